This design comes from an exercise in tuning for small area, a short achievable clock period and few clock cycles on the open sky130 flow, not from production work. Only simulation tests tie the RTL to the original design; equivalence was not proved. Order is by start time. A run may have started before the one above it ended, and the first run may already hold edits. Not every run is shown, and edits may drop behaviour that the tests do not exercise. Power figures rest on the tool's default switching activity, not on a simulated workload.

`design/flow/design.v`:
```
`timescale 1ns / 1ps
module clock_divider(clock_in, reset, counter, last_phase
    );
	input clock_in;
	input reset;
	output reg [1:0] counter;
	output last_phase;
	parameter [1:0] DIVISOR = 2'd3;
always @(posedge clock_in or posedge reset)
	begin
 if (reset)
  counter <= 2'd0;
 else if(counter>=DIVISOR)
  counter <= 2'd0;
 else
  counter <= counter + 2'd1;
	end
assign last_phase = (counter == DIVISOR);
endmodule
`timescale 1ns / 1ps
module adder( input [31:0] inp , output wire [31:0] out
    );
        assign out = inp + 1  ;
endmodule
`timescale 1ns / 1ps
module adder32( input [31:0] a , input [31:0] b , output [31:0] c 
    );
	assign c = (a + b ) ;
endmodule
`timescale 1ns / 1ps
module mux2_1( input [31:0] a , input [31:0] b ,  input s ,  output [31:0] out
    );
	 assign out = (s) ? b : a ; 
endmodule
`timescale 1ns / 1ps
module sign_extend(input [15:0] a , input zero_ext , input clock , input en , output reg [31:0] b
    );
	 always @ (posedge clock ) begin
	  if (en)
	  b <=  (a[15] & ~zero_ext) ? {{16{1'b1}} , a } : {{16{1'b0}} , a };
		end
endmodule
`timescale 1ns / 1ps
module Latch_alu_reg( input [31:0] result_alu , input zero , input clock , input en , input reset , output reg[31:0] funal_alu , output reg z );
	always @(posedge clock or posedge reset) begin
		if (reset) begin
		funal_alu <= 32'd0 ;
		z <= 1'b0 ;
		end
		else if (en) begin
		funal_alu <= result_alu ;
		z <= zero ;
		end
	end
endmodule
`timescale 1ns / 1ps
module bank_reg(input [4:0] src1 , input [4:0] src2 ,  input [4:0] dst , input [31:0] Data , input reg_write , input clock ,
                  output [31:0] data1 , output [31:0] data2
    );
	 reg [31:0] Bank [31:1] ;
	 assign data1 = (src1 == 5'd0) ? 32'd0 : Bank[src1] ;
	 assign data2 = (src2 == 5'd0) ? 32'd0 : Bank[src2] ;
	 always @ (posedge clock) begin
	 if (reg_write && dst != 5'd0)
	   Bank[dst] <= Data ;
	 end
endmodule
`timescale 1ns / 1ps
module alu(
      input          [31:0]     a,           
      input          [31:0]     b,           
      input          [3:0]     alu_control,      
      output     reg     [31:0]     result,           
      output zero
   );
		always @ (*)
		begin
			case (alu_control)
	   4'b0000: result = a & b;
      4'b0001: result = a | b;
      4'b0010: result = a + b;
      4'b0110: result = a - b;
		 4'b0111: result = (a > b ) ?  b : a ;
		 4'b1100: result =  ~ (a ^ b ) ;
		 4'b0011: result =  a ;     
      default: result = a + b;
			endcase
		end
		assign zero = (result == 0  ) ? 1'b1 : 1'b0 ;
endmodule
`timescale 1ns / 1ps
module ALU_control(
input [1:0]ALU_op,
input [5:0]inst,
input opc0,
output reg [3:0]op,
output reg JR
 );
always @(*)
begin
JR = 0 ;
op = 4'b0010 ;
	if(ALU_op == 2'b00)
	begin
	op = 4'b0010 ;
	end
	else if(ALU_op == 2'b01)
	begin
	op = 4'b0110 ;
	end
	else if(ALU_op == 2'b11) 
	begin
	op = opc0 ? 4'b0001 : 4'b0000 ;
	end
	else if(ALU_op == 2'b10)
	begin
		if(inst == 6'b100000)
		op = 4'b0010 ;
		if(inst == 6'b011000)
		op = 4'b0010 ;
		if(inst == 6'b100010)
		op = 4'b0110 ;
		if(inst == 6'b100100)
		op = 4'b0000 ;
		if(inst == 6'b100101)
		op = 4'b0001 ;
		if(inst == 6'b101010)
		op = 4'b0111 ;
		if(inst == 6'b001100)
		op = 4'b0000 ;
		if(inst == 6'b001101)
		op = 4'b0001 ;
		if(inst == 6'b001000) 
		begin
		JR = 1 ;
		op = 4'b0011 ;
		end
	end
end
endmodule
`timescale 1ns / 1ps
module control(
    input [5:0] inst_in,
    output reg RegDst,
	 output reg Branch,
    output reg MemRead,
    output reg MemtoReg,
    output reg [1:0] ALUop,
    output reg MemWrite,
    output reg ALUsrc,
    output reg RegWrite,
	 output reg Jump ,
	 output reg JAL
    );
always @(*)
begin
	RegDst = 0;
	ALUsrc = 0;
	MemtoReg = 0;
	RegWrite = 0;
	MemRead = 0;
	MemWrite = 0;
	Branch = 0;
	Jump = 0 ;
	JAL = 0 ;
	ALUop = 2'b00;
   if(inst_in == 6'b000000) 
	begin
	RegDst = 1;
	RegWrite = 1;
	ALUop = 2'b10;
	end
	else if(inst_in == 6'b100011) 
	begin
	ALUsrc = 1;
	MemtoReg = 1;
	RegWrite = 1;
	MemRead = 1;
	ALUop = 2'b00;
	end
	else if(inst_in == 6'b001000) 
	begin
	ALUsrc = 1;
	RegWrite = 1;
	ALUop = 2'b00;
	end
	else if(inst_in == 6'b001100) 
	begin
	ALUsrc = 1;
	RegWrite = 1;
	ALUop = 2'b11;
	end
	else if(inst_in == 6'b001101) 
	begin
	ALUsrc = 1;
	RegWrite = 1;
	ALUop = 2'b11;
	end
	else if(inst_in == 6'b000100) 
	begin
	Branch = 1;
	ALUop = 2'b01;
	end
	else if(inst_in == 6'b000010) 
	begin
	Jump = 1 ;
	ALUop = 2'b01;
	end
	else if(inst_in == 6'b000011) 
	begin
	RegWrite = 1;
	Jump = 1 ;
	JAL = 1 ;
	ALUop = 2'b01;
	end
end
endmodule
`timescale 1ns / 1ps
module Mips_core( input clock , input reset ,
	output wire [31:0] imem_addr , input [31:0] imem_data ,
	output wire [6:0] dmem_addr , input [31:0] dmem_data ,
	output wire wb_valid , output wire [4:0] wb_reg , output wire [31:0] wb_data
    );
	 reg [31:0] current_pc ;
	 wire[31:0] pc1 ;
	 wire[31:0] sign_data ;
	 wire[31:0] pc2;
	 wire[31:0] instruction ;
	 wire [1:0] phase ;
	 wire last_phase ;
	 clock_divider  clk ( clock , reset , phase , last_phase ) ;
	 wire[31:0] pc_JR ;
	 always @ (posedge clock or posedge reset)
	 begin
	 if (reset)
	 current_pc <= 0 ;
	 else if (last_phase)
	 current_pc <= pc_JR ;
	 end
	 assign imem_addr = current_pc ;
	 assign instruction = imem_data ;
    wire RegDst;
	 wire Branch;
    wire MemRead;
    wire MemtoReg;
    wire [1:0] ALUop;
    wire MemWrite;
    wire ALUsrc;
    wire RegWrite;
	 wire Jump ;
	 wire jr ;
	 wire JAL ;
	  wire [4:0]  reg_wr2 ;
	  wire[4:0] miany ;
	  wire[4:0] JAL_specefic ;
	  assign JAL_specefic = 5'd31 ;
	assign miany = (RegDst) ?   instruction[15:11] : instruction[20:16]  ;
	assign reg_wr2 = (JAL)  ?   JAL_specefic :  miany  ;
	wire[31:0] final_write_data ;
	wire[31:0] JAL_write_data ;
	mux2_1    p_JAL   ( final_write_data , pc1 , JAL , JAL_write_data ) ;
	   adder  		     pc_plus_1( current_pc ,  pc1 ) ;
	  sign_extend    sign ( instruction[15:0] , ALUop == 2'b11 , clock , phase == 2'd0 , sign_data) ;
	  adder32  		  pc_32 ( pc1 , sign_data , pc2) ;
	 control      control_unit (instruction[31:26] , RegDst , Branch , MemRead , MemtoReg , ALUop , MemWrite , ALUsrc , RegWrite , Jump , JAL) ;
	 wire [31:0] Read_data1 ;
	 wire [31:0] Read_data2 ;
	 wire do_write = RegWrite & ~jr ;
 bank_reg  Regsisters ( instruction [25:21] , instruction [20:16] , reg_wr2 , JAL_write_data  ,   do_write & last_phase , clock , Read_data1 , Read_data2 ) ;
	wire [31:0] for_src2_alu ;
	wire [31:0] Result_alu ;
	wire [31:0] result_alu ;
	wire Zero ;
	wire zero ;
	mux2_1 SRC2_ALU ( Read_data2 , sign_data , ALUsrc , for_src2_alu) ;
	wire [3:0] cont_alu ;
	alu   Alu (  Read_data1 , for_src2_alu , cont_alu , Result_alu , Zero ) ;
	Latch_alu_reg  lutch (Result_alu , Zero , clock , phase == 2'd1 , reset , result_alu ,  zero ) ;
	ALU_control contrat  ( ALUop , instruction[5:0] , instruction[26] , cont_alu , jr) ;
	 reg [31:0] data_Date_memory ;
	 assign dmem_addr = result_alu[6:0] ;
	 always @ (posedge clock)
	 if (phase == 2'd2 && MemRead)
	   data_Date_memory <= dmem_data ;
	 wire [31:0] jump_adress ;
	 wire [31:0] pc_next ;
	 wire [31:0] pc_next_j ;
	 assign jump_adress =  {6'b000000 , instruction[25:0] } ;
	 mux2_1  ff ( result_alu , data_Date_memory , MemtoReg , final_write_data ) ;
	 mux2_1  p_counter ( pc1 , pc2 , (zero & Branch ) ,  pc_next ) ;
	 mux2_1  p_jump    ( pc_next , jump_adress , Jump , pc_next_j ) ;
	 mux2_1  p_JR     ( pc_next_j , result_alu , jr , pc_JR ) ;
	 assign wb_valid = do_write & last_phase ;
	 assign wb_reg = reg_wr2 ;
	 assign wb_data = JAL_write_data ;
endmodule
```
`design/flow/run.sh`:
```
#!/bin/bash
# synth_recipe.tcl (not shown) runs the flow's synth.tcl, then flattens the netlist and writes it again
# the make line also repeats each setting of config.mk as NAME=value (left out here)
make -C /OpenROAD-flow-scripts/flow DESIGN_CONFIG=/design/flow/config.mk WORK_HOME=/design/flow/orfs CLKGATE_MAP_FILE= SYNTH_SCRIPT=/design/flow/synth_recipe.tcl finish
```
`design/flow/config.mk`:
```
export PLATFORM = sky130hd
export DESIGN_NAME = Mips_core
export DESIGN_NICKNAME = Mips_core
export VERILOG_FILES = /design/flow/design.v
export SDC_FILE = /design/flow/constraint.sdc
export NUM_CORES = 4
export LEC_CHECK = 0
export CAP_MARGIN = 20
export CORE_MARGIN = 2
export CORE_UTILIZATION = 40
export PLACE_DENSITY = 0.6
export SLEW_MARGIN = 20
```
`design/flow/constraint.sdc`:
```
create_clock -name core_clock -period 9.0 [get_ports {clock}]
set_input_delay 1.8000 -clock core_clock [delete_from_list [all_inputs] [get_ports {clock}]]
set_output_delay 1.8000 -clock core_clock [all_outputs]
set_load 0.01 [all_outputs]
```
==> results of run 1 <==
[cells by family after synthesis]
group	count (synthesis)	share of synthesized area
AND/OR/NAND/NOR	821	0.0635
adder cells (fa/ha/maj)	135	0.0286
XOR/XNOR	86	0.0126
multiplexers	712	0.204
AO/OA/AOI/OAI	930	0.105
flip-flops	1108	0.550
buffers and inverters	437	0.0354
[area by class of cell]
class / count / area share
Timing Repair Buffer: 440 / 0.0580
Antenna cell: 4 / 0.000145
Multi-Input combinational cell: 2684 / 0.365
Sequential cell: 1108 / 0.476
Inverter: 131 / 0.00713
Clock buffer: 135 / 0.0436
Tap cell: 1930 / 0.0349
Clock inverter: 84 / 0.0145
[power groups by stage]
| stage | registers [mW] | logic (mW) | clock network [mW] |
|---|---|---|---|
| after floorplan | 6.55 | 2.01 | 0 |
| after global placement | 6.59 | 3.68 | 0 |
| after detailed placement | 6.59 | 3.69 | 0 |
| after CTS | 6.48 | 3.71 | 5.12 |
| after global routing | 6.49 | 4.01 | 5.33 |
| final | 6.49 | 3.76 | 5.07 |
[worst min-delay path by stage]
| stage | slack (ns) | cells after the start | start | end |
|---|---|---|---|---|
| after floorplan | 0.45 | 1 | clk.counter[0] | clk.counter[0] |
| after global routing | 0.52 | 1 | clk.counter[0] | clk.counter[0] |
| after global placement | 0.49 | 1 | clk.counter[0] | clk.counter[0] |
| after CTS | 0.51 | 1 | clk.counter[0] | clk.counter[0] |
| final | 0.51 | 1 | clk.counter[0] | clk.counter[0] |
| after detailed placement | 0.50 | 1 | clk.counter[0] | clk.counter[0] |
[placed cells by master, fill, tap and decap left out, drive strengths merged, types with 59 or more instances in the layout]
| cell | synthesis | layout |
|---|---|---|
| dfrtp | 67 | 67 |
| a22oi | 61 | 61 |
| clkdlybuf4s50 | 0 | 132 |
| o221ai | 59 | 59 |
| ha | 132 | 132 |
| mux4 | 399 | 399 |
| o21ai | 132 | 132 |
| mux2i | 259 | 259 |
| o211ai | 66 | 66 |
| inv | 131 | 135 |
| nand3 | 76 | 76 |
| nor2 | 293 | 293 |
| clkbuf | 132 | 135 |
| a21oi | 264 | 264 |
| buf | 174 | 308 |
| edfxtp | 1041 | 1041 |
| nand2 | 225 | 225 |
[per-layer routing]
layer | share of wire | vias up
met5 | 0.00031 | -
met4 | 0.044 | 8
met3 | 0.12 | 493
met2 | 0.45 | 2692
met1 | 0.38 | 21900
li1 | - | 17500
[stage by stage]
step                      area (sq um)  power [mW]  std cells  setup slack, ns  hold slack (ns)
after floorplan                  59800        8.56       4229             1.57            0.450
after global placement           65100        10.3       6291            0.285            0.489
after detailed placement         65100        10.3       6292            0.226            0.499
after CTS                        69100        15.3       6511            0.972            0.509
after global routing             69100        15.8       6513            0.515            0.518
final                            69200        15.3       6516            0.934            0.511
==> run notes, run 1 <==
* Static Leakage at 23.7 nW
* CTS Buffer Depth at 3
* Top Ports at 143
* Post-Syn Instances at 4,229
* Post_cts resized at 0
* Final min period at 8.07 ns
* Num rows at 141
* Sw frac at 0.314
* # clock sinks at 1,108
* Worst-Margin Slew at 1.29 ns
* Grt peak-use layer: met2
* Initial DRC Count at 6,059
* Die height at 391 um
* Relative slew slack at 0.135
* Global-route wire length before repair at 314 mm
* Met3 Track Usage GR at 0.0732
* Synth unique cells at 102
* GPL Wtd Cong at 0.977
* Reg2reg setup slack at 2.13 ns
* Biggest register: Regsisters.Bank
* Startpoint Class: input port
* PortBufs at 142
* Top-count cell post-synth: edfxtp_1
* Multi-input gate area at 25,300 sq um
* NumNets Final at 4,683
* Largest cells by area after synthesis: edfxtp_1, mux4_2, mux2i_1
* Pwr per Cell Area at 221 nW/um^2
* Critical Path Stages at 21
* Vias in the first global route at 41,000
* Cell Area, Synth at 59,800 sq um
* Fin util at 0.467
* Critical path fanouts, max at 18
* Routed WL per cell at 34.5 um
* Net Switching at 4.80 mW
* CTS Buf Count at 117
* Fillcell total at 12,900
* Final Setup Violations at 0
* Met1 usage at 0.396
* Initial antenna violation count at 15
* Synth cell count leaders: edfxtp_1, mux4_2, nor2_1, a21oi_1, mux2i_1
* CP endpoint: lutch.z
* Combinational Power Share at 0.246
* Final hold violations at 0
* CP startpoint: imem_data[29]
* Post-synth EDFFs at 1,041
* Ys async rst share at 0.0605
* Hpwl dp at 147 mm
* Crit. End Element: flip-flop
* TritonCTS clock tree: yes
* Pre-antenna DRT Iters at 5
* RR Startpoint: Regsisters.Bank[14][0]
* Most used DFF post-synth: edfxtp_1
* Critical path data required time at 9.63 ns
* # DRC at 0
* GR Layer Usage met2 at 0.447
* P_int at 10.5 mW
* CP bufs+invs at 3
* Max-cap viol count at 0
* Die span in x at 391 um
* Drt via density at 6.53
* Max reg flops at 992
* CP top delay family: simple AND/OR/NAND/NOR gates
* P&R area growth vs syn at 15.6%
* Capture point of the worst reg-to-reg path: lutch.z
* Full die area at 153,000 sq um
* Clock power frac at 0.331
* RSZ-0062 raised after global routing: no
* Critical path data arrival time at 8.69 ns
* Setup TNS at 0 ns
* Fin crit share at 0.896
* R2r worst-path depth at 20
* Crit Path Class: in -> reg
* Worst-skew pair later-pin latency at 0.81 ns
* Setup Buffers After CTS at 0
* Placeable Area at 148,000 sq um
* Vias at 42,600
* Run status: no timing/DRC/antenna violations
* Clock skew at 0.0907 ns
* Share of layout cells above drive strength 1 at 0.233
* Clock root cell: clkbuf_16
* Htree depth at 3
* Max Clock Freq at 124 MHz
* Cells along the critical path: clkdlybuf4s50_1 > or3b_1 > nor3_2 > or2_2 > and2_1 > a31oi_1 > inv_1 > ha_1 > or4_4 > nor3_2 > nand3_1 > or2_1 > o211a_4 > o21ai_2 > a211oi_1 > a211oi_1 > buf_4 > or4bb_1 > nor4_2 > nand4_1 > o32ai_2
* Worst path slowest cell: o21ai_2
* Largest net degree at the start of global routing at 69
* Peak supply drop at 0.165 mV
* Post-route antenna net violation count at 0
* Initial core utilization at 0.404
* Max Slew Vio Count at 0
* Routed WL at 225 mm
* Slowest stage delay, CP at 0.62 ns
* Gr ovfl total at 0
* CTS Hold Buffers Added at 0
* Hold WC Path Type: reg -> reg
* Worst-path clk slew at 0.07 ns
* Syn Area/Cell at 14.1 sq um
* Post-synth top area share at 0.522
* Seq/Total Area, Yosys at 0.550
* Syn Nets at 4,430
* Post-synth top area cell: edfxtp_1
* Synth Warn # at 8
* Total global-route track usage at 0.291
* Seq pwr share at 0.423
* Synth Register Bits at 1,108
* Register area at 32,900 sq um
Testbench counts, summed over its fixed seeds: cycles 101,656.
==> run 2: changes to the inputs <==
--- a/design/flow/design.v
+++ b/design/flow/design.v
@@ -219,78 +219,78 @@
 module Mips_core( input clock , input reset ,
 	output wire [31:0] imem_addr , input [31:0] imem_data ,
 	output wire [6:0] dmem_addr , input [31:0] dmem_data ,
-	output wire wb_valid , output wire [4:0] wb_reg , output wire [31:0] wb_data
-    );
-	 reg [31:0] current_pc ;
-	 wire[31:0] pc1 ;
-	 wire[31:0] sign_data ;
-	 wire[31:0] pc2;
-	 wire[31:0] instruction ;
-	 wire [1:0] phase ;
-	 wire last_phase ;
-	 clock_divider  clk ( clock , reset , phase , last_phase ) ;
-	 wire[31:0] pc_JR ;
-	 always @ (posedge clock or posedge reset)
-	 begin
-	 if (reset)
-	 current_pc <= 0 ;
-	 else if (last_phase)
-	 current_pc <= pc_JR ;
-	 end
-	 assign imem_addr = current_pc ;
-	 assign instruction = imem_data ;
-    wire RegDst;
-	 wire Branch;
-    wire MemRead;
-    wire MemtoReg;
-    wire [1:0] ALUop;
-    wire MemWrite;
-    wire ALUsrc;
-    wire RegWrite;
-	 wire Jump ;
-	 wire jr ;
-	 wire JAL ;
-	  wire [4:0]  reg_wr2 ;
-	  wire[4:0] miany ;
-	  wire[4:0] JAL_specefic ;
-	  assign JAL_specefic = 5'd31 ;
-	assign miany = (RegDst) ?   instruction[15:11] : instruction[20:16]  ;
-	assign reg_wr2 = (JAL)  ?   JAL_specefic :  miany  ;
-	wire[31:0] final_write_data ;
-	wire[31:0] JAL_write_data ;
-	mux2_1    p_JAL   ( final_write_data , pc1 , JAL , JAL_write_data ) ;
-	   adder  		     pc_plus_1( current_pc ,  pc1 ) ;
-	  sign_extend    sign ( instruction[15:0] , ALUop == 2'b11 , clock , phase == 2'd0 , sign_data) ;
-	  adder32  		  pc_32 ( pc1 , sign_data , pc2) ;
-	 control      control_unit (instruction[31:26] , RegDst , Branch , MemRead , MemtoReg , ALUop , MemWrite , ALUsrc , RegWrite , Jump , JAL) ;
-	 wire [31:0] Read_data1 ;
-	 wire [31:0] Read_data2 ;
-	 wire do_write = RegWrite & ~jr ;
- bank_reg  Regsisters ( instruction [25:21] , instruction [20:16] , reg_wr2 , JAL_write_data  ,   do_write & last_phase , clock , Read_data1 , Read_data2 ) ;
-	wire [31:0] for_src2_alu ;
-	wire [31:0] Result_alu ;
-	wire [31:0] result_alu ;
-	wire Zero ;
-	wire zero ;
-	mux2_1 SRC2_ALU ( Read_data2 , sign_data , ALUsrc , for_src2_alu) ;
-	wire [3:0] cont_alu ;
-	alu   Alu (  Read_data1 , for_src2_alu , cont_alu , Result_alu , Zero ) ;
-	Latch_alu_reg  lutch (Result_alu , Zero , clock , phase == 2'd1 , reset , result_alu ,  zero ) ;
-	ALU_control contrat  ( ALUop , instruction[5:0] , instruction[26] , cont_alu , jr) ;
-	 reg [31:0] data_Date_memory ;
-	 assign dmem_addr = result_alu[6:0] ;
-	 always @ (posedge clock)
-	 if (phase == 2'd2 && MemRead)
-	   data_Date_memory <= dmem_data ;
-	 wire [31:0] jump_adress ;
-	 wire [31:0] pc_next ;
-	 wire [31:0] pc_next_j ;
-	 assign jump_adress =  {6'b000000 , instruction[25:0] } ;
-	 mux2_1  ff ( result_alu , data_Date_memory , MemtoReg , final_write_data ) ;
-	 mux2_1  p_counter ( pc1 , pc2 , (zero & Branch ) ,  pc_next ) ;
-	 mux2_1  p_jump    ( pc_next , jump_adress , Jump , pc_next_j ) ;
-	 mux2_1  p_JR     ( pc_next_j , result_alu , jr , pc_JR ) ;
-	 assign wb_valid = do_write & last_phase ;
-	 assign wb_reg = reg_wr2 ;
-	 assign wb_data = JAL_write_data ;
-endmodule
+	output reg wb_valid , output reg [4:0] wb_reg , output reg [31:0] wb_data
+    );
+	reg [31:0] pc ;
+	assign imem_addr = pc ;
+	wire [31:0] ins = imem_data ;
+	wire [5:0] op = ins[31:26] ;
+	wire [5:0] fn = ins[5:0] ;
+	wire [4:0] rs = ins[25:21] ;
+	wire [4:0] rt = ins[20:16] ;
+	wire [4:0] rd = ins[15:11] ;
+	wire is_r    = (op == 6'b000000) ;
+	wire is_lw   = (op == 6'b100011) ;
+	wire is_addi = (op == 6'b001000) ;
+	wire is_andi = (op == 6'b001100) ;
+	wire is_ori  = (op == 6'b001101) ;
+	wire is_beq  = (op == 6'b000100) ;
+	wire is_j    = (op == 6'b000010) ;
+	wire is_jal  = (op == 6'b000011) ;
+	wire is_jr   = is_r & (fn == 6'b001000) ;
+	reg [31:0] bank [1:31] ;
+	wire [31:0] a = (rs == 5'd0) ? 32'd0 : bank[rs] ;
+	wire [31:0] b = (rt == 5'd0) ? 32'd0 : bank[rt] ;
+	wire [31:0] simm = {{16{ins[15]}}, ins[15:0]} ;
+	wire [31:0] zimm = {16'd0, ins[15:0]} ;
+	wire r_sub = (fn == 6'b100010) ;
+	wire r_and = (fn == 6'b100100) | (fn == 6'b001100) ;
+	wire r_or  = (fn == 6'b100101) | (fn == 6'b001101) ;
+	wire r_min = (fn == 6'b101010) ;
+	wire [31:0] add_b = is_r ? (r_sub ? ~b : b) : simm ;
+	wire [31:0] sum = a + add_b + {31'd0, is_r & r_sub} ;
+	wire [31:0] min_ab = (a > b) ? b : a ;
+	reg [31:0] res ;
+	always @(*) begin
+		if (is_r) begin
+			if (r_and)      res = a & b ;
+			else if (r_or)  res = a | b ;
+			else if (r_min) res = min_ab ;
+			else            res = sum ;
+		end
+		else if (is_andi) res = a & zimm ;
+		else if (is_ori)  res = a | zimm ;
+		else              res = sum ;
+	end
+	wire [31:0] pc1 = pc + 32'd1 ;
+	assign dmem_addr = a[6:0] + ins[6:0] ;
+	wire we = (is_r & ~is_jr) | is_lw | is_addi | is_andi | is_ori | is_jal ;
+	wire [4:0] wreg = is_jal ? 5'd31 : (is_r ? rd : rt) ;
+	wire [31:0] wdata = is_lw ? dmem_data : (is_jal ? pc1 : res) ;
+	always @(posedge clock) begin
+		if (we && wreg != 5'd0)
+			bank[wreg] <= wdata ;
+	end
+	wire [31:0] pc_br = pc1 + simm ;
+	reg [31:0] pc_n ;
+	always @(*) begin
+		if (is_j | is_jal)           pc_n = {6'd0, ins[25:0]} ;
+		else if (is_jr)              pc_n = a ;
+		else if (is_beq && a == b)   pc_n = pc_br ;
+		else                         pc_n = pc1 ;
+	end
+	always @(posedge clock or posedge reset) begin
+		if (reset) begin
+			pc <= 32'd0 ;
+			wb_valid <= 1'b0 ;
+		end
+		else begin
+			pc <= pc_n ;
+			wb_valid <= we ;
+		end
+	end
+	always @(posedge clock) begin
+		wb_reg <= wreg ;
+		wb_data <= wdata ;
+	end
+endmodule
==> run 2 against run 1 <==
Net effect:
- synthesized area fell by 3.4%
- clock power fell by 4.9%
- worst hold slack improved by 0.26 ns
- die area fell by 3.3%
- clock skew fell by 0.011 ns
- combinational power fell by 17%
- still clean
- register-to-register slack improved by 0.86 ns
- global-route usage fell by 1.8 points
- setup slack improved by 0.099 ns
- highest routed layer unchanged
- final cell count fell by 4.7%
- cell area fell by 3.8%
==> run notes, run 2 <==
* Clock skew at 0.0801 ns (-0.0106 ns)
* Clock root cell: clkbuf_16
* Clock power frac at 0.343 (+0.012)
* Net Switching at 4.12 mW (-14%)
* Full die area at 148,000 sq um (-3.3%)
* Initial core utilization at 0.403 (-0.000731)
* Most common cell after layout, fill and taps aside: edfxtp_1
* Max-cap viol count at 0 (unchanged)
* Reg2reg setup slack at 2.99 ns (+0.86 ns)
* Post-synth top area cell: edfxtp_1
* Post-Syn Instances at 4,009 (-5.2%)
* Max Slew Vio Count at 0 (unchanged)
* Crit. End Element: output port
* Gr ovfl total at 0 (unchanged)
* Final hold violations at 0 (unchanged)
* Synth Register Bits at 1,062 (-4.2%)
* Final Setup Violations at 0 (unchanged)
* CTS Hold Buffers Added at 0 (unchanged)
* Pre-antenna DRT Iters at 6 (+1)
* # DRC at 0 (unchanged)
* NumNets Final at 4,449 (-5.0%)
* CP startpoint: imem_data[21]
* Relative slew slack at 0.227 (+0.0921)
* Largest net degree at the start of global routing at 91 (+32%)
* R2r worst-path depth at 19 (-5.0%)
* Capture point of the worst reg-to-reg path: bank[29][25]
* Post_cts resized at 0 (unchanged)
* Placeable Area at 143,000 sq um (-3.2%)
* P_int at 9.91 mW (-5.7%)
* Commonest cells after routing, fill and taps aside: edfxtp_1, mux4_2, mux2i_1
* Vias in the first global route at 39,000 (-4.9%)
* Die height at 384 um (-1.7%)
* Critical path data arrival time at 6.17 ns (-2.52 ns)
* Num rows at 139 (-1.4%)
* Worst-skew pair later-pin latency at 0.78 ns (-0.03 ns)
* Max Clock Freq at 126 MHz (+1.2%)
* Total global-route track usage at 0.273 (-0.0182)
* Initial antenna violation count at 6 (-9)
* Die span in x at 384 um (-1.7%)
* Largest cells by area after synthesis: edfxtp_1, mux4_2, mux2i_1
* Global-route wire length before repair at 289 mm (-8.2%)
* Fin util at 0.464 (-0.00305)
* Critical path data required time at 7.20 ns (-2.43 ns)
* Htree depth at 3 (unchanged)
* Synth Warn # at 1 (-7)
* Fin crit share at 0.885 (-0.0110)
* Setup TNS at 0 ns (unchanged)
* Top Ports at 143 (unchanged)
* Run status: no timing/DRC/antenna violations
* Hold Crit Depth at 4 (+3)
* Seq/Total Area, Yosys at 0.542 (-0.00824)
* Final min period at 7.97 ns (-0.0994 ns)
* Hold EP: pc[31]
* Post-route antenna net violation count at 0 (unchanged)
* Peak supply drop at 0.187 mV (+14%)
* RR Startpoint: bank[7][1]
* CTS Buffer Depth at 3 (unchanged)
* Sw frac at 0.294 (-0.0201)
* Hold WC Path Type: reg -> reg
* Synth unique cells at 90 (-12%)
* CTS Buf Count at 110 (-6.0%)
* Routed WL per cell at 32.8 um (-4.9%)
* HP Start: pc[31]
* Hpwl dp at 133 mm (-10%)
* Crit Path Class: in -> out
* Syn Area/Cell at 14.4 sq um (+1.9%)
* Routed WL at 203 mm (-9.4%)
* Combinational Power Share at 0.223 (-0.023)
* Synth cell count leaders: edfxtp_1, mux4_2, mux2i_1, a21oi_1, nor2_1
* Static Leakage at 23.0 nW (-3.0%)
* Setup Buffers After CTS at 0 (unchanged)
* Cell Area, Synth at 57,800 sq um (-3.4%)
* Post-synth EDFFs at 992 (-4.7%)
* Critical path fanouts, max at 33 (+15)
* Syn Nets at 4,251 (-4.0%)
* Vias at 40,000 (-6.1%)
* Share of layout cells above drive strength 1 at 0.218 (-0.0146)
* TritonCTS clock tree: yes
* GPL Wtd Cong at 0.977 (about the same)
* Pwr per Cell Area at 211 nW/um^2 (-4.7%)
* P&R area growth vs syn at 15.0%
* # clock sinks at 1,062 (-4.2%)
* Fillcell total at 12,400 (-4.0%)
* PortBufs at 142 (unchanged)
* Worst-path clk slew at 0.06 ns (about the same)
* Post-synth top area share at 0.515 (-0.00731)
* Top-count cell post-synth: edfxtp_1
* Ys async rst share at 0.0311 (-0.0294)
* Initial DRC Count at 4,693 (-23%)
* Worst-Margin Slew at 1.16 ns (-0.130 ns)
* Seq pwr share at 0.434 (+0.011)
* Drt via density at 6.44 (-1.4%)
* Max reg flops at 992 (unchanged)
* Most used DFF post-synth: edfxtp_1
* Startpoint Class: input port
* Worst hold slack at 0.769 ns (+0.259 ns)
* RSZ-0062 raised after global routing: no
[run 2: power by group through the flow]
stage | clock [mW] | combinational (mW) | sequential (mW)
3_5_place_dp | 0 | 3.07 | 6.20
2_1_floorplan | 0 | 1.77 | 6.21
5_1_grt | 5.07 | 3.36 | 6.10
3_3_place_gp | 0 | 3.06 | 6.20
6_report | 4.82 | 3.13 | 6.09
4_1_cts | 4.88 | 3.09 | 6.09
[run 2: worst max-delay path by stage]
stage,end,slack [ns],cells after the start
final,dmem_addr[6],1.03,18
after global routing,dmem_addr[6],0.79,18
after CTS,dmem_addr[6],1.08,18
after detailed placement,bank[11][26],0.77,21
after global placement,bank[12][26],0.73,21
after floorplan,bank[10][30],0.96,24
[run 2: routing by layer]
metal | up-vias | global-route usage | wire (um)
met1 | 20500 | 0.376 | 81000
met5 | - | 0 | 24
met4 | 4 | 0.120 | 9630
li1 | 16700 | - | -
met2 | 2417 | 0.423 | 92400
met3 | 447 | 0.0497 | 20400
[run 2: cells by family (layout without fill, tap and decap cells)]
group / Yosys count / after routing / synth area share
and+or+nand+nor: 632 / 632 / 0.0500
AOI/OAI and AO/OA: 915 / 915 / 0.105
buffers and inverters: 399 / 693 / 0.0333
xor gates and xnor gates: 116 / 116 / 0.0176
other: 0 / 1 / 0
DFF: 1062 / 1062 / 0.542
adders and majority gates: 176 / 176 / 0.0386
muxes: 709 / 709 / 0.214
[run 2: layout make-up]
type / count / area, sq um / area share
antenna: 1 / 2.50 / 0.0000376
clock inverter: 64 / 818 / 0.0123
clock buffer: 144 / 2980 / 0.0448
timing repair buffer: 368 / 3540 / 0.0532
sequential: 1062 / 31400 / 0.471
inverter: 117 / 439 / 0.00660
multi-input combinational: 2548 / 25000 / 0.376
tap: 1903 / 2380 / 0.0358
[run 2: through the flow]
| stage | setup WS (ns) | instances | power [mW] | cell area [sq um] |
|---|---|---|---|---|
| floorplan | 0.958 | 4009 | 7.98 | 57800 |
| global placement | 0.731 | 5994 | 9.26 | 62600 |
| detailed placement | 0.768 | 5997 | 9.27 | 62700 |
| CTS | 1.08 | 6205 | 14.1 | 66500 |
| global route | 0.789 | 6206 | 14.5 | 66500 |
| finish | 1.03 | 6207 | 14.0 | 66500 |
[run 2: critical path, cell delays in order]
cell	delay, ns
buf_8	0.35
buf_4	0.48
mux2i_1	0.25
a21oi_1	0.08
mux4_2	0.48
mux2_2	0.28
nand2_1	0.24
inv_2	0.12
ha_1	0.22
inv_1	0.08
fa_1	0.22
inv_1	0.05
a21oi_1	0.14
o21bai_1	0.11
a21o_1	0.20
a21oi_1	0.19
xnor2_1	0.19
clkdlybuf4s50_1	0.59
Testbench counts for the RTL of run 2, summed over its fixed seeds: cycles 25,478.
==> run 3: changes to the inputs <==
--- a/design/flow/design.v
+++ b/design/flow/design.v
@@ -23,9 +23,31 @@
         assign out = inp + 1  ;
 endmodule
 `timescale 1ns / 1ps
-module adder32( input [31:0] a , input [31:0] b , output [31:0] c 
+module adder32 #( parameter W = 32 , parameter L = 5 ) ( input [W-1:0] a , input [W-1:0] b , input cin , output [W-1:0] c , output cout
     );
-	assign c = (a + b ) ;
+	wire [W-1:0] p0 = a ^ b ;
+	wire [W-1:0] g0 = a & b ;
+	wire [W-1:0] g [0:L] ;
+	wire [W-1:0] p [0:L] ;
+	assign g[0] = {g0[W-1:1], g0[0] | (p0[0] & cin)} ;
+	assign p[0] = p0 ;
+	genvar k , i ;
+	generate
+		for (k = 0 ; k < L ; k = k + 1) begin : lvl
+			for (i = 0 ; i < W ; i = i + 1) begin : bitk
+				if (i >= (1 << k)) begin : comb
+					assign g[k+1][i] = g[k][i] | (p[k][i] & g[k][i - (1 << k)]) ;
+					assign p[k+1][i] = p[k][i] & p[k][i - (1 << k)] ;
+				end
+				else begin : pass
+					assign g[k+1][i] = g[k][i] ;
+					assign p[k+1][i] = p[k][i] ;
+				end
+			end
+		end
+	endgenerate
+	assign c = p0 ^ {g[L][W-2:0], cin} ;
+	assign cout = g[L][W-1] ;
 endmodule
 `timescale 1ns / 1ps
 module mux2_1( input [31:0] a , input [31:0] b ,  input s ,  output [31:0] out
@@ -238,59 +260,103 @@
 	wire is_j    = (op == 6'b000010) ;
 	wire is_jal  = (op == 6'b000011) ;
 	wire is_jr   = is_r & (fn == 6'b001000) ;
-	reg [31:0] bank [1:31] ;
-	wire [31:0] a = (rs == 5'd0) ? 32'd0 : bank[rs] ;
-	wire [31:0] b = (rt == 5'd0) ? 32'd0 : bank[rt] ;
+	wire same_rs_rt = (rs == rt) ;
 	wire [31:0] simm = {{16{ins[15]}}, ins[15:0]} ;
 	wire [31:0] zimm = {16'd0, ins[15:0]} ;
+	reg [31:0] e_A , e_B , e_tgt ;
+	reg [4:0] e_wreg ;
+	reg e_we , e_beq ;
+	reg e_neg , e_and , e_or , e_min , e_lw ;
+	reg [6:0] d_addr ;
+	wire [31:0] res ;
+	wire redirect ;
+	reg [31:0] bank [1:31] ;
+	reg [31:0] rA , rB ;
+	integer ri ;
+	always @(*) begin
+		rA = 32'd0 ;
+		rB = 32'd0 ;
+		for (ri = 1 ; ri < 32 ; ri = ri + 1) begin
+			rA = rA | (bank[ri] & {32{rs == ri[4:0]}}) ;
+			rB = rB | (bank[ri] & {32{rt == ri[4:0]}}) ;
+		end
+	end
+	wire fwdA_sel = e_we & (e_wreg == rs) & (rs != 5'd0) ;
+	wire fwdB_sel = e_we & (e_wreg == rt) & (rt != 5'd0) ;
+	wire [31:0] fA = fwdA_sel ? res : rA ;
+	wire [31:0] fB = fwdB_sel ? res : rB ;
+	wire [31:0] pc1 , br_tgt ;
+	adder32 pc_inc ( pc , 32'd0 , 1'b1 , pc1 , ) ;
+	adder32 br_add ( pc , simm , 1'b1 , br_tgt , ) ;
+	wire [6:0] lw_addr ;
+	adder32 #(7, 3) da_add ( rA[6:0] , ins[6:0] , 1'b0 , lw_addr , ) ;
+	wire stall = is_lw & fwdA_sel ;
 	wire r_sub = (fn == 6'b100010) ;
 	wire r_and = (fn == 6'b100100) | (fn == 6'b001100) ;
 	wire r_or  = (fn == 6'b100101) | (fn == 6'b001101) ;
 	wire r_min = (fn == 6'b101010) ;
-	wire [31:0] add_b = is_r ? (r_sub ? ~b : b) : simm ;
-	wire [31:0] sum = a + add_b + {31'd0, is_r & r_sub} ;
-	wire [31:0] min_ab = (a > b) ? b : a ;
-	reg [31:0] res ;
-	always @(*) begin
-		if (is_r) begin
-			if (r_and)      res = a & b ;
-			else if (r_or)  res = a | b ;
-			else if (r_min) res = min_ab ;
-			else            res = sum ;
+	wire dec_we = (is_r & ~is_jr) | is_lw | is_addi | is_andi | is_ori | is_jal ;
+	always @(posedge clock or posedge reset) begin
+		if (reset) begin
+			e_we <= 1'b0 ;
+			e_beq <= 1'b0 ;
+			d_addr <= 7'd0 ;
+		end
+		else begin
+			e_we <= dec_we & ~redirect & ~stall ;
+			e_beq <= is_beq & ~same_rs_rt & ~redirect ;
+			d_addr <= lw_addr ;
 		end
-		else if (is_andi) res = a & zimm ;
-		else if (is_ori)  res = a | zimm ;
-		else              res = sum ;
-	end
-	wire [31:0] pc1 = pc + 32'd1 ;
-	assign dmem_addr = a[6:0] + ins[6:0] ;
-	wire we = (is_r & ~is_jr) | is_lw | is_addi | is_andi | is_ori | is_jal ;
-	wire [4:0] wreg = is_jal ? 5'd31 : (is_r ? rd : rt) ;
-	wire [31:0] wdata = is_lw ? dmem_data : (is_jal ? pc1 : res) ;
+	end
 	always @(posedge clock) begin
-		if (we && wreg != 5'd0)
-			bank[wreg] <= wdata ;
+		e_A <= is_jal ? 32'd0 : fA ;
+		e_B <= is_jal ? pc1 : (is_lw | is_addi) ? simm : (is_andi | is_ori) ? zimm :
+		       (is_r & (r_sub | r_min)) ? ~fB : fB ;
+		e_tgt <= br_tgt ;
+		e_wreg <= is_jal ? 5'd31 : (is_r ? rd : rt) ;
+		e_neg <= is_r & (r_sub | r_min) ;
+		e_and <= (is_r & r_and) | is_andi ;
+		e_or  <= (is_r & r_or) | is_ori ;
+		e_min <= is_r & r_min ;
+		e_lw  <= is_lw ;
 	end
-	wire [31:0] pc_br = pc1 + simm ;
 	reg [31:0] pc_n ;
 	always @(*) begin
-		if (is_j | is_jal)           pc_n = {6'd0, ins[25:0]} ;
-		else if (is_jr)              pc_n = a ;
-		else if (is_beq && a == b)   pc_n = pc_br ;
-		else                         pc_n = pc1 ;
+		if (redirect)                   pc_n = e_tgt ;
+		else if (is_j | is_jal)         pc_n = {6'd0, ins[25:0]} ;
+		else if (stall)                 pc_n = pc ;
+		else if (is_jr)                 pc_n = fA ;
+		else if (is_beq & same_rs_rt)   pc_n = br_tgt ;
+		else                            pc_n = pc1 ;
 	end
 	always @(posedge clock or posedge reset) begin
-		if (reset) begin
+		if (reset)
 			pc <= 32'd0 ;
-			wb_valid <= 1'b0 ;
-		end
-		else begin
+		else
 			pc <= pc_n ;
-			wb_valid <= we ;
-		end
+	end
+	assign dmem_addr = d_addr ;
+	wire [31:0] sum ;
+	wire cout ;
+	adder32 alu_add ( e_A , e_B , e_neg , sum , cout ) ;
+	wire [31:0] min_ab = cout ? ~e_B : e_A ;
+	assign res = e_lw ? dmem_data :
+	             e_and ? (e_A & e_B) :
+	             e_or ? (e_A | e_B) :
+	             e_min ? min_ab : sum ;
+	assign redirect = e_beq & (e_A == e_B) ;
+	always @(posedge clock) begin
+		if (e_we && e_wreg != 5'd0)
+			bank[e_wreg] <= res ;
+	end
+	always @(posedge clock or posedge reset) begin
+		if (reset)
+			wb_valid <= 1'b0 ;
+		else
+			wb_valid <= e_we ;
 	end
 	always @(posedge clock) begin
-		wb_reg <= wreg ;
-		wb_data <= wdata ;
+		wb_reg <= e_wreg ;
+		wb_data <= res ;
 	end
 endmodule
==> run 3 against run 2 <==
Net effect:
- still clean
- largest power group unchanged
- global-route usage increased by 12 points
- non-clock buffer count decreased by 14
- die area decreased by 4.1%
- maximum frequency increased by 32%
- utilization increased by 0.81 points
- highest routed layer unchanged
- combinational power increased by about 20%
- sequential power increased by 19%
- setup slack improved by 1.9 ns
- cell area decreased by 2.5%
- sequential cell count increased by 115
==> run notes, run 3 <==
* Max reg flops at 992 (unchanged)
* Relative slew slack at 0.111 (-0.116)
* Cell Area, Synth at 55,400 sq um (-4.2%)
* Post-synth top area share at 0.538 (+0.0224)
* Compound-Gate Fraction of Synth Area at 0.209 (+0.104)
* Grt peak-use layer: met2
* Post-Synth XOR/XNOR Area at 0.0171 (-0.000500)
* Clock root cell: clkbuf_16
* RR Startpoint: e_B[0]
* Syn Nets at 4,861 (+14%)
* PortBufs at 142 (unchanged)
* Post-synth top area cell: edfxtp_1
* Top Ports at 143 (unchanged)
* Fin util at 0.472 (+0.00813)
* RSZ-0062 raised after global routing: no
* Final Cell Area at 64,900 sq um (-2.5%)
* Clock skew at 0.0568 ns (-0.0232 ns)
* Routed WL at 287 mm (+41%)
* Setup TNS at 0 ns (unchanged)
* Most common cell after layout, fill and taps aside: edfxtp_1
* Final min period at 6.02 ns (-1.94 ns)
* Worst-path clk slew at 0.06 ns (about the same)
* Share of layout cells above drive strength 1 at 0.121 (-0.0972)
* Full die area at 142,000 sq um (-4.1%)
* Synth Warn # at 3 (+2)
* # clock sinks at 1,177 (+11%)
* Hold WC Path Type: reg -> reg
* Num rows at 136 (-2.2%)
* Total global-route track usage at 0.396 (+0.124)
* Critical path data required time at 9.66 ns (+2.46 ns)
* NumNets Final at 5,030 (+13%)
* Commonest cells after routing, fill and taps aside: edfxtp_1, a22oi_1, nand2_1
* Die height at 376 um (-2.1%)
* Post-Synth Simple-Gate Area at 0.103 (+0.0532)
* Crit Path Class: in -> reg
* Drt via density at 7.37 (+14%)
* Setup Buffers After CTS at 0 (unchanged)
* Gr ovfl total at 0 (unchanged)
* Die span in x at 376 um (-2.1%)
* Worst-Margin Slew at 1.32 ns (+0.166 ns)
* Peak supply drop at 0.165 mV (-12%)
* Post-synthesis mux area share at 0.00865 (-0.205)
* Run status: no timing/DRC/antenna violations
* Final Setup Violations at 0 (unchanged)
* Met3 Track Usage GR at 0.161 (+0.111)
* Cells along the critical path: clkdlybuf4s50_1 > nand2_1 > nor2_4 > buf_4 > a22oi_1 > nand4_1 > nor2_1 > or4b_2 > inv_1 > fa_1 > inv_1 > a21o_1 > a21oi_1 > o21bai_1 > a21oi_1 > xor2_1 > xnor2_1
* Hpwl dp at 176 mm (+33%)
* CTS Hold Buffers Added at 0 (unchanged)
* Largest net degree at the start of global routing at 56 (-38%)
* Pre-antenna DRT Iters at 11 (+5)
* Initial antenna violation count at 26 (+20)
* Met1 usage at 0.488 (+0.112)
* Pwr per Cell Area at 254 nW/um^2 (+21%)
* Max Slew Vio Count at 0 (unchanged)
* Initial DRC Count at 10,600 (+120%)
* # DRC at 0 (unchanged)
* CP top delay family: simple AND/OR/NAND/NOR gates
* CTS Buffer Depth at 3 (unchanged)
* Vias in the first global route at 46,400 (+19%)
* Top-count cell post-synth: edfxtp_1
* Syn Area/Cell at 11.8 sq um (-18%)
* CP startpoint: imem_data[22]
* Max Clock Freq at 166 MHz (+32%)
* Largest cells by area after synthesis: edfxtp_1, a22oi_1, dfxtp_1
* Fin crit share at 0.669 (-0.216)
* Htree depth at 4 (+1)
* Max-cap viol count at 0 (unchanged)
* Synth unique cells at 86 (-4.4%)
* Static Leakage at 22.2 nW (-3.2%)
* GR Layer Usage met2 at 0.565 (+0.142)
* Placeable Area at 137,000 sq um (-4.2%)
* Post-Syn Instances at 4,688 (+17%)
* Vias at 49,900 (+25%)
* CTS Buf Count at 133 (+21%)
* Crit. End Element: flip-flop
* Critical path fanouts, max at 17 (-48%)
* Seq/Total Area, Yosys at 0.608 (+0.0660)
* Most used DFF post-synth: edfxtp_1
* CP bufs+invs at 4 (-2)
* Initial core utilization at 0.403 (about the same)
* Routed WL per cell at 42.5 um (+30%)
* HP Start: e_tgt[28]
* Synth Register Bits at 1,177 (+11%)
* Worst path slowest cell: nor2_4
* Post_cts resized at 0 (unchanged)
* Ys async rst share at 0.0357 (+0.00461)
* P&R area growth vs syn at 17.0%
* Critical path data arrival time at 6.69 ns (+0.52 ns)
* Worst-skew pair later-pin latency at 0.83 ns (+0.05 ns)
* GPL Wtd Cong at 1.01 (+3.8%)
* Post-route antenna net violation count at 0 (unchanged)
* Fillcell total at 12,300 (-0.85%)
* Post-synth EDFFs at 992 (unchanged)
* Area share of fa/ha/maj cells after synthesis at 0.0247 (-0.0139)
* TritonCTS clock tree: yes
* Final hold violations at 0 (unchanged)
* Synth cell count leaders: edfxtp_1, a22oi_1, nand2_1, nor2_1, clkbuf_1
* Largest family of logic cells by synthesized area: compound AO/OA/AOI/OAI gates
* Slowest stage delay, CP at 1.00 ns (+0.41 ns)
* Post-DP Area at 60,400 sq um (-3.6%)
* Startpoint Class: input port
* Global-route wire length before repair at 387 mm (+34%)
[run 3: cell types whose count changed in the layout (fill, tap and decap cells not counted), sizes merged, moves of 50 or more]
cell | previous run | this run
o221ai | 91 | 17
nand2 | 178 | 402
dfxtp | 37 | 143
ha | 172 | 103
mux4 | 419 | 0
nor2 | 225 | 282
nand3 | 45 | 141
mux2i | 279 | 40
nor3 | 55 | 105
a22oi | 16 | 901
a211oi | 119 | 37
a222oi | 3 | 60
a21oi | 227 | 170
nand4 | 14 | 111
[run 3: worst register-to-register path: stages (launching register included)]
cell,delay [ns]
dfxtp_1,0.42
fa_1,0.28
inv_1,0.07
fa_1,0.42
nand2b_1,0.21
a21o_1,0.20
a31o_2,0.27
o211a_1,0.41
nor2_1,0.48
buf_4,0.29
nor2_2,0.13
buf_4,0.21
a2111oi_0,0.78
o31ai_4,0.12
buf_4,0.28
o21ai_0,0.93
or2_1,0.21
a21oi_1,0.06
[run 3: metrics by stage]
| stage | worst slack [ns] | hold WS (ns) | std cells | total power, mW |
|---|---|---|---|---|
| floorplan | 3.98 | 0.329 | 4688 | 9.09 |
| global placement | 2.39 | 0.456 | 6512 | 10.9 |
| detailed placement | 2.49 | 0.459 | 6513 | 10.9 |
| CTS | 3.21 | 0.468 | 6756 | 16.3 |
| global route | 3.03 | 0.494 | 6759 | 16.9 |
| finish | 2.98 | 0.466 | 6765 | 16.5 |
[run 3: final timing paths]
check	to	slack [ns]	depth (start not counted)
worst max-delay path	d_addr[6]	2.98	17
worst min-delay path	pc[28]	0.47	2
worst max register to register	pc[17]	3.12	17
worst min register to register	pc[28]	0.47	2
max in group asynchronous	wb_valid	6.95	2
min in group asynchronous	pc[10]	1.49	2
[run 3: layout make-up]
class	instances	area (sq um)	area share
sequential	1177	33700	0.520
multi-input combinational	3089	21100	0.325
clock buffer	168	3560	0.0549
timing repair buffer	354	3080	0.0475
tap	1794	2240	0.0346
clock inverter	75	816	0.0126
inverter	102	384	0.00592
antenna	6	15.0	0.000231
[run 3: cell families after synthesis]
kind of cell	after synthesis
AOI/OAI and AO/OA	1609
and+or+nand+nor	1218
DFF	1177
buffers and inverters	422
xor gates and xnor gates	108
adders and majority gates	107
muxes	47
[run 3: power by group]
group	internal, mW	switching, mW	total [mW]
registers	6.96	0.257	7.22
logic	1.13	2.64	3.77
clock network	3.13	2.37	5.51
[run 3: layer usage]
metal  part of all wire  vias to the layer above
li1                   -                    19100
met3               0.16                     1631
met2               0.41                     5263
met5            0.00054                        -
met4              0.095                       20
met1               0.34                    23900
Testbench counts for the RTL of run 3, summed over its fixed seeds: cycles 26,702.
==> run 4: changes to the inputs <==
--- a/design/flow/config.mk
+++ b/design/flow/config.mk
@@ -9,4 +9,5 @@
 export CORE_MARGIN = 2
 export CORE_UTILIZATION = 40
 export PLACE_DENSITY = 0.6
+export SETUP_SLACK_MARGIN = 5
 export SLEW_MARGIN = 20
==> run 4 against run 3 <==
Net effect:
- clock skew shrank 0.0025 ns
- cell area grew 5.5%
- worst hold slack improved by 0.0039 ns
- non-clock buffer count grew 176
- register-to-register slack improved by 1.9 ns
- power rose by 4.9%
- combinational power increased by 25%
- sequential power about the same
- critical path depth down 5
- wire length increased by 6.4%
- sequential cell count unchanged
- largest cell class unchanged
==> run notes, run 4 <==
* Run status: no timing/DRC/antenna violations
* Hold WC Path Type: reg -> reg
* Worst-path clk slew at 0.06 ns (about the same)
* Total global-route track usage at 0.416 (+0.0200)
* Worst Slack Setup Final at 4.82 ns (+1.85 ns)
* RSZ-0062 raised after global routing: yes
* Synth Register Bits at 1,177 (unchanged)
* Share of layout cells above drive strength 1 at 0.188 (+0.0669)
* Startpoint Class: input port
* Initial antenna violation count at 27 (+3.8%)
* Worst-skew pair later-pin latency at 0.82 ns (about the same)
* Static Leakage at 23.7 nW (+6.7%)
* Pre-antenna DRT Iters at 17 (+6)
* Synth unique cells at 86 (unchanged)
* Gr ovfl total at 0 (unchanged)
* R2r worst-path depth at 9 (-8)
* Critical path data arrival time at 4.82 ns (-1.87 ns)
* Largest net degree at the start of global routing at 56 (unchanged)
* Final Setup Violations at 0 (unchanged)
* Num rows at 136 (unchanged)
* Post-synth EDFFs at 992 (unchanged)
* Post-Synth XOR/XNOR Area at 0.0171 (unchanged)
* Final Cell Area at 68,400 sq um (+5.5%)
* Post-synth top area cell: edfxtp_1
* Cell Area, Synth at 55,400 sq um (unchanged)
* Compound-Gate Fraction of Synth Area at 0.209 (unchanged)
* Worst hold slack at 0.469 ns (+0.00389 ns)
* Most used DFF post-synth: edfxtp_1
* Post-place setup slack at 2.41 ns (-0.0855 ns)
* Final std cells w/o fill at 6,955 (+2.8%)
* Cells after DPL at 6,469 (-0.68%)
* Syn Nets at 4,861 (unchanged)
* Max Clock Freq at 240 MHz (+44%)
* Met1 Wirelength at 102 mm (+5.6%)
* Global-route wire length before repair at 403 mm (+4.0%)
* Max Slew Vio Count at 0 (unchanged)
* Largest family of logic cells by synthesized area: compound AO/OA/AOI/OAI gates
* Post-Synth Simple-Gate Area at 0.103 (unchanged)
* DR WL met3 at 53.3 mm (+14%)
* P&R area growth vs syn at 23.5%
* Worst-Margin Slew at 1.36 ns (+0.0353 ns)
* GPL Wtd Cong at 1.01 (-0.67%)
* Routed WL at 306 mm (+6.4%)
* Most common cell after layout, fill and taps aside: edfxtp_1
* Post-Syn Instances at 4,688 (unchanged)
* Setup TNS at 0 ns (unchanged)
* # DRC at 0 (unchanged)
* Ys async rst share at 0.0357 (unchanged)
* Htree depth at 4 (unchanged)
* Peak supply drop at 0.183 mV (+11%)
* Max-cap viol count at 0 (unchanged)
* Seq/Total Area, Yosys at 0.608 (unchanged)
* Pwr per Cell Area at 253 nW/um^2 (-0.55%)
* Post-synthesis mux area share at 0.00865 (unchanged)
* Placeable Area at 137,000 sq um (unchanged)
* Critical path data required time at 9.64 ns (-0.02 ns)
* Initial core utilization at 0.403 (unchanged)
* Commonest cells after routing, fill and taps aside: edfxtp_1, a22oi_1, nand2_1
* Post-synth top area share at 0.538 (unchanged)
* DR WL met2 at 119 mm (+2.5%)
* Crit Path Class: in -> reg
* NumNets Final at 5,214 (+3.7%)
* Clock root cell: clkbuf_16
* Critical path fanouts, max at 18 (+1)
* Full die area at 142,000 sq um (unchanged)
* Routed WL per cell at 44.0 um (+3.5%)
* Post-route antenna net violation count at 0 (unchanged)
* Syn Area/Cell at 11.8 sq um (unchanged)
* Max reg flops at 992 (unchanged)
* PortBufs at 142 (unchanged)
* Top layer in use: met5
* Clock skew at 0.0544 ns (-0.00247 ns)
* Area share of fa/ha/maj cells after synthesis at 0.0247 (unchanged)
* Final hold violations at 0 (unchanged)
* Hold Crit Depth at 2 (unchanged)
* Overall power at 17.3 mW (+4.9%)
* Die span in x at 376 um (unchanged)
* Drt via density at 7.51 (+1.8%)
* CTS Buf Count at 130 (-2.3%)
* CTS Hold Buffers Added at 0 (unchanged)
* Post-DP Area at 60,300 sq um (-0.19%)
* Fin crit share at 0.464 (-0.205)
* Synth cell count leaders: edfxtp_1, a22oi_1, nand2_1, nor2_1, clkbuf_1
* Top Ports at 143 (unchanged)
* Crit. End Element: flip-flop
* Vias at 52,200 (+4.7%)
* Largest cells by area after synthesis: edfxtp_1, a22oi_1, dfxtp_1
* Final min period at 4.18 ns (-1.85 ns)
* Top-count cell post-synth: edfxtp_1
* Relative slew slack at 0.0947 (-0.0162)
* Die height at 376 um (unchanged)
* Vias in the first global route at 47,800 (+3.0%)
* Hpwl dp at 174 mm (-0.97%)
* Fin util at 0.498 (+0.0259)
* TritonCTS clock tree: yes
* Synth Warn # at 3 (unchanged)
* CTS Buffer Depth at 3 (unchanged)
* # clock sinks at 1,177 (unchanged)
* Initial DRC Count at 11,600 (+10%)
[run 4: cell counts after synthesis]
No cell type changed its count.
[run 4: cell type report]
type	count	area [sq um]
repair buffers	530	5340
fillers	12000	69100
clock inverters	57	627
diodes	17	42.5
clock buffers	178	3590
multi-input cells	3100	22500
well taps	1794	2240
inverters	102	409
flip-flops and latches	1177	33700
[run 4: critical path, stage by stage]
cell and delay (ns):
clkbuf_4 0.20, or3b_4 0.36, nor2_4 0.06, buf_12 0.14
buf_4 0.29, a222oi_1 0.56, nand3_1 0.14, nor3_1 0.27
nand3_2 0.27, o21ai_0 0.23, mux2i_2 0.37, nor3_1 0.10
[run 4: cells by family after synthesis]
logic type / count (synthesis)
AOI/OAI and AO/OA: 1609
xor gates and xnor gates: 108
adders and majority gates: 107
buffers and inverters: 422
DFF: 1177
muxes: 47
and+or+nand+nor: 1218
[run 4: path summary, 6_finish.rpt]
path                       slack, ns      end     startpoint
setup / recovery                4.82  e_B[31]  imem_data[20]
hold / removal                  0.47   pc[28]      e_tgt[28]
setup reg to reg                5.01   pc[15]        e_B[15]
hold reg to reg                 0.47   pc[28]      e_tgt[28]
max in group asynchronous       6.97   pc[25]          reset
min in group asynchronous       1.50   pc[20]          reset
[run 4: report_power, final]
| part | internal, mW | leakage (nW) | total, mW | switching [mW] |
|---|---|---|---|---|
| registers | 6.95 | 10.6 | 7.22 | 0.272 |
| clock network | 3.07 | 2.04 | 5.39 | 2.31 |
| logic | 1.59 | 11.1 | 4.70 | 3.10 |
[run 4: layer usage]
metal	up-vias	GRT usage
li1	19500	-
met1	25100	0.493
met2	5671	0.568
met3	1945	0.216
met4	34	0.310
met5	-	0.0247
[run 4: what timing repair did]
action                                  in CTS  in global routing
cloned                                      13                  8
resized for setup                          288                200
pin swaps                                   89                 49
buffers inserted                           156                 51
endpoints found under the setup margin     765                287
==> run 5: changes to the inputs <==
==> design/flow/flow/run.sh (new file) <==
#!/bin/bash
# The standard layout (standard.sh: unchanged synthesis, the design's clock
# and constraints), with two settings changed for the later steps:
#  - the port buffers are buf_4 cells instead of the default delay buffers.
# Each step's full output goes to its own log file in this folder.
set -euo pipefail
MARGIN=5.5
sed "s|CLKGATE_MAP_FILE= |CLKGATE_MAP_FILE= SETUP_SLACK_MARGIN=$MARGIN 'BUFFER_PORTS_ARGS=-buffer_cell sky130_fd_sc_hd__buf_4' |" standard.sh > standard_tuned.sh
bash standard.sh synth > synth.log 2>&1
bash standard_tuned.sh floorplan > floorplan.log 2>&1
bash standard_tuned.sh place > place.log 2>&1
bash standard_tuned.sh cts > cts.log 2>&1
bash standard_tuned.sh route > route.log 2>&1
bash standard_tuned.sh finish > finish.log 2>&1
test -f out/final.def
==> design/flow/standard.sh (new file) <==
#!/bin/bash
# synth_recipe.tcl (not shown) runs the flow's synth.tcl, then flattens the netlist and writes it again
# the make line also repeats each setting of config.mk as NAME=value (left out here)
make -C /OpenROAD-flow-scripts/flow DESIGN_CONFIG=/design/flow/config.mk WORK_HOME=/design/flow/orfs CLKGATE_MAP_FILE= SYNTH_SCRIPT=/design/flow/synth_recipe.tcl "${@:-finish}"
--- a/design/flow/config.mk
+++ b/design/flow/config.mk
@@ -9,5 +9,4 @@
 export CORE_MARGIN = 2
 export CORE_UTILIZATION = 40
 export PLACE_DENSITY = 0.6
-export SETUP_SLACK_MARGIN = 5
 export SLEW_MARGIN = 20
removed: design/flow/run.sh
==> run 5 against run 4 <==
Net effect:
- sequential power barely moved
- global-route usage up 2.7 points
- largest cell class unchanged
- still clean on timing, DRC and antenna
- setup slack improved by 0.045 ns
- largest power group is now combinational cells
- worst hold slack got worse by 0.0097 ns
- count of clock-buffer cells in the layout shrank 19
==> run notes, run 5 <==
* Run status: no timing/DRC/antenna violations
* Top-count cell post-synth: edfxtp_1
* Clock root cell: clkbuf_16
* HP Start: e_tgt[28]
* Final Cell Area at 76,300 sq um (+11%)
* Placeable Area at 137,000 sq um (unchanged)
* Static Leakage at 27.2 nW (+14%)
* Max-cap viol count at 0 (unchanged)
* Peak supply drop at 0.183 mV (about the same)
* Pwr per Cell Area at 263 nW/um^2 (+3.8%)
* Gr ovfl total at 0 (unchanged)
* Worst Slack Setup Final at 4.87 ns (+0.0450 ns)
* Drt via density at 7.69 (+2.4%)
* Final hold violations at 0 (unchanged)
* # clock sinks at 1,177 (unchanged)
* Pre-antenna DRT Iters at 15 (-2)
* Most used DFF post-synth: edfxtp_1
* Capture point of the worst reg-to-reg path: pc[27]
* RR Startpoint: e_B[0]
* Most common cell after layout, fill and taps aside: edfxtp_1
* RSZ-0062 raised after global routing: yes
* Vias in the first global route at 50,100 (+4.8%)
* # DRC at 0 (unchanged)
* Commonest cells after routing, fill and taps aside: edfxtp_1, a22oi_1, buf_4
* Initial antenna violation count at 17 (-37%)
* Post-DP Area at 60,400 sq um (+0.16%)
* Post-route antenna net violation count at 0 (unchanged)
* Die span in x at 376 um (unchanged)
* Post-Syn Instances at 4,688 (unchanged)
* Relative slew slack at 0.134 (+0.0390)
* Routed WL per cell at 45.5 um (+3.4%)
* Worst-Margin Slew at 1.29 ns (-0.0671 ns)
* Initial core utilization at 0.403 (unchanged)
* Post-synth top area cell: edfxtp_1
* Critical path data required time at 9.73 ns (+0.09 ns)
* Hold EP: pc[28]
* Synth cell count leaders: edfxtp_1, a22oi_1, nand2_1, nor2_1, clkbuf_1
* Ys async rst share at 0.0357 (unchanged)
* Share of layout cells above drive strength 1 at 0.314 (+0.126)
* Seq/Total Area, Yosys at 0.608 (unchanged)
* Global-route wire length before repair at 428 mm (+6.1%)
* Synth unique cells at 86 (unchanged)
* Final min period at 4.13 ns (-0.0450 ns)
* Synth Register Bits at 1,177 (unchanged)
* Post-synth top area share at 0.538 (unchanged)
* Largest net degree at the start of global routing at 56 (unchanged)
* Syn Nets at 4,861 (unchanged)
* Fillcell total at 11,100 (-6.9%)
* Max reg flops at 992 (unchanged)
* Setup TNS at 0 ns (unchanged)
* Reg2reg setup slack at 5.15 ns (+0.14 ns)
* Critical path data arrival time at 4.86 ns (+0.04 ns)
* Top Ports at 143 (unchanged)
* Hold WC Path Type: reg -> reg
* Clock skew at 0.0455 ns (-0.00885 ns)
* Critical path fanouts, max at 22 (+4)
* CTS Buf Count at 121 (-6.9%)
* Startpoint Class: input port
* Cell Area, Synth at 55,400 sq um (unchanged)
* CTS Buffer Depth at 3 (unchanged)
* Die height at 376 um (unchanged)
* Max Clock Freq at 242 MHz (+1.1%)
* Initial DRC Count at 12,900 (+11%)
* R2r worst-path depth at 18 (+9)
* Htree depth at 3 (-1)
* Post-synth EDFFs at 992 (unchanged)
* Num rows at 136 (unchanged)
* NumNets Final at 5,534 (+6.1%)
* Max Slew Vio Count at 0 (unchanged)
* Hold Crit Depth at 2 (unchanged)
* Hpwl dp at 171 mm (-2.0%)
* Vias at 56,000 (+7.2%)
* PortBufs at 142 (unchanged)
* Full die area at 142,000 sq um (unchanged)
* Syn Area/Cell at 11.8 sq um (unchanged)
* Final Setup Violations at 0 (unchanged)
* Fin crit share at 0.459 (-0.00500)
* TritonCTS clock tree: yes
* Total global-route track usage at 0.443 (+0.0271)
* Largest cells by area after synthesis: edfxtp_1, a22oi_1, dfxtp_1
* Crit. End Element: flip-flop
* Worst-path clk slew at 0.06 ns (about the same)
* Synth Warn # at 3 (unchanged)
* P&R area growth vs syn at 37.6%
* Post-place setup slack at 3.09 ns (+0.679 ns)
* Crit Path Class: in -> reg
* GPL Wtd Cong at 0.997 (-0.97%)
* Routed WL at 331 mm (+8.2%)
* Worst-skew pair later-pin latency at 0.82 ns (about the same)
-- run 5: what timing repair did --
item,in CTS,in global routing
hold buffers,0,0
cloned,69,27
pin swaps,249,233
setup buffers,338,111
resized for setup,851,373
setup endpoints to repair,1132,1069
-- run 5: worst max path at each step --
| stage | startpoint | to | slack (ns) | depth (start not counted) |
|---|---|---|---|---|
| 3_5_place_dp | imem_data[21] | d_addr[6] | 3.09 | 17 |
| 2_1_floorplan | imem_data[22] | d_addr[6] | 4.51 | 20 |
| 6_report | imem_data[24] | d_addr[5] | 4.87 | 17 |
| 4_1_cts | imem_data[25] | d_addr[6] | 4.99 | 17 |
| 3_3_place_gp | imem_data[21] | d_addr[6] | 3.02 | 17 |
| 5_1_grt | imem_data[22] | d_addr[5] | 4.85 | 16 |
-- run 5: per-layer routing --
metal | up-vias | GRT usage | wire length, um
met5 | - | 0.0762 | 2180
met4 | 42 | 0.335 | 35800
met3 | 2301 | 0.262 | 63500
met2 | 6665 | 0.590 | 125000
met1 | 26800 | 0.512 | 104000
li1 | 20100 | - | -
-- run 5: final cells by class --
type | instances | area [sq um] | share of cell area
flip-flops and latches | 1177 | 33700 | 0.442
repair buffers | 853 | 10900 | 0.143
multi-input cells | 3104 | 24800 | 0.325
inverters | 102 | 433 | 0.00568
clock inverters | 71 | 718 | 0.00942
repair inverters | 2 | 27.5 | 0.000361
diodes | 18 | 45.0 | 0.000591
well taps | 1794 | 2240 | 0.0294
clock buffers | 159 | 3380 | 0.0443
-- run 5: per-stage QoR --
| stage | utilization | std cells | total power [mW] | hold WS (ns) |
|---|---|---|---|---|
| after CTS | 0.530 | 7120 | 18.6 | 0.462 |
| after global placement | 0.439 | 6482 | 10.9 | 0.449 |
| after global routing | 0.555 | 7268 | 20.3 | 0.485 |
| after detailed placement | 0.439 | 6483 | 11.0 | 0.449 |
| after floorplan | - | 4688 | 9.24 | 0.329 |
| final | 0.555 | 7280 | 20.0 | 0.460 |
-- run 5: logic make-up (layout without fill, tap and decap cells) --
group                    after synthesis  count (layout)  synth area share
AND/OR/NAND/NOR                     1218            1227             0.103
multiplexers                          47              47           0.00865
buffers and inverters                422            1187            0.0291
AO/OA/AOI/OAI                       1609            1615             0.209
adder cells (fa/ha/maj)              107             107            0.0247
other                                  0              18                 0
flip-flops                          1177            1177             0.608
XOR/XNOR                             108             108            0.0171
-- run 5: critical path, cell delays in order --
cell      delay, ns
buf_12         0.13
nand3b_1       0.14
buf_6          0.17
nor2_4         0.06
buf_6          0.23
a22oi_1        0.21
nand4_1        0.13
nor2_1         0.14
or4b_4         0.57
buf_6          0.16
buf_6          0.11
ha_4           0.20
a21o_1         0.18
a21oi_2        0.16
o21bai_1       0.09
a21oi_1        0.17
xnor2_1        0.14
-- run 5: power breakdown --
group | switching, mW | total [mW] | internal, mW
clock network | 2.35 | 5.27 | 2.92
logic | 4.18 | 7.51 | 3.34
registers | 0.310 | 7.25 | 6.94
total | 6.84 | 20.0 | 13.2
==> run 6: changes to the inputs <==
==> design/flow/flow/run.sh (replaced) <==
#!/bin/bash
# The standard layout (standard.sh: unchanged synthesis, the design's clock
# and constraints), with some settings changed for the later steps:
#  - the port buffers are buf_4 cells instead of the default delay buffers;
#  - the clock tree is built from clkbuf_8 cells.
# Each step's full output goes to its own log file in this folder.
set -euo pipefail
MARGIN=5
sed "s|CLKGATE_MAP_FILE= |CLKGATE_MAP_FILE= SETUP_SLACK_MARGIN=$MARGIN 'BUFFER_PORTS_ARGS=-buffer_cell sky130_fd_sc_hd__buf_4' 'CTS_BUF_LIST=sky130_fd_sc_hd__clkbuf_8' |" standard.sh > standard_tuned.sh
bash standard.sh synth > synth.log 2>&1
bash standard_tuned.sh floorplan > floorplan.log 2>&1
bash standard_tuned.sh place > place.log 2>&1
bash standard_tuned.sh cts > cts.log 2>&1
bash standard_tuned.sh route > route.log 2>&1
bash standard_tuned.sh finish > finish.log 2>&1
test -f out/final.def
==> run 6 against run 5 <==
Net effect:
- wire length down 10%
- critical endpoint is now e_B[10]
- register-to-register slack lost 0.20 ns
- sequential power barely moved
- critical path depth fell by 5
- non-clock buffer count is 360 lower
- still clean
- utilization decreased by 6.9 points
- worst hold slack better by 0.0038 ns
- global-route usage is 4.2 points lower
- final cell count shrank 3.2%
- first-iteration DRC count is 5.6% lower
- power decreased by 18%
==> run notes, run 6 <==
* Worst path slowest cell: buf_4
* Worst-path clk slew at 0.07 ns (about the same)
* Share of layout cells above drive strength 1 at 0.204 (-0.110)
* Num rows at 136 (unchanged)
* Setup TNS at 0 ns (unchanged)
* Pwr per Cell Area at 245 nW/um^2 (-6.8%)
* Critical path data required time at 9.82 ns (+0.09 ns)
* Total global-route track usage at 0.402 (-0.0416)
* Die height at 376 um (unchanged)
* Vias at 52,100 (-6.9%)
* # DRC at 0 (unchanged)
* Hpwl dp at 167 mm (-2.5%)
* Post-synth EDFFs at 992 (unchanged)
* Max Clock Freq at 242 MHz (about the same)
* Hold WC Path Type: reg -> reg
* Initial core utilization at 0.403 (unchanged)
* Static Leakage at 23.6 nW (-13%)
* Syn Nets at 4,861 (unchanged)
* # clock sinks at 1,177 (unchanged)
* Cells along the critical path: buf_4 > nand3_1 > nor2_4 > buf_4 > a22oi_1 > nand2_1 > nor4_2 > nand3_2 > o21ai_0 > xnor2_1 > a211o_1 > o21ai_0
* PortBufs at 142 (unchanged)
* Relative slew slack at 0.119 (-0.0143)
* Final Setup Violations at 0 (unchanged)
* Post-synth top area share at 0.538 (unchanged)
* NumNets Final at 5,240 (-5.3%)
* RSZ-0062 raised after global routing: yes
* Initial DRC Count at 12,100 (-5.6%)
* Commonest cells after routing, fill and taps aside: edfxtp_1, a22oi_1, buf_4
* Cell Area, Synth at 55,400 sq um (unchanged)
* Vias in the first global route at 47,700 (-4.9%)
* Synth cell count leaders: edfxtp_1, a22oi_1, nand2_1, nor2_1, clkbuf_1
* Max reg flops at 992 (unchanged)
* CP top delay family: simple AND/OR/NAND/NOR gates
* Die span in x at 376 um (unchanged)
* Most common cell after layout, fill and taps aside: edfxtp_1
* Post-Syn Instances at 4,688 (unchanged)
* Most used DFF post-synth: edfxtp_1
* Worst-skew pair later-pin latency at 1.00 ns (+0.18 ns)
* Top Ports at 143 (unchanged)
* Routed WL at 298 mm (-10%)
* Largest net degree at the start of global routing at 56 (unchanged)
* Max-cap viol count at 0 (unchanged)
* Max Slew Vio Count at 0 (unchanged)
* Synth unique cells at 86 (unchanged)
* Final min period at 4.13 ns (-0.00171 ns)
* Crit. End Element: flip-flop
* Critical path data arrival time at 4.95 ns (+0.09 ns)
* Post-route antenna net violation count at 0 (unchanged)
* Crit Path Class: in -> reg
* Syn Area/Cell at 11.8 sq um (unchanged)
* Htree depth at 4 (+1)
* Initial antenna violation count at 22 (+5)
* Final hold violations at 0 (unchanged)
* Clock root cell: clkbuf_8
* TritonCTS clock tree: yes
* Gr ovfl total at 0 (unchanged)
* Clock skew at 0.0817 ns (+0.0362 ns)
* Routed WL per cell at 42.3 um (-7.0%)
* Global-route wire length before repair at 391 mm (-8.5%)
* Fin crit share at 0.459 (about the same)
* GPL Wtd Cong at 0.985 (-1.1%)
* P&R area growth vs syn at 20.4%
* Synth Register Bits at 1,177 (unchanged)
* CP bufs+invs at 2 (-3)
* Top-count cell post-synth: edfxtp_1
* Drt via density at 7.40 (-3.8%)
* Peak supply drop at 0.158 mV (-14%)
* Ys async rst share at 0.0357 (unchanged)
* Placeable Area at 137,000 sq um (unchanged)
* CTS Buf Count at 192 (+59%)
* Seq/Total Area, Yosys at 0.608 (unchanged)
* Pre-antenna DRT Iters at 14 (-1)
* Fin util at 0.485 (-0.0694)
* Synth Warn # at 3 (unchanged)
* Worst-Margin Slew at 1.32 ns (+0.0302 ns)
* Largest cells by area after synthesis: edfxtp_1, a22oi_1, dfxtp_1
* Post-synth top area cell: edfxtp_1
* Full die area at 142,000 sq um (unchanged)
* Startpoint Class: input port
* Run status: no timing/DRC/antenna violations
* Critical path fanouts, max at 26 (+18%)
* Slowest stage delay, CP at 0.65 ns (+0.08 ns)
* CTS Buffer Depth at 3 (unchanged)
-- run 6: cell types whose count changed in the layout (fill, tap and decap cells not counted), moves of 53 or more --
| cell | before | now |
|---|---|---|
| o21ai_0 | 68 | 121 |
| inv_1 | 89 | 156 |
| clkbuf_8 | 9 | 203 |
| clkbuf_16 | 152 | 7 |
| buf_6 | 139 | 33 |
| buf_12 | 155 | 37 |
-- run 6: worst register-to-register path, delay by kind of cell (launching register included) --
family                   cells  cell delay [ns]
adder cells (fa/ha/maj)      2             0.63
buffers and inverters        4             0.69
multiplexers                 2             0.78
AND/OR/NAND/NOR              2             0.25
flip-flops                   1             0.32
AO/OA/AOI/OAI                6             1.05
XOR/XNOR                     1             0.20
-- run 6: report_power, final --
part	switching (mW)	internal (mW)	total [mW]
sequential	0.278	6.95	7.23
clock	2.35	2.38	4.73
combinational	2.94	1.43	4.37
-- run 6: per-layer routing --
metal,track usage,share of wire
met5,0,0.00089
met1,0.492,0.33
met4,0.268,0.094
met3,0.193,0.18
met2,0.559,0.39
-- run 6: path summary, 6_finish.rpt --
kind / startpoint / end / slack [ns] / cells past startpoint
worst max-delay path: imem_data[18] / e_B[10] / 4.87 / 12
worst min register to register: e_tgt[28] / pc[28] / 0.46 / 2
min in group asynchronous: reset / pc[4] / 1.00 / 2
worst max register to register: e_neg / e_B[13] / 4.95 / 17
max in group asynchronous: reset / pc[29] / 7.41 / 2
worst min-delay path: e_tgt[28] / pc[28] / 0.46 / 2
-- run 6: area by class of cell --
class                           instances  area [sq um]
Tap cell                             1794          2240
Timing Repair Buffer                  493          4570
Fill cell                           12200         70700
Multi-Input combinational cell       3100         22000
Timing Repair inverter                  1          8.76
Clock inverter                        152          1010
Clock buffer                          201          2770
Inverter                              102           407
Sequential cell                      1177         33700
Antenna cell                           24          60.1
-- run 6: cell families (layout without fill, tap and decap cells) --
| kind of cell | count (synthesis) | after routing | synth area share |
|---|---|---|---|
| adders and majority gates | 107 | 107 | 0.0247 |
| xor gates and xnor gates | 108 | 108 | 0.0171 |
| AOI/OAI and AO/OA | 1609 | 1613 | 0.209 |
| other | 0 | 24 | 0 |
| buffers and inverters | 422 | 949 | 0.0291 |
| DFF | 1177 | 1177 | 0.608 |
| muxes | 47 | 47 | 0.00865 |
| and+or+nand+nor | 1218 | 1225 | 0.103 |
-- run 6: metrics by stage --
stage,instance area [sq um],power [mW],std cells,hold slack [ns],setup WS (ns)
global route,66700,16.7,7025,0.474,4.85
global placement,59900,10.8,6472,0.442,2.96
floorplan,56400,9.16,4688,0.329,4.51
finish,66700,16.3,7044,0.463,4.87
CTS,65300,15.9,6946,0.459,4.97
detailed placement,59900,10.9,6472,0.453,3.02
-- run 6: repair_timing --
| action | CTS | global route |
|---|---|---|
| endpoints found under the hold margin | 0 | 0 |
| buffers inserted | 109 | 63 |
| setup endpoints to repair | 607 | 243 |
| gates resized for setup | 140 | 158 |
| cloned | 12 | 10 |
| pin swaps | 59 | 46 |
| hold buffers | 0 | 0 |
==> run 7: changes to the inputs <==
--- a/design/flow/flow/run.sh
+++ b/design/flow/flow/run.sh
@@ -5,7 +5,7 @@
 #  - the clock tree is built from clkbuf_8 cells.
 # Each step's full output goes to its own log file in this folder.
 set -euo pipefail
-MARGIN=5
+MARGIN=4.75
 sed "s|CLKGATE_MAP_FILE= |CLKGATE_MAP_FILE= SETUP_SLACK_MARGIN=$MARGIN 'BUFFER_PORTS_ARGS=-buffer_cell sky130_fd_sc_hd__buf_4' 'CTS_BUF_LIST=sky130_fd_sc_hd__clkbuf_8' |" standard.sh > standard_tuned.sh
 bash standard.sh synth > synth.log 2>&1
 bash standard_tuned.sh floorplan > floorplan.log 2>&1
==> run 7 against run 6 <==
Net effect:
- sequential share of layout area is 0.92 points higher
- worst hold slack got worse by 0.0051 ns
- utilization shrank 0.88 points
- power down 0.44%
- first-iteration DRC count is 15% lower
- critical endpoint is now e_B[12]
- largest power group unchanged
- highest routed layer unchanged
==> run notes, run 7 <==
* Initial core utilization at 0.403 (unchanged)
* Vias in the first global route at 47,600 (-0.27%)
* Post-place setup slack at 3.22 ns (+0.206 ns)
* Gr ovfl total at 0 (unchanged)
* # clock sinks at 1,177 (unchanged)
* Post-route antenna net violation count at 0 (unchanged)
* Synth unique cells at 86 (unchanged)
* Worst-skew pair later-pin latency at 1.03 ns (+0.03 ns)
* Overall power at 16.3 mW (-0.44%)
* Hpwl dp at 178 mm (+7.1%)
* RSZ-0062 raised after global routing: yes
* Final std cells w/o fill at 6,971 (-1.0%)
* Largest cells by area after synthesis: edfxtp_1, a22oi_1, dfxtp_1
* Capture point of the worst reg-to-reg path: pc[12]
* Vias at 51,100 (-2.0%)
* Run status: no timing/DRC/antenna violations
* Relative slew slack at 0.125 (+0.00573)
* Max Slew Vio Count at 0 (unchanged)
* Max reg flops at 992 (unchanged)
* Final hold violations at 0 (unchanged)
* Post-Syn Instances at 4,688 (unchanged)
* Cells after DPL at 6,474 (+0.031%)
* CP startpoint: imem_data[18]
* Critical path data arrival time at 5.26 ns (+0.31 ns)
* Share of layout cells above drive strength 1 at 0.185 (-0.0190)
* CTS Buf Count at 201 (+4.7%)
* Worst hold slack at 0.458 ns (-0.00513 ns)
* Critical path fanouts, max at 24 (-7.7%)
* CTS Hold Buffers Added at 0 (unchanged)
* TritonCTS clock tree: yes
* Global-route wire length before repair at 397 mm (+1.4%)
* Crit. End Element: flip-flop
* NumNets Final at 5,162 (-1.5%)
* Largest net degree at the start of global routing at 56 (unchanged)
* Seq/Total Area, Yosys at 0.608 (unchanged)
* Cell Area, Synth at 55,400 sq um (unchanged)
* Ys async rst share at 0.0357 (unchanged)
* Clock skew at 0.108 ns (+0.0259 ns)
* Synth Warn # at 3 (unchanged)
* Most common cell after layout, fill and taps aside: edfxtp_1
* Setup TNS at 0 ns (unchanged)
* Drt via density at 7.32 (-0.99%)
* R2r worst-path depth at 10 (-7)
* Grt peak-use layer: met2
* Pwr per Cell Area at 248 nW/um^2 (+1.4%)
* Synth Register Bits at 1,177 (unchanged)
* Commonest cells after routing, fill and taps aside: edfxtp_1, a22oi_1, nand2_1
* GR Layer Usage met2 at 0.577 (+0.0181)
* Final Setup Violations at 0 (unchanged)
* Num rows at 136 (unchanged)
* Final Cell Area at 65,500 sq um (-1.8%)
* P&R area growth vs syn at 18.3%
* Most used DFF post-synth: edfxtp_1
* Initial antenna violation count at 18 (-18%)
* Top-count cell post-synth: edfxtp_1
* Peak supply drop at 0.142 mV (-10%)
* Hold WC Path Type: reg -> reg
* Met1 usage at 0.493 (+0.000812)
* Static Leakage at 23.0 nW (-2.3%)
* PortBufs at 142 (unchanged)
* Worst Slack Setup Final at 4.63 ns (-0.243 ns)
* RR Startpoint: e_and
* Pre-antenna DRT Iters at 10 (-4)
* Startpoint Class: input port
* Top Ports at 143 (unchanged)
* Htree depth at 4 (unchanged)
* Post-DP Area at 59,800 sq um (-0.19%)
* Routed WL per cell at 42.7 um (+0.86%)
* # DRC at 0 (unchanged)
* Met3 Track Usage GR at 0.182 (-0.0106)
* Hold Crit Depth at 2 (unchanged)
* Post-synth top area cell: edfxtp_1
* Clock root cell: clkbuf_8
* Full die area at 142,000 sq um (unchanged)
* Initial DRC Count at 10,300 (-15%)
* Post-synth top area share at 0.538 (unchanged)
* Worst-path clk slew at 0.06 ns (about the same)
* GPL Wtd Cong at 1.02 (+3.5%)
* Final min period at 4.37 ns (+0.243 ns)
* Syn Nets at 4,861 (unchanged)
* Crit Path Class: in -> reg
* Routed WL at 297 mm (-0.19%)
* Post-synth EDFFs at 992 (unchanged)
* Die span in x at 376 um (unchanged)
* Total global-route track usage at 0.408 (+0.00623)
* CP endpoint: e_B[12]
* Synth cell count leaders: edfxtp_1, a22oi_1, nand2_1, nor2_1, clkbuf_1
* Syn Area/Cell at 11.8 sq um (unchanged)
* Max Clock Freq at 229 MHz (-5.6%)
* Critical path data required time at 9.89 ns (+0.07 ns)
* Die height at 376 um (unchanged)
* Fin util at 0.477 (-0.00880)
* Placeable Area at 137,000 sq um (unchanged)
* Fin crit share at 0.486 (+0.0270)
* Worst-Margin Slew at 1.30 ns (-0.0194 ns)
* Reg2reg setup slack at 4.71 ns (-0.24 ns)
* Max-cap viol count at 0 (unchanged)
* CTS Buffer Depth at 3 (unchanged)
-- run 7: changes by cell type in the layout (fill, tap and decap cells not counted), sizes merged, moves of 2 or more --
cell / change
inv: -9
clkinvlp: +2
bufbuf: -3
clkbuf: +6
nor2: -3
clkinv: +16
buf: -70
diode: -9
a31oi: -2
-- run 7: cells by family (layout without fill, tap and decap cells) --
| logic type | Yosys count | after routing | share of synthesized area |
|---|---|---|---|
| adders and majority gates | 107 | 107 | 0.0247 |
| buffers and inverters | 422 | 891 | 0.0291 |
| and+or+nand+nor | 1218 | 1221 | 0.103 |
| muxes | 47 | 47 | 0.00865 |
| AOI/OAI and AO/OA | 1609 | 1611 | 0.209 |
| other | 0 | 15 | 0 |
| DFF | 1177 | 1177 | 0.608 |
| xor gates and xnor gates | 108 | 108 | 0.0171 |
-- run 7: repair_timing --
action | CTS | global route
pin swaps | 29 | 22
cloned | 5 | 1
setup endpoints to repair | 536 | 131
resized for setup | 96 | 96
buffers inserted | 64 | 35
-- run 7: worst min-delay path by stage --
stage	from	end
after floorplan	e_wreg[2]	wb_reg[2]
after CTS	e_tgt[28]	pc[28]
final	e_tgt[28]	pc[28]
after detailed placement	e_tgt[12]	pc[12]
after global placement	e_tgt[28]	pc[28]
after global routing	e_tgt[31]	pc[31]
-- run 7: layout make-up --
| class | count | area (sq um) |
|---|---|---|
| Sequential cell | 1177 | 33700 |
| Antenna cell | 15 | 37.5 |
| Inverter | 102 | 390 |
| Timing Repair Buffer | 413 | 3500 |
| Fill cell | 12400 | 72000 |
| Multi-Input combinational cell | 3094 | 21600 |
| Clock buffer | 214 | 2950 |
| Tap cell | 1794 | 2240 |
| Clock inverter | 162 | 1090 |
-- run 7: where the power goes --
group	switching (mW)	leakage [nW]	total, mW	internal, mW
registers	0.263	10.6	7.22	6.95
clock network	2.43	2.27	4.95	2.52
logic	2.85	10.1	4.09	1.24
-- run 7: worst max-delay path, cell delays in order --
cell	delay, ns
buf_4	0.19
or3b_2	0.63
nor2_4	0.46
buf_6	0.51
a22oi_1	0.17
nand4_1	0.15
nor3_1	0.05
nand2_1	0.35
mux2_2	0.39
a21oi_1	0.13
o2111ai_1	0.24
o21ai_0	0.16
-- run 7: per-layer routing --
metal	wire length (um)	share of wire
met1	101000	0.34
met2	120000	0.40
met3	48800	0.16
met4	27800	0.093
met5	383	0.0013
==> run 8: changes to the inputs <==
--- a/design/flow/flow/run.sh
+++ b/design/flow/flow/run.sh
@@ -5,7 +5,7 @@
 #  - the clock tree is built from clkbuf_8 cells.
 # Each step's full output goes to its own log file in this folder.
 set -euo pipefail
-MARGIN=4.75
+MARGIN=5
 sed "s|CLKGATE_MAP_FILE= |CLKGATE_MAP_FILE= SETUP_SLACK_MARGIN=$MARGIN 'BUFFER_PORTS_ARGS=-buffer_cell sky130_fd_sc_hd__buf_4' 'CTS_BUF_LIST=sky130_fd_sc_hd__clkbuf_8' |" standard.sh > standard_tuned.sh
 bash standard.sh synth > synth.log 2>&1
 bash standard_tuned.sh floorplan > floorplan.log 2>&1
--- a/design/flow/config.mk
+++ b/design/flow/config.mk
@@ -7,6 +7,6 @@
 export LEC_CHECK = 0
 export CAP_MARGIN = 20
 export CORE_MARGIN = 2
-export CORE_UTILIZATION = 40
-export PLACE_DENSITY = 0.6
+export CORE_UTILIZATION = 52
+export PLACE_DENSITY = 0.68
 export SLEW_MARGIN = 20
==> run 8 against run 7 <==
Net effect:
- count of clock-buffer cells in the layout down 9
- critical path depth grew 1
- worst hold slack worse by 0.0028 ns
- critical path type unchanged
- largest power group unchanged
==> run notes, run 8 <==
* NumNets Final at 5,218 (+1.1%)
* Net Switching at 5.38 mW (-3.0%)
* Ys async rst share at 0.0357 (unchanged)
* Worst-path clk slew at 0.06 ns (about the same)
* P_int at 10.7 mW (about the same)
* Initial DRC Count at 12,100 (+17%)
* RR Startpoint: e_A[23]
* Cells after DPL at 6,068 (-6.3%)
* Fin crit share at 0.467 (-0.0192)
* Top-count cell post-synth: edfxtp_1
* Post-place setup slack at 3.09 ns (-0.129 ns)
* Hpwl dp at 166 mm (-7.0%)
* Largest family of logic cells by synthesized area: compound AO/OA/AOI/OAI gates
* Initial antenna violation count at 15 (-3)
* Htree depth at 4 (unchanged)
* Pre-antenna DRT Iters at 17 (+7)
* Clock skew at 0.0415 ns (-0.0661 ns)
* Worst Slack Setup Final at 4.80 ns (+0.173 ns)
* Gr ovfl total at 0 (unchanged)
* Clock root cell: clkbuf_8
* Setup TNS at 0 ns (unchanged)
* Routed WL per cell at 43.1 um (+1.1%)
* Cell Area, Synth at 55,400 sq um (unchanged)
* CTS Buffer Depth at 3 (unchanged)
* Synth Register Bits at 1,177 (unchanged)
* Clock power frac at 0.291 (-0.014)
* Final Cell Area at 65,800 sq um (+0.44%)
* Critical path data required time at 9.86 ns (-0.03 ns)
* Num rows at 119 (-13%)
* Max Slew Vio Count at 0 (unchanged)
* Syn Nets at 4,861 (unchanged)
* Seq pwr share at 0.449 (+0.005)
* Seq/Total Area, Yosys at 0.608 (unchanged)
* Worst-Margin Slew at 1.33 ns (+0.0259 ns)
* Synth cell count leaders: edfxtp_1, a22oi_1, nand2_1, nor2_1, clkbuf_1
* Vias at 52,200 (+2.3%)
* Post-Syn Instances at 4,688 (unchanged)
* Static Leakage at 23.3 nW (+1.3%)
* Post-synth top area share at 0.538 (unchanged)
* Run status: no timing/DRC/antenna violations
* Post-synth top area cell: edfxtp_1
* Commonest cells after routing, fill and taps aside: edfxtp_1, a22oi_1, buf_4
* CP startpoint: imem_data[24]
* CTS Buf Count at 188 (-6.5%)
* Max Clock Freq at 238 MHz (+4.1%)
* Most used DFF post-synth: edfxtp_1
* Combinational Power Share at 0.260 (+0.008)
* Largest net degree at the start of global routing at 55 (-1.8%)
* # clock sinks at 1,177 (unchanged)
* HP Start: e_tgt[28]
* Post-route antenna net violation count at 0 (unchanged)
* PortBufs at 142 (unchanged)
* Final min period at 4.20 ns (-0.173 ns)
* Overall power at 16.1 mW (-1.0%)
* Final std cells w/o fill at 6,610 (-5.2%)
* Share of layout cells above drive strength 1 at 0.201 (+0.0158)
* Syn Area/Cell at 11.8 sq um (unchanged)
* Routed WL at 285 mm (-4.1%)
* Vias in the first global route at 48,000 (+0.83%)
* Post-Synth Simple-Gate Area at 0.103 (unchanged)
* Hold WC Path Type: reg -> reg
* Max-cap viol count at 0 (unchanged)
* RSZ-0062 raised after global routing: yes
* Final Setup Violations at 0 (unchanged)
* Die span in x at 330 um (-12%)
* Final hold violations at 0 (unchanged)
* Worst-skew pair later-pin latency at 0.94 ns (-0.09 ns)
* Peak supply drop at 0.161 mV (+13%)
* Pwr per Cell Area at 245 nW/um^2 (-1.4%)
* Critical path fanouts, max at 13 (-46%)
* Post-synth EDFFs at 992 (unchanged)
* Startpoint Class: input port
* Synth Warn # at 3 (unchanged)
* Critical path data arrival time at 5.05 ns (-0.21 ns)
* Die height at 330 um (-12%)
* Synth unique cells at 86 (unchanged)
* P&R area growth vs syn at 18.8%
* Crit. End Element: flip-flop
* Full die area at 109,000 sq um (-23%)
* Total global-route track usage at 0.507 (+0.0993)
* Initial core utilization at 0.525 (+0.122)
* Max reg flops at 992 (unchanged)
* Placeable Area at 106,000 sq um (-23%)
* TritonCTS clock tree: yes
* GPL Wtd Cong at 1.05 (+2.6%)
* Top Ports at 143 (unchanged)
* Area share of fa/ha/maj cells after synthesis at 0.0247 (unchanged)
* Compound-Gate Fraction of Synth Area at 0.209 (unchanged)
* Relative slew slack at 0.115 (-0.0100)
* Global-route wire length before repair at 378 mm (-4.7%)
* Fillcell total at 8,313 (-33%)
* Crit Path Class: in -> reg
* Post-DP Area at 59,300 sq um (-0.75%)
* Drt via density at 7.90 (+7.9%)
* Post-synthesis mux area share at 0.00865 (unchanged)
* # DRC at 0 (unchanged)
* Most common cell after layout, fill and taps aside: edfxtp_1
* Sw frac at 0.334 (-0.00688)
* Largest cells by area after synthesis: edfxtp_1, a22oi_1, dfxtp_1
* Post-Synth XOR/XNOR Area at 0.0171 (unchanged)
[run 8: cell counts after synthesis]
Identical to the previous run, type by type.
[run 8: area by class of cell]
| cell class | count | area [sq um] | area share |
|---|---|---|---|
| multi-input combinational | 3090 | 21800 | 0.331 |
| clock buffer | 205 | 2820 | 0.0429 |
| inverter | 102 | 405 | 0.00616 |
| clock inverter | 139 | 928 | 0.0141 |
| tap | 1391 | 1740 | 0.0264 |
| timing repair buffer | 486 | 4360 | 0.0663 |
| antenna | 20 | 50.0 | 0.000760 |
| sequential | 1177 | 33700 | 0.512 |
[run 8: through the flow]
step / util / hold slack (ns)
floorplan: - / 0.329
global placement: 0.562 / 0.446
detailed placement: 0.562 / 0.445
CTS: 0.612 / 0.453
global route: 0.623 / 0.488
finish: 0.623 / 0.456
[run 8: power groups by stage]
stage	sequential [mW]	clock, mW	combinational, mW
2_1_floorplan	7.29	0	1.87
3_3_place_gp	7.32	0	3.48
3_5_place_dp	7.32	0	3.52
4_1_cts	7.21	4.64	3.73
5_1_grt	7.23	4.89	4.30
6_report	7.22	4.69	4.19
[run 8: repair_timing]
action / 4_1_cts / 5_1_grt
setup endpoints to repair: 574 / 193
cloned: 3 / 6
pin swaps: 65 / 37
resized for setup: 161 / 120
hold buffers: 0 / 0
setup buffers: 107 / 61
[run 8: cells by family (layout without fill, tap and decap cells)]
family                     Yosys count  after routing
AOI/OAI and AO/OA                 1609           1609
and+or+nand+nor                   1218           1219
DFF                               1177           1177
buffers and inverters              422            932
xor gates and xnor gates           108            108
adders and majority gates          107            107
muxes                               47             47
other                                0             20
[run 8: worst paths after layout]
path | depth (start not counted) | to | slack (ns)
setup / recovery | 13 | pc[22] | 4.80
hold / removal | 2 | pc[28] | 0.46
setup reg to reg | 16 | e_B[11] | 4.99
hold reg to reg | 2 | pc[28] | 0.46
max in group asynchronous | 3 | d_addr[0] | 7.49
min in group asynchronous | 3 | pc[15] | 1.03
[run 8: metal layers]
layer,track usage,part of all wire,up-vias
li1,-,-,19500
met1,0.601,0.31,24600
met2,0.696,0.39,6171
met3,0.265,0.19,2015
met4,0.377,0.11,28
met5,0.0361,0.0033,-
[run 8: critical path, stage by stage]
cell and delay (ns):
buf_8 0.14, or3b_4 0.50, nor2_4 0.29, buf_4 0.30
buf_12 0.23, a22oi_1 0.11, nand2_1 0.11, nor3_1 0.06
a21oi_1 1.02, nor2_1 0.08, a21oi_1 0.15, o21ai_0 0.10
a31oi_1 0.15

static timing again, ports no longer ideal:
How much do the figures lean on ideal ports? The routed layouts below were timed once more, with nothing changed but the port constraints.
Step 1 assumes that a clkbuf_16 drives the clock port and a buf_2 every other input.
Step 2 also shifts input and output timing later by t, the mid clock arrival at the registers, as if the neighbouring blocks saw the same clock.
a / b / c = ideal / step 1 / step 2; a / b = the first two.
run	t (ns)	setup WS [ns]	latest minus earliest clock arrival (ns)	worst slew at a driven data input, ns
run 1	0.850	0.934 / 0.987 / 0.137	0.091 / 0.091	0.09
run 2	0.828	1.034 / 0.968 / 0.778	0.080 / 0.080	0.07
run 3	0.871	2.976 / 3.026 / 2.155	0.063 / 0.063	0.05
run 4	0.865	4.825 / 4.876 / 4.011	0.057 / 0.057	0.07
run 5	0.869	4.870 / 4.826 / 3.957	0.046 / 0.046	0.17
run 6	1.032	4.871 / 4.923 / 3.890	0.109 / 0.109	0.15
run 7	1.046	4.629 / 4.675 / 3.630	0.113 / 0.113	0.09
run 8	0.991	4.801 / 4.778 / 3.787	0.051 / 0.051	0.14
After both steps every run listed still meets setup and hold. The setup slack of run 8, which loses most, moves by -0.023 ns with the drivers and by -1.014 ns with both steps.
